From an optimization exercise on the open Yosys and OpenROAD flow, aimed at small area and a short achievable clock period; shortcuts taken in it are not production practice.
Where RTL was checked, it was by simulation tests only, not by an equivalence proof against the original.
Runs are listed by start time; runs that overlapped did not see each other's results, and the first one shown may already differ from the original design.
Some runs may be left out. An edit can pass the tests and still lose a function that they never use.
Only the layout flow was run in run 1; the RTL was not checked for function there.
Power and IR drop assume default switching activity.

==> design.v <==
module RST_N_SYN(
    clk_sys,     
    rst_n,       
	en,          
	rst_syn_n
);
input clk_sys;          
input rst_n;            
input en;               
output reg rst_syn_n;  
reg rst_syn_n_buf;
always @(posedge clk_sys or negedge rst_n) begin
	if(~rst_n) begin
		rst_syn_n_buf <= 1'b0;
		rst_syn_n <= 1'b0;
	end else if(en) begin
		rst_syn_n_buf <= 1'b1;
		rst_syn_n <= rst_syn_n_buf;		
	end
end
endmodule
module CLK_12P(
	clk_50M,
	rst_n,
	clk_3p2M,
	en_rise,
	en_fall
);
input  clk_50M;
input  rst_n;
output clk_3p2M;
output en_rise;  
output en_fall;  
reg [3:0] cnt_12;
always @(posedge clk_50M or negedge rst_n) begin
	if(!rst_n) begin
		cnt_12 <= 0;
	end else if(cnt_12==11) begin
		cnt_12 <= 0;
	end else begin
		cnt_12 <= cnt_12 + 1'b1;
	end
end
assign clk_3p2M = cnt_12>5 ? 1 : 0;
assign en_rise  = (cnt_12==5);
assign en_fall  = (cnt_12==11);
endmodule
module elec_register_cache(
	clk,
	en,
	rst_n,
	state,
	write_cache_en,
	addr,
	data_in,
	data_out
);
parameter SPI_ADDR_LEN = 10;
parameter SPI_DATA_LEN = 16;
input	clk;
input	en;  
input	rst_n;
input	[3:0] state;
input	write_cache_en;
input	[SPI_ADDR_LEN-1:0]	addr;
input	[SPI_DATA_LEN-1:0]	data_in;
output	data_out;
reg 	[1023:0] 	reg_cache;
always @(posedge clk or negedge rst_n) begin
	if(!rst_n)
		reg_cache <= 0;
	else if(!en)
		reg_cache <= reg_cache;
	else if(write_cache_en) begin
		case(addr)
			0: reg_cache[15:0] <= data_in;
			1: reg_cache[31:16] <= data_in;
			2: reg_cache[47:32] <= data_in;
			3: reg_cache[63:48] <= data_in;
			4: reg_cache[79:64] <= data_in;
			5: reg_cache[95:80] <= data_in;
			6: reg_cache[111:96] <= data_in;
			7: reg_cache[127:112] <= data_in;
			8: reg_cache[143:128] <= data_in;
			9: reg_cache[159:144] <= data_in;
			10: reg_cache[175:160] <= data_in;
			11: reg_cache[191:176] <= data_in;
			12: reg_cache[207:192] <= data_in;
			13: reg_cache[223:208] <= data_in;
			14: reg_cache[239:224] <= data_in;
			15: reg_cache[255:240] <= data_in;
			16: reg_cache[271:256] <= data_in;
			17: reg_cache[287:272] <= data_in;
			18: reg_cache[303:288] <= data_in;
			19: reg_cache[319:304] <= data_in;
			20: reg_cache[335:320] <= data_in;
			21: reg_cache[351:336] <= data_in;
			22: reg_cache[367:352] <= data_in;
			23: reg_cache[383:368] <= data_in;
			24: reg_cache[399:384] <= data_in;
			25: reg_cache[415:400] <= data_in;
			26: reg_cache[431:416] <= data_in;
			27: reg_cache[447:432] <= data_in;
			28: reg_cache[463:448] <= data_in;
			29: reg_cache[479:464] <= data_in;
			30: reg_cache[495:480] <= data_in;
			31: reg_cache[511:496] <= data_in;
			32: reg_cache[527:512] <= data_in;
			33: reg_cache[543:528] <= data_in;
			34: reg_cache[559:544] <= data_in;
			35: reg_cache[575:560] <= data_in;
			36: reg_cache[591:576] <= data_in;
			37: reg_cache[607:592] <= data_in;
			38: reg_cache[623:608] <= data_in;
			39: reg_cache[639:624] <= data_in;
			40: reg_cache[655:640] <= data_in;
			41: reg_cache[671:656] <= data_in;
			42: reg_cache[687:672] <= data_in;
			43: reg_cache[703:688] <= data_in;
			44: reg_cache[719:704] <= data_in;
			45: reg_cache[735:720] <= data_in;
			46: reg_cache[751:736] <= data_in;
			47: reg_cache[767:752] <= data_in;
			48: reg_cache[783:768] <= data_in;
			49: reg_cache[799:784] <= data_in;
			50: reg_cache[815:800] <= data_in;
			51: reg_cache[831:816] <= data_in;
			52: reg_cache[847:832] <= data_in;
			53: reg_cache[863:848] <= data_in;
			54: reg_cache[879:864] <= data_in;
			55: reg_cache[895:880] <= data_in;
			56: reg_cache[911:896] <= data_in;
			57: reg_cache[927:912] <= data_in;
			58: reg_cache[943:928] <= data_in;
			59: reg_cache[959:944] <= data_in;
			60: reg_cache[975:960] <= data_in;
			61: reg_cache[991:976] <= data_in;
			62: reg_cache[1007:992] <= data_in;
			63: reg_cache[1023:1008] <= data_in;			
		endcase
	end
	else if(state==4'b0010 || state==4'b0100)
		reg_cache <= {reg_cache[0],reg_cache[1023:1]};
end
assign data_out = reg_cache[0];
endmodule
module FSM(
    clk,         
    rst_n,       
	rx_output,      
	rdy_spi,        
	spi_busy,       
	push_tx,        
	ack_fetch_spi,  
	tx_input,   
	code,      
	addr,      
	data_in,   
	data_out,  
	data_to_elec,  
	clk_to_elec,   
	data_to_elec_chem,   
	clk_to_elec_chem,    
	rst_n_to_probe,  
	clk_3p2M,  
	en_rise,   
	en_fall,   
	chem_out  
);
parameter LEN_SPI = 32 ;  
parameter SPI_ADDR_LEN = 10;
parameter SPI_DATA_LEN = 16;
parameter SPI_CODE_LEN = 6;
parameter ELE_NUM       = 1024;  
parameter ELE_CHEM_NUM  = 1024;  
parameter ELE_GROUP_WID = 16;    
localparam IDLE             = 5'b00001;
localparam WRITE_ELEC       = 5'b00010;
localparam READ_ELEC        = 5'b00100;
localparam FINISH_READ_ELEC	= 5'b01000;
localparam RESET_ELEC       = 5'b10000;
input clk;
input rst_n;
input [LEN_SPI-1:0] rx_output;
input rdy_spi;
input spi_busy;
output reg [LEN_SPI-1:0] tx_input;
output push_tx;
output reg ack_fetch_spi;
output data_to_elec;        
output clk_to_elec;         
output data_to_elec_chem;   
output clk_to_elec_chem;    
output rst_n_to_probe;      
wire   rst_n_to_elec;       
wire   rst_n_to_elec_chem;  
assign rst_n_to_probe = rst_n_to_elec & rst_n_to_elec_chem;
output [SPI_CODE_LEN-1:0] code;
output [SPI_ADDR_LEN-1:0] addr;
output [SPI_DATA_LEN-1:0] data_in;
input  [SPI_DATA_LEN-1:0] data_out;
wire data_out_en;  
input clk_3p2M;
input en_rise;
input en_fall;
input [7:0] chem_out;  
reg  [7:0] chem_out_cnt_1d;
reg  [7:0] chem_out_cnt_2d;
wire [7:0] chem_out_cnt_pos;
reg [15:0] chem_out_cnt[7:0];
reg [15:0] chem_out_cnt_buf[7:0];
integer i; 
always @(posedge clk or negedge rst_n) begin
	if(~rst_n) begin
		for (i = 0; i<8; i=i+1) begin
			chem_out_cnt[i] <= 16'b0;
		end
	end else begin
		for (i = 0; i<8; i=i+1) begin
			if (chem_out[i] == 1'b1) begin
				chem_out_cnt[i] <= chem_out_cnt[i] + 1'b1;
			end else if(chem_out_cnt_pos[i])begin 
				chem_out_cnt[i] <= 16'b0;
			end else begin 
				chem_out_cnt[i] <= chem_out_cnt[i];
			end
		end
	end
end
always @(posedge clk or negedge rst_n) begin
	if(~rst_n) begin
		for (i = 0; i<8; i=i+1) begin
			chem_out_cnt_1d[i] <= 1'b0;
			chem_out_cnt_2d[i] <= 1'b0;
		end
	end else begin
		for (i = 0; i<8; i=i+1) begin
			chem_out_cnt_1d[i] <= chem_out[i];
			chem_out_cnt_2d[i] <= chem_out_cnt_1d[i];
		end
	end
end
assign chem_out_cnt_pos = chem_out_cnt_2d & ~chem_out_cnt_1d;
always @(negedge clk or negedge rst_n) begin
	if(~rst_n) begin
		for (i = 0; i<8; i=i+1) begin
			chem_out_cnt_buf[i] <= 16'b0;
		end
	end else begin
		for (i = 0; i<8; i=i+1) begin
			if (chem_out_cnt_pos[i] == 1'b1) begin
				chem_out_cnt_buf[i] <= chem_out_cnt[i];
			end else begin 
				chem_out_cnt_buf[i] <= chem_out_cnt_buf[i];
			end
		end
	end
end
reg [LEN_SPI-1:0] rx_output_buf;
always @(negedge clk or negedge rst_n) begin
	if(!rst_n) begin
		rx_output_buf <= {(LEN_SPI){1'b0}};
		ack_fetch_spi <= 1'b0;
	end else if(rdy_spi==1'b1 && spi_busy==1'b0) begin
		rx_output_buf <= rx_output;
		ack_fetch_spi <= 1'b1;
	end else begin
		ack_fetch_spi <= 1'b0;
	end
end
reg [4:0]              current_state;
reg [4:0]              next_state;
reg [9:0]              counter_1024;
reg [SPI_DATA_LEN-1:0] read_elec_data;  
reg [4:0]              current_state_chem;
reg [4:0]              next_state_chem;
reg [9:0]              counter_1024_chem;
reg [SPI_DATA_LEN-1:0] read_elec_data_chem;  
always @(posedge clk or negedge rst_n) begin
	if(!rst_n) begin		
		tx_input <= {(LEN_SPI){1'b0}};
	end else if(data_out_en) begin  
		tx_input <= {rx_output_buf[LEN_SPI-1:SPI_DATA_LEN],data_out};
	end else if(current_state == FINISH_READ_ELEC) begin  
		tx_input <= read_elec_data;
	end else if(current_state_chem == FINISH_READ_ELEC) begin  
		tx_input <= read_elec_data_chem;
	end else if(code == 25) begin  
		case (addr[2:0])
			3'd0: tx_input <= chem_out_cnt_buf[0];
			3'd1: tx_input <= chem_out_cnt_buf[1];
			3'd2: tx_input <= chem_out_cnt_buf[2];
			3'd3: tx_input <= chem_out_cnt_buf[3];
			3'd4: tx_input <= chem_out_cnt_buf[4];
			3'd5: tx_input <= chem_out_cnt_buf[5];
			3'd6: tx_input <= chem_out_cnt_buf[6];
			3'd7: tx_input <= chem_out_cnt_buf[7];
			default:  ;
		endcase
	end
end
reg [LEN_SPI-1:0] spi_bus;  
always @(posedge clk or negedge rst_n) begin
	if(~rst_n) begin
		spi_bus <= {(LEN_SPI){1'b0}};
	end else if(en_rise) begin
		spi_bus <= rx_output_buf;
	end
end
assign code    = spi_bus[LEN_SPI-1:LEN_SPI-SPI_CODE_LEN];
assign addr    = spi_bus[SPI_ADDR_LEN+SPI_DATA_LEN-1:SPI_DATA_LEN];
assign data_in = spi_bus[SPI_DATA_LEN-1:0];
reg data_out_en_1d;
reg data_out_en_2d;
reg data_out_en_3d;
always @(posedge clk or negedge rst_n) begin
	if(!rst_n) begin
		data_out_en_1d <= 1'b0;
		data_out_en_2d <= 1'b0;
		data_out_en_3d <= 1'b0;
	end else if(!en_fall) begin
		data_out_en_1d <= data_out_en_1d;
		data_out_en_2d <= data_out_en_2d;
		data_out_en_3d <= data_out_en_3d;
	end else if(code==1 || code==2 || code==3 || code==15 || code==17 || code==19) begin
		data_out_en_1d <= 1'b1;
		data_out_en_2d <= data_out_en_1d;
		data_out_en_3d <= data_out_en_2d;
	end else begin
		data_out_en_1d <= 1'b0;
		data_out_en_2d <= data_out_en_1d;
		data_out_en_3d <= data_out_en_2d;
	end
end
assign data_out_en = data_out_en_3d & data_out_en_1d;
assign push_tx = 1'b1;
wire 	reg_cache_0;
always @(posedge clk or negedge rst_n) begin
	if(!rst_n)
		current_state <= IDLE;
	else if(en_rise)
		current_state <= next_state;
end
always @(*)
	case(current_state)
		IDLE:	
			if(code == 10)				next_state <= WRITE_ELEC;
			else if(code == 11)			next_state <= READ_ELEC;
			else if(code ==12)			next_state <= RESET_ELEC;
			else						next_state <= IDLE;
		WRITE_ELEC:
			if(counter_1024 == ELE_NUM-1) next_state <= IDLE;
			else						next_state <= WRITE_ELEC;
		READ_ELEC:
			if(counter_1024 == ELE_NUM-1) next_state <= FINISH_READ_ELEC;
			else						next_state <= READ_ELEC;
		FINISH_READ_ELEC:					next_state <= IDLE;
		RESET_ELEC:						next_state <= IDLE;
		default:						next_state <= IDLE;
	endcase
always @(posedge clk or negedge rst_n) begin
	if(!rst_n)
		counter_1024 <= 0;
	else if(!en_rise)
		counter_1024 <= counter_1024;
	else if(current_state==WRITE_ELEC || current_state == READ_ELEC) begin
		if(counter_1024 == ELE_NUM-1) 		counter_1024 <= 0;
		else						counter_1024 <= counter_1024 + 1;
	end
	else
		counter_1024 <= 0;		
end
assign clk_to_elec = ~clk_3p2M && (current_state == WRITE_ELEC);
assign data_to_elec = reg_cache_0;
assign rst_n_to_elec = rst_n && (~(code == 12));
reg [5:0] elec_addr;
always @(posedge clk or negedge rst_n)
	if(!rst_n)
		elec_addr <= 0;
	else if(!en_rise)
		elec_addr <= elec_addr;
	else if(next_state == READ_ELEC && current_state == IDLE)
		elec_addr <= addr;
	else if(next_state == IDLE && current_state == IDLE)
		elec_addr <= 0;
always @(posedge clk or negedge rst_n) begin
	if(!rst_n)
		read_elec_data <= 0;
	else if(en_rise && current_state == READ_ELEC && (counter_1024>>4)==elec_addr)
		read_elec_data <= {reg_cache_0,read_elec_data[15:1]};		
end
wire 	reg_cache_0_chem;
always @(posedge clk or negedge rst_n) begin
	if(!rst_n)
		current_state_chem <= IDLE;
	else if(en_rise)
		current_state_chem <= next_state_chem;
end
always @(*)
	case(current_state_chem)
		IDLE:	
			if(code == 20)				next_state_chem <= WRITE_ELEC;
			else if(code == 21)			next_state_chem <= READ_ELEC;
			else if(code ==22)			next_state_chem <= RESET_ELEC;
			else						next_state_chem <= IDLE;
		WRITE_ELEC:
			if(counter_1024_chem == ELE_CHEM_NUM-1) next_state_chem <= IDLE;
			else						next_state_chem <= WRITE_ELEC;
		READ_ELEC:
			if(counter_1024_chem == ELE_CHEM_NUM-1) next_state_chem <= FINISH_READ_ELEC;
			else						next_state_chem <= READ_ELEC;
		FINISH_READ_ELEC:					next_state_chem <= IDLE;
		RESET_ELEC:						next_state_chem <= IDLE;
		default:						next_state_chem <= IDLE;
	endcase
always @(posedge clk or negedge rst_n) begin
	if(!rst_n)
		counter_1024_chem <= 0;
	else if(!en_rise)
		counter_1024_chem <= counter_1024_chem;
	else if(current_state_chem==WRITE_ELEC || current_state_chem == READ_ELEC) begin
		if(counter_1024_chem == ELE_CHEM_NUM-1) 		counter_1024_chem <= 0;
		else						counter_1024_chem <= counter_1024_chem + 1;
	end
	else
		counter_1024_chem <= 0;		
end
assign clk_to_elec_chem = ~clk_3p2M && (current_state_chem == WRITE_ELEC);
assign data_to_elec_chem = reg_cache_0_chem;
assign rst_n_to_elec_chem = rst_n && (~(code == 22));
reg [5:0] elec_addr_chem;
always @(posedge clk or negedge rst_n)
	if(!rst_n)
		elec_addr_chem <= 0;
	else if(!en_rise)
		elec_addr_chem <= elec_addr_chem;
	else if(next_state_chem == READ_ELEC && current_state_chem == IDLE)
		elec_addr_chem <= addr;
	else if(next_state_chem == IDLE && current_state_chem == IDLE)
		elec_addr_chem <= 0;
always @(posedge clk or negedge rst_n) begin
	if(!rst_n)
		read_elec_data_chem <= 0;
	else if(en_rise && current_state_chem == READ_ELEC && (counter_1024_chem>>4)==elec_addr_chem)
		read_elec_data_chem <= {reg_cache_0_chem,read_elec_data_chem[15:1]};		
end
wire 	write_cache_en;
assign 	write_cache_en = (code==23) ? 1 : 0;
elec_register_cache elec_register_cache_i1(
	.clk					(clk),
	.en					(en_rise),
	.rst_n				(rst_n),
	.state				(current_state[3:0]),
	.write_cache_en		(write_cache_en),
	.addr				(addr),
	.data_in				(data_in),
	.data_out			(reg_cache_0)
);
wire 	write_cache_en_chem;
assign 	write_cache_en_chem = (code==24) ? 1 : 0;
elec_register_cache elec_register_cache_i2(
	.clk					(clk),
	.en					(en_rise),
	.rst_n				(rst_n),
	.state				(current_state_chem[3:0]),
	.write_cache_en		(write_cache_en_chem),
	.addr				(addr),
	.data_in				(data_in),
	.data_out			(reg_cache_0_chem)
);
endmodule
module P2S(
	p_data,
	clk_50M,
	en_fall,
	rst_n,
	s_data,
	data_valid
);
parameter NUM_COL = 8;    
parameter BITS_ADC = 12;
input [BITS_ADC:0] p_data;  
input			   clk_50M;
input			   en_fall;  
input              rst_n;
output             s_data;
output   	       data_valid;
reg [BITS_ADC:0] p_data_syn;  
always @(posedge clk_50M or negedge rst_n) begin 
	if(!rst_n) begin 
		p_data_syn <= {(BITS_ADC){1'b1}};
	end else if(en_fall) begin 
		p_data_syn <= p_data;
	end
end
reg clk_gate_en_l;
always @(negedge clk_50M or negedge rst_n) begin 
	if(!rst_n) begin 
		clk_gate_en_l <= 1'b1;
	end else begin 
		clk_gate_en_l <= p_data_syn[BITS_ADC];
	end
end
reg clk_gate_en_l_1d;
always @(negedge clk_50M or negedge rst_n) begin 
	if(!rst_n) begin 
		clk_gate_en_l_1d <= 1'b1;
	end else begin 
		clk_gate_en_l_1d <= clk_gate_en_l;
	end
end
reg	[4:0]	cnt_12;  
always @(negedge clk_50M or negedge rst_n) begin 
	if(!rst_n) begin 
		cnt_12 <= 'b0;
	end else if (clk_gate_en_l) begin
		cnt_12 <= cnt_12;
	end else if (p_data_syn[BITS_ADC]==0) begin 
		if (cnt_12 < BITS_ADC-1) begin
			cnt_12 <= cnt_12 + 1;
		end else begin 
			cnt_12 <= 'b0;
		end
	end else begin 
		cnt_12 <= 'b0;
	end
end
reg [BITS_ADC:0] p_buffer;
always @(negedge clk_50M or negedge rst_n) begin 
	if(!rst_n) begin 
		p_buffer <= 'b0;
	end else if (clk_gate_en_l) begin
		p_buffer <= p_buffer;
	end else if ((p_data_syn[BITS_ADC]==0) && (cnt_12 == 'b0)) begin  
		p_buffer <= p_data_syn[BITS_ADC:0];
	end else begin  
		p_buffer <= {1'b0,p_buffer[BITS_ADC:1]};
	end
end
assign s_data = p_buffer[0];
assign data_valid = clk_gate_en_l_1d;
endmodule
module npx_main_fsm (
	clk_50M,        
	rst_n,          
	chem_out,       
	p_data,         
	s_data,         
	data_valid,     
	clk_3p2M,       
	rst_n_block,    
	code,           
	addr,           
	data_in,        
	data_out,       
	data_to_elec,
	clk_to_elec,
	data_to_elec_chem,
	clk_to_elec_chem,
	rst_n_to_probe,
	rx_output,      
	rdy_spi,        
	spi_busy,       
	ack_fetch_spi,  
	tx_input        
);
parameter LEN_SPI = 32;
parameter SPI_ADDR_LEN = 10;
parameter SPI_DATA_LEN = 16;
parameter SPI_CODE_LEN = 6;
parameter ROW_NUM = 8;
parameter BITS_ADC = 12;
input rst_n, clk_50M;
input [7:0] chem_out;
input  [ROW_NUM*(BITS_ADC+1)-1:0] p_data;
output [ROW_NUM-1:0] s_data;
output [ROW_NUM-1:0] data_valid;
output clk_3p2M;
output rst_n_block;
output [SPI_CODE_LEN-1:0] code;
output [SPI_ADDR_LEN-1:0] addr;
output [SPI_DATA_LEN-1:0] data_in;
input  [SPI_DATA_LEN-1:0] data_out;
output data_to_elec;
output clk_to_elec;
output data_to_elec_chem;
output clk_to_elec_chem;
output rst_n_to_probe;
input  [LEN_SPI-1:0] rx_output;
input  rdy_spi;
input  spi_busy;
output ack_fetch_spi;
output [LEN_SPI-1:0] tx_input;
wire rst_syn_n;
wire en_rise;
wire en_fall;
wire push_tx;
RST_N_SYN rst_n_syn(
	.clk_sys(clk_50M),
	.rst_n(rst_n),
	.en(1'b1),
	.rst_syn_n(rst_syn_n)
);
RST_N_SYN rst_n_syn2block(
	.clk_sys(clk_50M),
	.rst_n(rst_syn_n),
	.en(en_rise),
	.rst_syn_n(rst_n_block)
);
CLK_12P clk_12p(
	.clk_50M(clk_50M),
	.rst_n(rst_syn_n),
	.clk_3p2M(clk_3p2M),
	.en_rise(en_rise),
	.en_fall(en_fall)
);
FSM fsm(
	.clk(clk_50M),
	.rst_n(rst_syn_n),
	.rx_output(rx_output),
	.rdy_spi(rdy_spi),
	.spi_busy(spi_busy),
	.push_tx(push_tx),
	.ack_fetch_spi(ack_fetch_spi),
	.tx_input(tx_input),
	.code(code),
	.addr(addr),
	.data_in(data_in),
	.data_out(data_out),
	.data_to_elec(data_to_elec),
	.clk_to_elec(clk_to_elec),
	.data_to_elec_chem(data_to_elec_chem),
	.clk_to_elec_chem(clk_to_elec_chem),
	.rst_n_to_probe(rst_n_to_probe),
	.clk_3p2M(clk_3p2M),
	.en_rise(en_rise),
	.en_fall(en_fall),
	.chem_out(chem_out)
);
genvar x;
generate
	for (x = 0; x < ROW_NUM; x=x+1) begin : P2S_i
		P2S p2s(
			.p_data(p_data[x*(BITS_ADC+1)+:(BITS_ADC+1)]),
			.clk_50M(clk_50M),
			.en_fall(en_fall),
			.rst_n(rst_syn_n),
			.s_data(s_data[x]),
			.data_valid(data_valid[x])
		);
	end
endgenerate
endmodule
==> run.sh <==
#!/bin/bash
# synth_recipe.tcl (not shown) runs the flow's synth.tcl, then flattens the netlist and writes it again
# the make line also repeats each setting of config.mk as NAME=value (left out here)
make -C /OpenROAD-flow-scripts/flow DESIGN_CONFIG=/design/flow/config.mk WORK_HOME=/design/flow/orfs CLKGATE_MAP_FILE= SYNTH_SCRIPT=/design/flow/synth_recipe.tcl finish
==> config.mk <==
export PLATFORM = sky130hd
export DESIGN_NAME = npx_main_fsm
export DESIGN_NICKNAME = npx_main_fsm
export VERILOG_FILES = /design/flow/design.v
export SDC_FILE = /design/flow/constraint.sdc
export NUM_CORES = 4
export LEC_CHECK = 0
export CAP_MARGIN = 20
export CORE_MARGIN = 2
export CORE_UTILIZATION = 40
export SLEW_MARGIN = 20
==> constraint.sdc <==
create_clock -name core_clock -period 7.0 [get_ports {clk_50M}]
set_input_delay 1.4000 -clock core_clock [delete_from_list [all_inputs] [get_ports {clk_50M}]]
set_output_delay 1.4000 -clock core_clock [all_outputs]
set_load 0.01 [all_outputs]
==> results_dict.tcl, run 1 <==
set metrics [dict create \
    cts_tree "yes" \
    grt_pass1_wl_um 504000 \
    setup_violations 0 \
    whs_ns 0.351 \
    post_drt_wl_per_cell_um 19.4 \
    synth_seq_area_share_pct 55.0 \
    crit_fanout 1 \
    netlist_area_sq_um 126000 \
    die_area_sq_um 320000 \
    critPathKind "flop to output port" \
    synth_ff_type "dfrtp_1" \
    io_buffers 251 \
    io_pins 252 \
    outcome "complete, no violations" \
    r2r_cells 4 \
    hp-start "rst_n_syn.rst_syn_n_buf$_DFF_PN0_" \
    ys_types 80 \
    num_rows 206 \
    netlist_instances 12300 \
    grt-ovfl-total 0 \
    wirelength_um 318000 \
    clock_path_buffers 4 \
    finalNonFillerCells 16400 \
    root_buffer "clkbuf_16" \
    whs_endpoint "rst_n_syn.rst_syn_n$_DFF_PN0_" \
    comb_power_share_pct 6.6 \
    seqCellArea_sq_um 69400 \
    worst_hold_path.num_cells 0 \
    synth_edf_count 0 \
    hpwlAfterDp_um 175000 \
    grt_use_met3_pct 2.83 \
    pre_cts_ws_ns 0.665 \
    min_path_type "flop to flop" \
    drv_cap 0 \
    fillers 29200 \
    busiest_layer "met2" \
    firstDrtPassIters 6 \
    rrSetupSlack_ns 1.69 \
    leakagePower_nw 65.3 \
    coreArea_sq_um 314000 \
    p_sw_share_pct 24.6 \
    yosys_warnings 7 \
    vias 88900 \
    area_delta_synth_final_pct 11.6 \
    antenna_found_initial 9 \
    path_cells "clkdlybuf4s50_1" \
    slew_viol_final 0 \
    synthesis.nets 12500 \
    met1_usage_pct 29.1 \
    endpoint_kind "output port" \
    cts_resized 0 \
    drc 0 \
    htreeDepth 5 \
    cts.sinks 2766 \
    tightest_slew_ns 1.19 \
    grt_pass1_vias 85000 \
    finalHoldViolations 0 \
    final_nets 12200 \
    max_slew_margin_pct 20.6 \
    p_int_w 0.0266 \
    grt_usage_pct 19.6 \
    cp.arrival_ns 5.43 \
    use_met2_pct 29.5 \
    clkTransAtPathRegs_ns 0.06 \
    p_per_area_nw_per_um2 251 \
    post_route_cells_drive_above_1_share_pct 8.96 \
    async_flop_share_pct 100 \
    slowest_delay_ns 0.53 \
    crit_buf_inv 1 \
    p_switching_w 0.00869 \
    post_cts_buffers 0 \
    clkPwrFrac_pct 45.1 \
    gp_congestion 0.782 \
    rsz0062_at_grt "no" \
    cpMaxStageDelayCell "clkdlybuf4s50_1" \
    drtIter0Drc 8967 \
    vdd_drop_max_mv 0.182 \
    antenna_left 0 \
    numCtsBuffers 303 \
    hold_buffers 0 \
    fp.dieH_um 565 \
    fp.dieW_um 565 \
    worst_r2r_endpoint "P2S_i[0].p2s.p_buffer[6]$_DFFE_NN0N_" \
    via_per_inst 5.42 \
    cp_num_cells 1 \
    finClkSkew_ns 0.0950 \
    worst_skew_pair.late_latency_ns 0.91 \
    start_kind "flop" \
    required_ns 5.60 \
    placed_cells 15800 \
    power_frac_seq_pct 48.4 \
    synth_seq_cells 2766 \
    finalSetupTns_ns 0 \
    multi_input_area_sq_um 47200 \
    path_delay_family "buffers and inverters" \
    setup_ws_ns 0.167 \
    start_util_pct 40.1 \
    r2r-start "P2S_i[0].p2s.p_data_syn[12]$_DFFE_PN0N_" \
    avgSynthCellArea_sq_um 10.2 \
    grt_max_degree 265 \
]
==> layer usage <==
metal | part of all wire [%] | vias up
met5 | 0.012 | -
met4 | 2.7 | 6
met3 | 5.2 | 472
met2 | 44 | 1948
met1 | 48 | 44400
li1 | - | 42100
==> worst register-to-register path: cells and delay by family, from the launching register on <==
kind               cells  cell delay [ns]
DFF                    1             0.40
muxes                  1             0.27
AOI/OAI and AO/OA      1             0.09
and+or+nand+nor        2             0.82
==> layout by cell type (no fill, tap or decap), types with 55 or more instances in the layout <==
cell type,synthesis,final
clkdlybuf4s50_1,0,251
o21ai_4,60,98
inv_1,1323,1338
dfrtn_1,305,305
nand3_1,98,98
a31oi_1,793,793
mux2i_1,1435,1435
nand2_1,710,709
dfrtp_1,2347,2345
a21oi_1,2858,2858
nor2_1,124,123
clkbuf_1,611,89
dfstp_2,114,114
clkbuf_16,0,307
mux2_2,176,176
o21ai_0,271,271
clkbuf_8,0,55
buf_4,52,128
==> cell type report <==
class	instances	share of cell area (%)
multi-input cells	7175	33.6
flip-flops and latches	2766	49.3
repair buffers	411	2.91
clock inverters	100	0.710
inverters	1323	3.53
clock buffers	452	6.24
well taps	4160	3.70
diodes	4	0.00712
==> cells in the mapped netlist, types with 24 or more instances <==
master / instances / area share (%)
a21oi_1: 2858 / 11
dfrtp_1: 2347 / 47
mux2i_1: 1435 / 11
inv_1: 1323 / 3.9
a31oi_1: 793 / 3.9
nand2_1: 710 / 2.1
clkbuf_1: 611 / 1.8
dfrtn_1: 305 / 6.1
buf_2: 273 / 1.1
o21ai_0: 271 / 1.1
mux2_2: 176 / 1.6
nor2_1: 124 / 0.37
dfstp_2: 114 / 2.4
nand3_1: 98 / 0.39
buf_6: 61 / 0.55
o21ai_4: 60 / 0.77
buf_1: 57 / 0.17
and3_1: 52 / 0.26
buf_4: 52 / 0.31
nand2b_1: 51 / 0.25
o211ai_1: 43 / 0.26
nand4_1: 37 / 0.18
a221oi_1: 30 / 0.21
and2_1: 29 / 0.14
ha_1: 29 / 0.29
o21ai_2: 29 / 0.20
o31ai_1: 26 / 0.15
nor2b_1: 25 / 0.12
o22ai_1: 24 / 0.12
==> power groups by stage <==
| stage | Clock, W | Sequential (W) | Combinational [W] |
|---|---|---|---|
| floorplan | 0.0000149 | 0.0174 | 0.00128 |
| global placement | 0.0000149 | 0.0174 | 0.00233 |
| detailed placement | 0.0000149 | 0.0173 | 0.00235 |
| CTS | 0.0163 | 0.0171 | 0.00236 |
| global route | 0.0169 | 0.0171 | 0.00261 |
| finish | 0.0159 | 0.0171 | 0.00233 |
==> flip-flops by register name, indices dropped and copies added (netlist names), 6 cells and up <==
name,cells
fsm.rx_output_buf,32
fsm.elec_addr_chem,6
fsm.read_elec_data_chem,16
fsm.counter_1024,10
fsm.spi_bus,32
P2S_i.p2s.p_buffer,104
fsm.chem_out_cnt_1d,8
fsm.elec_register_cache_i2.reg_cache,1024
fsm.chem_out_cnt_buf,128
P2S_i.p2s.cnt_12,40
P2S_i.p2s.clk_gate_en_l_1d,8
fsm.chem_out_cnt,128
fsm.elec_addr,6
P2S_i.p2s.p_data_syn,104
fsm.counter_1024_chem,10
fsm.read_elec_data,16
P2S_i.p2s.clk_gate_en_l,8
fsm.tx_input,32
fsm.chem_out_cnt_2d,8
fsm.elec_register_cache_i1.reg_cache,1024
==> worst max path at each step <==
stage                                                 start                                  to  slack (ns)
finish              P2S_i[3].p2s.clk_gate_en_l_1d$_DFF_NN1_                       data_valid[3]        0.17
global route        P2S_i[3].p2s.clk_gate_en_l_1d$_DFF_NN1_                       data_valid[3]        0.11
CTS                 P2S_i[3].p2s.clk_gate_en_l_1d$_DFF_NN1_                       data_valid[3]        0.12
detailed placement                                  rdy_spi    fsm.rx_output_buf[7]$_DFFE_NN0P_        0.67
global placement                                    rdy_spi    fsm.rx_output_buf[9]$_DFFE_NN0P_        0.67
floorplan                     rst_n_syn.rst_syn_n$_DFF_PN0_  P2S_i[0].p2s.cnt_12[0]$_DFFE_NN0N_      -22.09
==> stage by stage <==
step | utilization, % | area [sq um] | power [W]
after floorplan | - | 126000 | 0.0187
final | 44.8 | 141000 | 0.0353
after global routing | 44.8 | 141000 | 0.0367
after global placement | 41.6 | 131000 | 0.0197
after CTS | 44.7 | 140000 | 0.0357
after detailed placement | 41.6 | 131000 | 0.0197
==> logic make-up after synthesis <==
group | count (synthesis) | share of synthesized area (%)
AO/OA/AOI/OAI | 4254 | 18.8
XOR/XNOR | 25 | 0.174
adder cells (fa/ha/maj) | 29 | 0.288
buffers and inverters | 2384 | 7.97
flip-flops | 2766 | 55.0
multiplexers | 1621 | 13.1
other | 1 | 0.00298
AND/OR/NAND/NOR | 1245 | 4.65
==> inputs of run 2 (changes only) <==
==> design.v (replaced) <==
module RST_N_SYN(
	clk_sys,
	rst_n,
	en,
	rst_syn_n
);
input clk_sys;
input rst_n;
input en;
output reg rst_syn_n;
reg rst_syn_n_buf;
always @(posedge clk_sys or negedge rst_n) begin
	if(~rst_n) begin
		rst_syn_n_buf <= 1'b0;
		rst_syn_n <= 1'b0;
	end else if(en) begin
		rst_syn_n_buf <= 1'b1;
		rst_syn_n <= rst_syn_n_buf;
	end
end
endmodule
module CLK_12P(
	clk_50M,
	rst_n,
	cnt,
	clk_3p2M,
	en_rise,
	en_fall
);
input  clk_50M;
input  rst_n;
output reg [3:0] cnt;
output clk_3p2M;
output en_rise;  
output en_fall;  
always @(posedge clk_50M or negedge rst_n) begin
	if(!rst_n)
		cnt <= 4'd0;
	else if(cnt == 4'd11)
		cnt <= 4'd0;
	else
		cnt <= cnt + 1'b1;
end
assign clk_3p2M = (cnt > 4'd5);
assign en_rise  = (cnt == 4'd5);
assign en_fall  = (cnt == 4'd11);
endmodule
module elec_register_cache(
	clk,
	en,
	rst_n,
	rotate,
	write_cache_en,
	addr,
	data_in,
	data_out
);
parameter SPI_ADDR_LEN = 10;
parameter SPI_DATA_LEN = 16;
input	clk;
input	en;              
input	rst_n;
input	rotate;          
input	write_cache_en;
input	[SPI_ADDR_LEN-1:0]	addr;
input	[SPI_DATA_LEN-1:0]	data_in;
output	data_out;
reg  [1023:0] cache;
reg  [63:0]   valid;
wire wr  = en & write_cache_en;
wire rot = en & ~write_cache_en & rotate;
wire addr_hi_zero = ~|addr[SPI_ADDR_LEN-1:6];
wire [63:0] we;    
wire [63:0] rv;    
wire [63:0] hold;  
wire [1023:0] nxt;
genvar w, o;
generate
	for (w = 0; w < 64; w = w + 1) begin : word
		assign we[w]   = wr & addr_hi_zero & (addr[5:0] == w);
		assign rv[w]   = rot & valid[w];
		assign hold[w] = ~(we[w] | rot);
		for (o = 0; o < 16; o = o + 1) begin : bit_
			localparam integer I = w*16 + o;
			localparam integer J = (I + 1) % 1024;
			wire src_valid = (o == 15) ? rv[(w + 1) % 64] : rv[w];
			assign nxt[I] = (we[w] & data_in[o]) | (src_valid & cache[J]) | (hold[w] & cache[I]);
		end
	end
endgenerate
always @(posedge clk)
	cache <= nxt;
always @(posedge clk or negedge rst_n) begin
	if(!rst_n)
		valid <= 64'b0;
	else if(rot)
		valid <= {64{1'b1}};
	else
		valid <= valid | we;
end
assign data_out = cache[0] & valid[0];
endmodule
module FSM(
	clk,
	rst_n,
	rx_output,
	rdy_spi,
	spi_busy,
	ack_fetch_spi,
	tx_input,
	code,
	addr,
	data_in,
	data_out,
	data_to_elec,
	clk_to_elec,
	data_to_elec_chem,
	clk_to_elec_chem,
	rst_n_to_probe,
	clk_3p2M,
	en_rise,
	en_fall,
	chem_out
);
parameter LEN_SPI = 32;
parameter SPI_ADDR_LEN = 10;
parameter SPI_DATA_LEN = 16;
parameter SPI_CODE_LEN = 6;
localparam [2:0] IDLE             = 3'd0;
localparam [2:0] WRITE_ELEC       = 3'd1;
localparam [2:0] READ_ELEC        = 3'd2;
localparam [2:0] FINISH_READ_ELEC = 3'd3;
localparam [2:0] RESET_ELEC       = 3'd4;
input clk;
input rst_n;
input [LEN_SPI-1:0] rx_output;
input rdy_spi;
input spi_busy;
output reg [LEN_SPI-1:0] tx_input;
output ack_fetch_spi;
output data_to_elec;
output clk_to_elec;
output data_to_elec_chem;
output clk_to_elec_chem;
output rst_n_to_probe;
output [SPI_CODE_LEN-1:0] code;
output [SPI_ADDR_LEN-1:0] addr;
output [SPI_DATA_LEN-1:0] data_in;
input  [SPI_DATA_LEN-1:0] data_out;
input clk_3p2M;
input en_rise;
input en_fall;
input [7:0] chem_out;
reg  [7:0] chem_out_cnt_1d;
reg  [7:0] chem_out_cnt_2d;
wire [7:0] chem_out_cnt_pos = chem_out_cnt_2d & ~chem_out_cnt_1d;
reg  [15:0] chem_out_cnt[7:0];
reg  [15:0] chem_out_cnt_buf[7:0];    
wire [15:0] chem_out_cnt_buf_n[7:0];  
integer i;
always @(posedge clk or negedge rst_n) begin
	if(~rst_n) begin
		for (i = 0; i < 8; i = i + 1)
			chem_out_cnt[i] <= 16'b0;
	end else begin
		for (i = 0; i < 8; i = i + 1) begin
			if (chem_out[i])
				chem_out_cnt[i] <= chem_out_cnt[i] + 1'b1;
			else if (chem_out_cnt_pos[i])
				chem_out_cnt[i] <= 16'b0;
		end
	end
end
always @(posedge clk or negedge rst_n) begin
	if(~rst_n) begin
		chem_out_cnt_1d <= 8'b0;
		chem_out_cnt_2d <= 8'b0;
	end else begin
		chem_out_cnt_1d <= chem_out;
		chem_out_cnt_2d <= chem_out_cnt_1d;
	end
end
genvar g;
generate
	for (g = 0; g < 8; g = g + 1) begin : chem_buf
		assign chem_out_cnt_buf_n[g] = chem_out_cnt_pos[g] ? chem_out_cnt[g] : chem_out_cnt_buf[g];
	end
endgenerate
always @(posedge clk or negedge rst_n) begin
	if(~rst_n) begin
		for (i = 0; i < 8; i = i + 1)
			chem_out_cnt_buf[i] <= 16'b0;
	end else begin
		for (i = 0; i < 8; i = i + 1)
			chem_out_cnt_buf[i] <= chem_out_cnt_buf_n[i];
	end
end
wire take = rdy_spi & ~spi_busy;
assign ack_fetch_spi = rst_n & take;
reg  [LEN_SPI-1:0] rx_output_buf;    
wire [LEN_SPI-1:0] rx_output_buf_n = take ? rx_output : rx_output_buf;
always @(posedge clk or negedge rst_n) begin
	if(!rst_n)
		rx_output_buf <= {(LEN_SPI){1'b0}};
	else
		rx_output_buf <= rx_output_buf_n;
end
reg [LEN_SPI-1:0] spi_bus;
always @(posedge clk or negedge rst_n) begin
	if(~rst_n)
		spi_bus <= {(LEN_SPI){1'b0}};
	else if(en_rise)
		spi_bus <= rx_output_buf_n;
end
assign code    = spi_bus[LEN_SPI-1:LEN_SPI-SPI_CODE_LEN];
assign addr    = spi_bus[SPI_ADDR_LEN+SPI_DATA_LEN-1:SPI_DATA_LEN];
assign data_in = spi_bus[SPI_DATA_LEN-1:0];
wire code_blk = (code==1 || code==2 || code==3 || code==15 || code==17 || code==19);
reg data_out_en_1d;
reg data_out_en_2d;
reg data_out_en_3d;
always @(posedge clk or negedge rst_n) begin
	if(!rst_n) begin
		data_out_en_1d <= 1'b0;
		data_out_en_2d <= 1'b0;
		data_out_en_3d <= 1'b0;
	end else if(en_fall) begin
		data_out_en_1d <= code_blk;
		data_out_en_2d <= data_out_en_1d;
		data_out_en_3d <= data_out_en_2d;
	end
end
wire data_out_en = data_out_en_3d & data_out_en_1d;
reg [2:0]              current_state;
reg [9:0]              counter_1024;
reg [5:0]              elec_addr;
reg [SPI_DATA_LEN-1:0] read_elec_data;
reg [2:0]              current_state_chem;
reg [9:0]              counter_1024_chem;
reg [5:0]              elec_addr_chem;
reg [SPI_DATA_LEN-1:0] read_elec_data_chem;
wire reg_cache_0;
wire reg_cache_0_chem;
always @(posedge clk or negedge rst_n) begin
	if(!rst_n)
		tx_input <= {(LEN_SPI){1'b0}};
	else if(data_out_en)
		tx_input <= {rx_output_buf_n[LEN_SPI-1:SPI_DATA_LEN], data_out};
	else if(current_state == FINISH_READ_ELEC)
		tx_input <= {16'b0, read_elec_data};
	else if(current_state_chem == FINISH_READ_ELEC)
		tx_input <= {16'b0, read_elec_data_chem};
	else if(code == 25)
		tx_input <= {16'b0, chem_out_cnt_buf_n[addr[2:0]]};
end
wire last     = (counter_1024 == 10'd1023);
wire last_chem = (counter_1024_chem == 10'd1023);
wire busy      = (current_state == WRITE_ELEC) || (current_state == READ_ELEC);
wire busy_chem = (current_state_chem == WRITE_ELEC) || (current_state_chem == READ_ELEC);
always @(posedge clk or negedge rst_n) begin
	if(!rst_n) begin
		current_state <= IDLE;
		counter_1024  <= 10'd0;
		elec_addr     <= 6'd0;
	end else if(en_rise) begin
		case(current_state)
			IDLE:
				if(code == 10)      current_state <= WRITE_ELEC;
				else if(code == 11) current_state <= READ_ELEC;
				else if(code == 12) current_state <= RESET_ELEC;
			WRITE_ELEC:
				if(last) current_state <= IDLE;
			READ_ELEC:
				if(last) current_state <= FINISH_READ_ELEC;
			default:
				current_state <= IDLE;
		endcase
		counter_1024 <= busy ? counter_1024 + 1'b1 : 10'd0;
		if(current_state == IDLE) begin
			if(code == 11)
				elec_addr <= addr[5:0];
			else if(code != 10 && code != 12)
				elec_addr <= 6'd0;
		end
	end
end
always @(posedge clk or negedge rst_n) begin
	if(!rst_n)
		read_elec_data <= 16'd0;
	else if(en_rise && current_state == READ_ELEC && counter_1024[9:4] == elec_addr)
		read_elec_data <= {reg_cache_0, read_elec_data[15:1]};
end
assign clk_to_elec  = ~clk_3p2M & (current_state == WRITE_ELEC);
assign data_to_elec = reg_cache_0;
always @(posedge clk or negedge rst_n) begin
	if(!rst_n) begin
		current_state_chem <= IDLE;
		counter_1024_chem  <= 10'd0;
		elec_addr_chem     <= 6'd0;
	end else if(en_rise) begin
		case(current_state_chem)
			IDLE:
				if(code == 20)      current_state_chem <= WRITE_ELEC;
				else if(code == 21) current_state_chem <= READ_ELEC;
				else if(code == 22) current_state_chem <= RESET_ELEC;
			WRITE_ELEC:
				if(last_chem) current_state_chem <= IDLE;
			READ_ELEC:
				if(last_chem) current_state_chem <= FINISH_READ_ELEC;
			default:
				current_state_chem <= IDLE;
		endcase
		counter_1024_chem <= busy_chem ? counter_1024_chem + 1'b1 : 10'd0;
		if(current_state_chem == IDLE) begin
			if(code == 21)
				elec_addr_chem <= addr[5:0];
			else if(code != 20 && code != 22)
				elec_addr_chem <= 6'd0;
		end
	end
end
always @(posedge clk or negedge rst_n) begin
	if(!rst_n)
		read_elec_data_chem <= 16'd0;
	else if(en_rise && current_state_chem == READ_ELEC && counter_1024_chem[9:4] == elec_addr_chem)
		read_elec_data_chem <= {reg_cache_0_chem, read_elec_data_chem[15:1]};
end
assign clk_to_elec_chem  = ~clk_3p2M & (current_state_chem == WRITE_ELEC);
assign data_to_elec_chem = reg_cache_0_chem;
assign rst_n_to_probe = rst_n & (code != 12) & (code != 22);
elec_register_cache elec_register_cache_i1(
	.clk            (clk),
	.en             (en_rise),
	.rst_n          (rst_n),
	.rotate         (busy),
	.write_cache_en (code == 23),
	.addr           (addr),
	.data_in        (data_in),
	.data_out       (reg_cache_0)
);
elec_register_cache elec_register_cache_i2(
	.clk            (clk),
	.en             (en_rise),
	.rst_n          (rst_n),
	.rotate         (busy_chem),
	.write_cache_en (code == 24),
	.addr           (addr),
	.data_in        (data_in),
	.data_out       (reg_cache_0_chem)
);
endmodule
module P2S(
	p_data,
	clk_50M,
	en_fall,
	rst_n,
	phase,
	s_data,
	data_valid
);
parameter BITS_ADC = 12;
input [BITS_ADC:0] p_data;  
input              clk_50M;
input              en_fall;
input              rst_n;
input  [11:0]      phase;    
output             s_data;
output reg         data_valid;
reg [BITS_ADC:0] p_data_syn;
always @(posedge clk_50M or negedge rst_n) begin
	if(!rst_n)
		p_data_syn <= {1'b0, {(BITS_ADC){1'b1}}};
	else if(en_fall)
		p_data_syn <= p_data;
end
reg z;
always @(posedge clk_50M or negedge rst_n) begin
	if(!rst_n)
		z <= 1'b0;
	else if(en_fall && !p_data_syn[BITS_ADC])
		z <= p_data_syn[BITS_ADC-1];
end
always @(posedge clk_50M or negedge rst_n) begin
	if(!rst_n)
		data_valid <= 1'b1;
	else
		data_valid <= p_data_syn[BITS_ADC];
end
wire [BITS_ADC-2:0] sel = phase[BITS_ADC-1:1] & {(BITS_ADC-1){~p_data_syn[BITS_ADC]}};
assign s_data = |(sel & p_data_syn[BITS_ADC-2:0]) | (z & ~|sel);
endmodule
module npx_main_fsm (
	clk_50M,        
	rst_n,          
	chem_out,       
	p_data,         
	s_data,         
	data_valid,     
	clk_3p2M,       
	rst_n_block,    
	code,           
	addr,           
	data_in,        
	data_out,       
	data_to_elec,
	clk_to_elec,
	data_to_elec_chem,
	clk_to_elec_chem,
	rst_n_to_probe,
	rx_output,      
	rdy_spi,        
	spi_busy,       
	ack_fetch_spi,  
	tx_input        
);
parameter LEN_SPI = 32;
parameter SPI_ADDR_LEN = 10;
parameter SPI_DATA_LEN = 16;
parameter SPI_CODE_LEN = 6;
parameter ROW_NUM = 8;
parameter BITS_ADC = 12;
input rst_n, clk_50M;
input [7:0] chem_out;
input  [ROW_NUM*(BITS_ADC+1)-1:0] p_data;
output [ROW_NUM-1:0] s_data;
output [ROW_NUM-1:0] data_valid;
output clk_3p2M;
output rst_n_block;
output [SPI_CODE_LEN-1:0] code;
output [SPI_ADDR_LEN-1:0] addr;
output [SPI_DATA_LEN-1:0] data_in;
input  [SPI_DATA_LEN-1:0] data_out;
output data_to_elec;
output clk_to_elec;
output data_to_elec_chem;
output clk_to_elec_chem;
output rst_n_to_probe;
input  [LEN_SPI-1:0] rx_output;
input  rdy_spi;
input  spi_busy;
output ack_fetch_spi;
output [LEN_SPI-1:0] tx_input;
wire rst_syn_n;
wire en_rise;
wire en_fall;
wire [3:0] cnt_12;
RST_N_SYN rst_n_syn(
	.clk_sys(clk_50M),
	.rst_n(rst_n),
	.en(1'b1),
	.rst_syn_n(rst_syn_n)
);
RST_N_SYN rst_n_syn2block(
	.clk_sys(clk_50M),
	.rst_n(rst_syn_n),
	.en(en_rise),
	.rst_syn_n(rst_n_block)
);
CLK_12P clk_12p(
	.clk_50M(clk_50M),
	.rst_n(rst_syn_n),
	.cnt(cnt_12),
	.clk_3p2M(clk_3p2M),
	.en_rise(en_rise),
	.en_fall(en_fall)
);
wire [11:0] phase;
genvar p;
generate
	for (p = 0; p < 12; p = p + 1) begin : phase_dec
		assign phase[p] = (cnt_12 == p);
	end
endgenerate
FSM fsm(
	.clk(clk_50M),
	.rst_n(rst_syn_n),
	.rx_output(rx_output),
	.rdy_spi(rdy_spi),
	.spi_busy(spi_busy),
	.ack_fetch_spi(ack_fetch_spi),
	.tx_input(tx_input),
	.code(code),
	.addr(addr),
	.data_in(data_in),
	.data_out(data_out),
	.data_to_elec(data_to_elec),
	.clk_to_elec(clk_to_elec),
	.data_to_elec_chem(data_to_elec_chem),
	.clk_to_elec_chem(clk_to_elec_chem),
	.rst_n_to_probe(rst_n_to_probe),
	.clk_3p2M(clk_3p2M),
	.en_rise(en_rise),
	.en_fall(en_fall),
	.chem_out(chem_out)
);
genvar x;
generate
	for (x = 0; x < ROW_NUM; x=x+1) begin : P2S_i
		P2S p2s(
			.p_data(p_data[x*(BITS_ADC+1)+:(BITS_ADC+1)]),
			.clk_50M(clk_50M),
			.en_fall(en_fall),
			.rst_n(rst_syn_n),
			.phase(phase),
			.s_data(s_data[x]),
			.data_valid(data_valid[x])
		);
	end
endgenerate
endmodule
==> run 2 against run 1 <==
Effect of this change: sequential share of layout area is 1.2 points lower; first-iteration DRC count shrank 7.8%; hold slack got worse by 0.0048 ns; worst setup slack gained 1.4 ns; clock power about the same; die area decreased by 14%; total power fell by 1.8%; register-to-register slack better by 0.70 ns; combinational power shrank 12%; largest cell class unchanged; synthesized area is 14% lower; still clean on timing, DRC and antenna; clock-buffer cell count up 3.
==> results_dict.tcl, run 2 <==
set metrics [dict create \
    numCtsBuffers 303 \
    period_needed_ns 5.40 \
    cts_tree "yes" \
    synthesis.nets 10500 \
    layout_commonest_cell "dfxtp_1" \
    hold_buffers 0 \
    critPathLaunch "clk_12p.cnt[3]$_DFF_PN0_" \
    die_area_sq_um 274000 \
    antenna_found_initial 22 \
    drc 0 \
    r2r_cells 9 \
    gp_congestion 0.884 \
    grt_pass1_wl_um 492000 \
    htreeDepth 5 \
    rrSetupSlack_ns 2.39 \
    leakagePower_nw 49.8 \
    endpoint_kind "output port" \
    tightest_slew_ns 1.19 \
    clock_path_buffers 4 \
    setup_violations 0 \
    netlist.area_leader.share_pct 38.0 \
    required_ns 5.60 \
    grt-ovfl-total 0 \
    firstDrtPassIters 6 \
    grt_usage_pct 22.6 \
    critPathKind "flop to output port" \
    post_cts_buffers 0 \
    hpwlAfterDp_um 191000 \
    worst_r2r_endpoint "fsm.elec_register_cache_i1.cache[300]$_DFF_P_" \
    place_area_sq_um 112000 \
    synth_ff_type "dfxtp_1" \
    worst_skew_pair.late_latency_ns 0.96 \
    synthTopCellsByArea "dfxtp_1 (38%), a221o_1 (18%), dfrtp_1 (14%)" \
    fp.dieW_um 524 \
    yosys_warnings 7 \
    async_flop_share_pct 25.4 \
    grt_max_degree 193 \
    cts_resized 0 \
    synth.most_common_cell "dfxtp_1" \
    power_w 0.0347 \
    cp.arrival_ns 4.00 \
    outcome "complete, no violations" \
    drtIter0Drc 8270 \
    io_pins 252 \
    setup_ws_ns 1.60 \
    post_drt_wl_per_cell_um 23.3 \
    finalSetupTns_ns 0 \
    finalHoldViolations 0 \
    via_per_inst 6.08 \
    start_util_pct 40.3 \
    layout_common_cells "dfxtp_1 (2048), a221o_1 (1924), nor2_1 (1300)" \
    avgSynthCellArea_sq_um 10.5 \
    fp.dieH_um 524 \
    netlist_area_sq_um 108000 \
    max_slew_margin_pct 19.9 \
    ys_types 77 \
    root_buffer "clkbuf_16" \
    num_rows 190 \
    clkTransAtPathRegs_ns 0.06 \
    rsz0062_at_grt "no" \
    post_route_cells_drive_above_1_share_pct 10.4 \
    vdd_drop_max_mv 0.278 \
    fmax_mhz 185 \
    wirelength_um 322000 \
    synth_edf_count 0 \
    synth_seq_cells 2745 \
    synth_seq_area_share_pct 54.2 \
    p_per_area_nw_per_um2 284 \
    min_path_type "flop to flop" \
    final_nets 10200 \
    start_kind "flop" \
    finalCritPeriodShare_pct 77.1 \
    grt_pass1_vias 80400 \
    slew_viol_final 0 \
    post-synth-top-area-cell "dfxtp_1" \
    pre_cts_ws_ns 2.12 \
    cts.sinks 2745 \
    vias 84000 \
    synth_common_cells "dfxtp_1 (2048), a221o_1 (1924), nor2_1 (1304), nand2_1 (887), and3_1 (798)" \
    crit_fanout 15 \
    drv_cap 0 \
    r2r-start "clk_12p.cnt[1]$_DFF_PN0_" \
    endpoint "s_data[7]" \
    final_area_sq_um 122000 \
    coreArea_sq_um 268000 \
    io_buffers 251 \
    largestRegisters "fsm.elec_register_cache_i1.cache: 1024 flops, fsm.elec_register_cache_i2.cache: 1024 flops" \
    finalCoreUtilization_pct 45.5 \
    fillers 24400 \
    antenna_left 0 \
    finClkSkew_ns 0.0844 \
    netlist_instances 10300 \
    area_delta_synth_final_pct 13.0 \
]
## run 2: cell count changes after synthesis, moves of 75 or more
cell	previous run	this run
a21oi_1	2858	71
a221o_1	0	1924
a31oi_1	793	23
and3_1	52	798
buf_2	273	198
dfrtn_1	305	0
dfrtp_1	2347	593
dfxtp_1	0	2048
inv_1	1323	51
mux2i_1	1435	72
nand2_1	710	887
nand3_1	98	199
nor2_1	124	1304
or3_1	7	88
## run 2: worst max-delay path: stages (launching register included)
cell and delay, ns:
dfrtp_1 0.68, buf_4 0.34, nor2b_1 0.55, a222oi_1 0.18, o22ai_1 0.27, nor2_1 0.12
o21ai_0 0.34, clkdlybuf4s50_1 0.62
## run 2: logic make-up after synthesis
| group | share of synthesized area [%] |
|---|---|
| adder cells (fa/ha/maj) | 0.162 |
| XOR/XNOR | 0.162 |
| multiplexers | 2.61 |
| AND/OR/NAND/NOR | 16.5 |
| flip-flops | 54.2 |
| buffers and inverters | 4.21 |
| AO/OA/AOI/OAI | 22.1 |
| other | 0.00347 |
## run 2: area by class of cell
type,instances,area [sq um],area share (%)
Tap cell,3552,4440,3.64
Clock buffer,455,8930,7.32
Sequential cell,2745,58600,48.1
Inverter,53,199,0.163
Multi-Input combinational cell,6539,45000,36.9
Antenna cell,20,50.0,0.0410
Timing Repair Buffer,374,3630,2.97
Clock inverter,84,1070,0.878
## run 2: metrics by stage
stage | hold WS, ns | instances
2_1_floorplan | 0.331 | 10300
4_1_cts | 0.352 | 13800
3_3_place_gp | 0.336 | 13300
6_report | 0.346 | 13800
5_1_grt | 0.352 | 13800
3_5_place_dp | 0.344 | 13300
## run 2: routing by layer
metal	GRT usage, %	vias up	wire, um
li1	-	38300	-
met1	31.0	42300	142000
met2	35.4	2830	146000
met3	4.37	634	22500
met4	8.33	2	11600
met5	0	-	16
## run 2: how the worst min path moves through the flow
stage	end	startpoint	slack [ns]	depth (start not counted)
after CTS	rst_n_syn.rst_syn_n$_DFF_PN0_	rst_n_syn.rst_syn_n_buf$_DFF_PN0_	0.35	0
after floorplan	rst_n_syn.rst_syn_n$_DFF_PN0_	rst_n_syn.rst_syn_n_buf$_DFF_PN0_	0.33	0
after global placement	rst_n_syn.rst_syn_n$_DFF_PN0_	rst_n_syn.rst_syn_n_buf$_DFF_PN0_	0.34	0
final	rst_n_syn.rst_syn_n$_DFF_PN0_	rst_n_syn.rst_syn_n_buf$_DFF_PN0_	0.35	0
after global routing	rst_n_syn.rst_syn_n$_DFF_PN0_	rst_n_syn.rst_syn_n_buf$_DFF_PN0_	0.35	0
after detailed placement	rst_n_syn.rst_syn_n$_DFF_PN0_	rst_n_syn.rst_syn_n_buf$_DFF_PN0_	0.34	0
## run 2: power by group
part	internal [W]	total [W]	switching [W]	leakage [nW]
Clock	0.00966	0.0162	0.00650	4.92
Combinational	0.000628	0.00206	0.00143	20.1
Sequential	0.0160	0.0165	0.000458	24.8
==> inputs of run 3 (changes only) <==
--- a/design.v
+++ b/design.v
@@ -2,13 +2,14 @@
 	clk_sys,
 	rst_n,
 	en,
-	rst_syn_n
+	rst_syn_n,
+	rst_syn_n_buf
 );
 input clk_sys;
 input rst_n;
 input en;
 output reg rst_syn_n;
-reg rst_syn_n_buf;
+output reg rst_syn_n_buf;  
 always @(posedge clk_sys or negedge rst_n) begin
 	if(~rst_n) begin
 		rst_syn_n_buf <= 1'b0;
@@ -30,7 +31,7 @@
 input  clk_50M;
 input  rst_n;
 output reg [3:0] cnt;
-output clk_3p2M;
+output reg clk_3p2M;
 output en_rise;  
 output en_fall;  
 always @(posedge clk_50M or negedge rst_n) begin
@@ -41,7 +42,12 @@
 	else
 		cnt <= cnt + 1'b1;
 end
-assign clk_3p2M = (cnt > 4'd5);
+always @(posedge clk_50M or negedge rst_n) begin
+	if(!rst_n)
+		clk_3p2M <= 1'b0;
+	else
+		clk_3p2M <= (cnt >= 4'd5) && (cnt != 4'd11);
+end
 assign en_rise  = (cnt == 4'd5);
 assign en_fall  = (cnt == 4'd11);
 endmodule
@@ -65,44 +71,71 @@
 input	[SPI_ADDR_LEN-1:0]	addr;
 input	[SPI_DATA_LEN-1:0]	data_in;
 output	data_out;
-reg  [1023:0] cache;
-reg  [63:0]   valid;
+reg           valid;
+wire [1023:0] cache;
 wire wr  = en & write_cache_en;
 wire rot = en & ~write_cache_en & rotate;
 wire addr_hi_zero = ~|addr[SPI_ADDR_LEN-1:6];
+wire no_hold = rot | (wr & ~valid);
 wire [63:0] we;    
-wire [63:0] rv;    
 wire [63:0] hold;  
+genvar w;
+generate
+	for (w = 0; w < 64; w = w + 1) begin : word
+		assign we[w]   = wr & addr_hi_zero & (addr[5:0] == w);
+		assign hold[w] = ~(we[w] | no_hold);
+	end
+endgenerate
+cache_array u_array (
+	.clk  (clk),
+	.we   (we),
+	.rv   (rot & valid),
+	.hold (hold),
+	.d    (data_in),
+	.q    (cache)
+);
+always @(posedge clk or negedge rst_n) begin
+	if(!rst_n)
+		valid <= 1'b0;
+	else if(wr | rot)
+		valid <= 1'b1;
+end
+assign data_out = cache[0] & valid;
+endmodule
+module cache_array(
+	clk,
+	we,
+	rv,
+	hold,
+	d,
+	q
+);
+input           clk;
+input  [63:0]   we;
+input           rv;
+input  [63:0]   hold;
+input  [15:0]   d;
+output reg [1023:0] q;
+wire [1023:0] src = {q[0], q[1023:1]};
 wire [1023:0] nxt;
 genvar w, o;
 generate
 	for (w = 0; w < 64; w = w + 1) begin : word
-		assign we[w]   = wr & addr_hi_zero & (addr[5:0] == w);
-		assign rv[w]   = rot & valid[w];
-		assign hold[w] = ~(we[w] | rot);
 		for (o = 0; o < 16; o = o + 1) begin : bit_
 			localparam integer I = w*16 + o;
-			localparam integer J = (I + 1) % 1024;
-			wire src_valid = (o == 15) ? rv[(w + 1) % 64] : rv[w];
-			assign nxt[I] = (we[w] & data_in[o]) | (src_valid & cache[J]) | (hold[w] & cache[I]);
+			assign nxt[I] = (we[w] & d[o]) | (rv & src[I]) | (hold[w] & q[I]);
 		end
 	end
 endgenerate
 always @(posedge clk)
-	cache <= nxt;
-always @(posedge clk or negedge rst_n) begin
-	if(!rst_n)
-		valid <= 64'b0;
-	else if(rot)
-		valid <= {64{1'b1}};
-	else
-		valid <= valid | we;
-end
-assign data_out = cache[0] & valid[0];
+	q <= nxt;
 endmodule
 module FSM(
 	clk,
 	rst_n,
+	rst_n_pad,
+	rst_n_pre,
+	cnt_12,
 	rx_output,
 	rdy_spi,
 	spi_busy,
@@ -133,16 +166,19 @@
 localparam [2:0] RESET_ELEC       = 3'd4;
 input clk;
 input rst_n;
+input rst_n_pad;   
+input rst_n_pre;   
+input [3:0] cnt_12;
 input [LEN_SPI-1:0] rx_output;
 input rdy_spi;
 input spi_busy;
 output reg [LEN_SPI-1:0] tx_input;
 output ack_fetch_spi;
 output data_to_elec;
-output clk_to_elec;
+output reg clk_to_elec;
 output data_to_elec_chem;
-output clk_to_elec_chem;
-output rst_n_to_probe;
+output reg clk_to_elec_chem;
+output reg rst_n_to_probe;
 output [SPI_CODE_LEN-1:0] code;
 output [SPI_ADDR_LEN-1:0] addr;
 output [SPI_DATA_LEN-1:0] data_in;
@@ -158,7 +194,7 @@
 reg  [15:0] chem_out_cnt_buf[7:0];    
 wire [15:0] chem_out_cnt_buf_n[7:0];  
 integer i;
-always @(posedge clk or negedge rst_n) begin
+always @(posedge clk) begin
 	if(~rst_n) begin
 		for (i = 0; i < 8; i = i + 1)
 			chem_out_cnt[i] <= 16'b0;
@@ -171,7 +207,7 @@
 		end
 	end
 end
-always @(posedge clk or negedge rst_n) begin
+always @(posedge clk) begin
 	if(~rst_n) begin
 		chem_out_cnt_1d <= 8'b0;
 		chem_out_cnt_2d <= 8'b0;
@@ -186,7 +222,7 @@
 		assign chem_out_cnt_buf_n[g] = chem_out_cnt_pos[g] ? chem_out_cnt[g] : chem_out_cnt_buf[g];
 	end
 endgenerate
-always @(posedge clk or negedge rst_n) begin
+always @(posedge clk) begin
 	if(~rst_n) begin
 		for (i = 0; i < 8; i = i + 1)
 			chem_out_cnt_buf[i] <= 16'b0;
@@ -199,7 +235,7 @@
 assign ack_fetch_spi = rst_n & take;
 reg  [LEN_SPI-1:0] rx_output_buf;    
 wire [LEN_SPI-1:0] rx_output_buf_n = take ? rx_output : rx_output_buf;
-always @(posedge clk or negedge rst_n) begin
+always @(posedge clk) begin
 	if(!rst_n)
 		rx_output_buf <= {(LEN_SPI){1'b0}};
 	else
@@ -219,7 +255,7 @@
 reg data_out_en_1d;
 reg data_out_en_2d;
 reg data_out_en_3d;
-always @(posedge clk or negedge rst_n) begin
+always @(posedge clk) begin
 	if(!rst_n) begin
 		data_out_en_1d <= 1'b0;
 		data_out_en_2d <= 1'b0;
@@ -258,23 +294,16 @@
 wire busy      = (current_state == WRITE_ELEC) || (current_state == READ_ELEC);
 wire busy_chem = (current_state_chem == WRITE_ELEC) || (current_state_chem == READ_ELEC);
 always @(posedge clk or negedge rst_n) begin
-	if(!rst_n) begin
+	if(!rst_n)
 		current_state <= IDLE;
+	else
+		current_state <= state_next;
+end
+always @(posedge clk) begin
+	if(!rst_n) begin
 		counter_1024  <= 10'd0;
 		elec_addr     <= 6'd0;
 	end else if(en_rise) begin
-		case(current_state)
-			IDLE:
-				if(code == 10)      current_state <= WRITE_ELEC;
-				else if(code == 11) current_state <= READ_ELEC;
-				else if(code == 12) current_state <= RESET_ELEC;
-			WRITE_ELEC:
-				if(last) current_state <= IDLE;
-			READ_ELEC:
-				if(last) current_state <= FINISH_READ_ELEC;
-			default:
-				current_state <= IDLE;
-		endcase
 		counter_1024 <= busy ? counter_1024 + 1'b1 : 10'd0;
 		if(current_state == IDLE) begin
 			if(code == 11)
@@ -284,32 +313,24 @@
 		end
 	end
 end
-always @(posedge clk or negedge rst_n) begin
+always @(posedge clk) begin
 	if(!rst_n)
 		read_elec_data <= 16'd0;
 	else if(en_rise && current_state == READ_ELEC && counter_1024[9:4] == elec_addr)
 		read_elec_data <= {reg_cache_0, read_elec_data[15:1]};
 end
-assign clk_to_elec  = ~clk_3p2M & (current_state == WRITE_ELEC);
 assign data_to_elec = reg_cache_0;
 always @(posedge clk or negedge rst_n) begin
-	if(!rst_n) begin
+	if(!rst_n)
 		current_state_chem <= IDLE;
+	else
+		current_state_chem <= state_next_chem;
+end
+always @(posedge clk) begin
+	if(!rst_n) begin
 		counter_1024_chem  <= 10'd0;
 		elec_addr_chem     <= 6'd0;
 	end else if(en_rise) begin
-		case(current_state_chem)
-			IDLE:
-				if(code == 20)      current_state_chem <= WRITE_ELEC;
-				else if(code == 21) current_state_chem <= READ_ELEC;
-				else if(code == 22) current_state_chem <= RESET_ELEC;
-			WRITE_ELEC:
-				if(last_chem) current_state_chem <= IDLE;
-			READ_ELEC:
-				if(last_chem) current_state_chem <= FINISH_READ_ELEC;
-			default:
-				current_state_chem <= IDLE;
-		endcase
 		counter_1024_chem <= busy_chem ? counter_1024_chem + 1'b1 : 10'd0;
 		if(current_state_chem == IDLE) begin
 			if(code == 21)
@@ -319,15 +340,65 @@
 		end
 	end
 end
-always @(posedge clk or negedge rst_n) begin
+always @(posedge clk) begin
 	if(!rst_n)
 		read_elec_data_chem <= 16'd0;
 	else if(en_rise && current_state_chem == READ_ELEC && counter_1024_chem[9:4] == elec_addr_chem)
 		read_elec_data_chem <= {reg_cache_0_chem, read_elec_data_chem[15:1]};
 end
-assign clk_to_elec_chem  = ~clk_3p2M & (current_state_chem == WRITE_ELEC);
 assign data_to_elec_chem = reg_cache_0_chem;
-assign rst_n_to_probe = rst_n & (code != 12) & (code != 22);
+wire clk_3p2M_next = (cnt_12 >= 4'd5) && (cnt_12 != 4'd11);
+wire [5:0] code_next = en_rise ? rx_output_buf_n[LEN_SPI-1:LEN_SPI-SPI_CODE_LEN] : code;
+reg [2:0] state_next;
+always @(*) begin
+	state_next = current_state;
+	if(en_rise)
+		case(current_state)
+			IDLE:
+				if(code == 10)      state_next = WRITE_ELEC;
+				else if(code == 11) state_next = READ_ELEC;
+				else if(code == 12) state_next = RESET_ELEC;
+			WRITE_ELEC:
+				if(last) state_next = IDLE;
+			READ_ELEC:
+				if(last) state_next = FINISH_READ_ELEC;
+			default:
+				state_next = IDLE;
+		endcase
+end
+reg [2:0] state_next_chem;
+always @(*) begin
+	state_next_chem = current_state_chem;
+	if(en_rise)
+		case(current_state_chem)
+			IDLE:
+				if(code == 20)      state_next_chem = WRITE_ELEC;
+				else if(code == 21) state_next_chem = READ_ELEC;
+				else if(code == 22) state_next_chem = RESET_ELEC;
+			WRITE_ELEC:
+				if(last_chem) state_next_chem = IDLE;
+			READ_ELEC:
+				if(last_chem) state_next_chem = FINISH_READ_ELEC;
+			default:
+				state_next_chem = IDLE;
+		endcase
+end
+always @(posedge clk or negedge rst_n) begin
+	if(!rst_n) begin
+		clk_to_elec      <= 1'b0;
+		clk_to_elec_chem <= 1'b0;
+	end else begin
+		clk_to_elec      <= ~clk_3p2M_next & (state_next == WRITE_ELEC);
+		clk_to_elec_chem <= ~clk_3p2M_next & (state_next_chem == WRITE_ELEC);
+	end
+end
+wire [5:0] code_after = rst_n ? code_next : 6'd0;
+always @(posedge clk or negedge rst_n_pad) begin
+	if(!rst_n_pad)
+		rst_n_to_probe <= 1'b0;
+	else
+		rst_n_to_probe <= rst_n_pre & (code_after != 6'd12) & (code_after != 6'd22);
+end
 elec_register_cache elec_register_cache_i1(
 	.clk            (clk),
 	.en             (en_rise),
@@ -354,7 +425,7 @@
 	clk_50M,
 	en_fall,
 	rst_n,
-	phase,
+	cnt,
 	s_data,
 	data_valid
 );
@@ -363,31 +434,26 @@
 input              clk_50M;
 input              en_fall;
 input              rst_n;
-input  [11:0]      phase;    
-output             s_data;
+input  [3:0]       cnt;      
+output reg         s_data;
 output reg         data_valid;
 reg [BITS_ADC:0] p_data_syn;
-always @(posedge clk_50M or negedge rst_n) begin
+always @(posedge clk_50M) begin
 	if(!rst_n)
 		p_data_syn <= {1'b0, {(BITS_ADC){1'b1}}};
 	else if(en_fall)
 		p_data_syn <= p_data;
 end
-reg z;
 always @(posedge clk_50M or negedge rst_n) begin
-	if(!rst_n)
-		z <= 1'b0;
-	else if(en_fall && !p_data_syn[BITS_ADC])
-		z <= p_data_syn[BITS_ADC-1];
-end
-always @(posedge clk_50M or negedge rst_n) begin
-	if(!rst_n)
+	if(!rst_n) begin
+		s_data     <= 1'b0;
 		data_valid <= 1'b1;
-	else
+	end else begin
+		if(!p_data_syn[BITS_ADC])
+			s_data <= p_data_syn[cnt];
 		data_valid <= p_data_syn[BITS_ADC];
+	end
 end
-wire [BITS_ADC-2:0] sel = phase[BITS_ADC-1:1] & {(BITS_ADC-1){~p_data_syn[BITS_ADC]}};
-assign s_data = |(sel & p_data_syn[BITS_ADC-2:0]) | (z & ~|sel);
 endmodule
 module npx_main_fsm (
 	clk_50M,        
@@ -441,6 +507,7 @@
 output ack_fetch_spi;
 output [LEN_SPI-1:0] tx_input;
 wire rst_syn_n;
+wire rst_syn_n_buf;
 wire en_rise;
 wire en_fall;
 wire [3:0] cnt_12;
@@ -448,13 +515,15 @@
 	.clk_sys(clk_50M),
 	.rst_n(rst_n),
 	.en(1'b1),
-	.rst_syn_n(rst_syn_n)
+	.rst_syn_n(rst_syn_n),
+	.rst_syn_n_buf(rst_syn_n_buf)
 );
 RST_N_SYN rst_n_syn2block(
 	.clk_sys(clk_50M),
 	.rst_n(rst_syn_n),
 	.en(en_rise),
-	.rst_syn_n(rst_n_block)
+	.rst_syn_n(rst_n_block),
+	.rst_syn_n_buf()
 );
 CLK_12P clk_12p(
 	.clk_50M(clk_50M),
@@ -464,16 +533,12 @@
 	.en_rise(en_rise),
 	.en_fall(en_fall)
 );
-wire [11:0] phase;
-genvar p;
-generate
-	for (p = 0; p < 12; p = p + 1) begin : phase_dec
-		assign phase[p] = (cnt_12 == p);
-	end
-endgenerate
 FSM fsm(
 	.clk(clk_50M),
 	.rst_n(rst_syn_n),
+	.rst_n_pad(rst_n),
+	.rst_n_pre(rst_syn_n_buf),
+	.cnt_12(cnt_12),
 	.rx_output(rx_output),
 	.rdy_spi(rdy_spi),
 	.spi_busy(spi_busy),
@@ -501,7 +566,7 @@
 			.clk_50M(clk_50M),
 			.en_fall(en_fall),
 			.rst_n(rst_syn_n),
-			.phase(phase),
+			.cnt(cnt_12),
 			.s_data(s_data[x]),
 			.data_valid(data_valid[x])
 		);
--- a/config.mk
+++ b/config.mk
@@ -6,6 +6,12 @@
 export NUM_CORES = 4
 export LEC_CHECK = 0
 export CAP_MARGIN = 20
+export CELL_PAD_IN_SITES_DETAIL_PLACEMENT = 1
+export CELL_PAD_IN_SITES_GLOBAL_PLACEMENT = 1
 export CORE_MARGIN = 2
 export CORE_UTILIZATION = 40
+export PLACE_DENSITY = 0.5
+export SETUP_SLACK_MARGIN = 3.8
 export SLEW_MARGIN = 20
+export SYNTH_HIERARCHICAL = 1
+export SYNTH_MINIMUM_KEEP_SIZE = 6000
==> run 3 against run 2 <==
Effect of this change: combinational power decreased by 27%; still clean on timing, DRC and antenna; total power decreased by 6.9%; largest cell class unchanged; synthesized cell count decreased by 3.9%; critical endpoint is now ack_fetch_spi.
==> results_dict.tcl, run 3 <==
set metrics [dict create \
    period_needed_ns 3.33 \
    finClkSkew_ns 0.0504 \
    power_w 0.0323 \
    synth_common_cells "dfxtp_1 (2523), inv_1 (2083), a222oi_1 (2048), clkbuf_1 (610), nor2_1 (468)" \
    finalCoreUtilization_pct 46.8 \
    htreeDepth 5 \
    max_slew_margin_pct 24.9 \
    async_flop_share_pct 3.81 \
    num_rows 182 \
    netlist_area_sq_um 98500 \
    crit_buf_inv 3 \
    grt-ovfl-total 0 \
    hold_buffers 0 \
    die_area_sq_um 250000 \
    layout_common_cells "dfxtp_1 (2521), inv_1 (2083), a222oi_1 (2048)" \
    outcome "complete, no violations" \
    coreArea_sq_um 245000 \
    tightest_slew_ns 1.12 \
    path_cells "buf_6 -> nand2b_4 -> buf_12 -> nor2_4 -> buf_6" \
    antenna_left 0 \
    cts_tree "yes" \
    worst_skew_pair.late_latency_ns 0.93 \
    finalSetupTns_ns 0 \
    area_delta_synth_final_pct 16.5 \
    drv_cap 0 \
    clock_path_buffers 4 \
    synthesis.nets 10100 \
    grt_pass1_vias 79900 \
    final_area_sq_um 115000 \
    cpMaxStageDelayCell "nand2b_4" \
    yosys_warnings 14 \
    synth_seq_area_share_pct 53.8 \
    setup_violations 0 \
    hpwlAfterDp_um 192000 \
    post-synth-top-area-cell "dfxtp_1" \
    vias 82000 \
    layout_commonest_cell "dfxtp_1" \
    synth_edf_count 0 \
    p_per_area_nw_per_um2 282 \
    final_nets 9939 \
    finalCritPeriodShare_pct 47.6 \
    ys_types 66 \
    via_per_inst 6.21 \
    multi_input_area_sq_um 34600 \
    crit_fanout 2 \
    netlist_instances 9885 \
    slew_viol_final 0 \
    synth_ff_type "dfxtp_1" \
    io_buffers 251 \
    clkTransAtPathRegs_ns 0.06 \
    cpMostUsedCell "buf_6" \
    synthTopCellsByArea "dfxtp_1 (51%), a222oi_1 (21%), inv_1 (7.9%)" \
    largestRegisters "fsm.elec_register_cache_i1.u_array.q: 1024 flops, fsm.elec_register_cache_i2.u_array.q: 1024 flops" \
    fillers 26500 \
    cp.arrival_ns 1.93 \
    antenna_found_initial 11 \
    io_pins 252 \
    numCtsBuffers 308 \
    firstDrtPassIters 14 \
    synth.most_common_cell "dfxtp_1" \
    drc 0 \
    grt_max_degree 215 \
    post_drt_wl_per_cell_um 26.9 \
    required_ns 5.60 \
    endpoint_kind "output port" \
    wirelength_um 355000 \
    root_buffer "clkbuf_16" \
    post_route_cells_drive_above_1_share_pct 11.5 \
    synth_seq_cells 2623 \
    rsz0062_at_grt "yes" \
    gp_congestion 0.778 \
    fp.dieH_um 500 \
    slowest_delay_ns 0.14 \
    avgSynthCellArea_sq_um 9.96 \
    drtIter0Drc 14200 \
    start_util_pct 40.1 \
    grt_usage_pct 27.0 \
    fmax_mhz 300 \
    place_area_sq_um 102000 \
    seqCellArea_sq_um 53100 \
    vdd_drop_max_mv 0.207 \
    finalHoldViolations 0 \
    grt_pass1_wl_um 522000 \
    fp.dieW_um 500 \
    start_kind "input pin" \
    min_path_type "flop to flop" \
    path_delay_family "buffers and inverters" \
    leakagePower_nw 57.2 \
    whs_ns 0.328 \
    cts.sinks 2623 \
    critPathKind "input pin to output port" \
    netlist.area_leader.share_pct 51.3 \
]
## run 3: final timing paths
kind	from	cells after the start	slack (ns)	endpoint
max in group asynchronous	rst_n_syn.rst_syn_n$_DFF_PN0_	3	4.51	clk_12p.cnt[1]$_DFF_PN0_
setup reg to reg	fsm.spi_bus[23]$_DFFE_PN0N_	8	3.84	fsm.elec_register_cache_i2.u_array.q[369]$_DFF_P_
hold / removal	P2S_i[2].p2s.p_data_syn[12]$_SDFFE_PN0N_	0	0.33	P2S_i[2].p2s.data_valid$_DFF_PN1_
setup / recovery	spi_busy	5	3.67	ack_fetch_spi
min in group asynchronous	rst_n_syn.rst_syn_n$_DFF_PN0_	1	0.49	fsm.spi_bus[11]$_DFFE_PN0N_
hold reg to reg	P2S_i[2].p2s.p_data_syn[12]$_SDFFE_PN0N_	0	0.33	P2S_i[2].p2s.data_valid$_DFF_PN1_
## run 3: layer usage
metal	track usage (%)	share of wire, %
met1	35.8	43
met2	46.7	49
met3	2.88	5.7
met4	7.37	2.4
met5	0	0.0065
## run 3: layout make-up
class	instances	area share, %
Multi-Input combinational cell	4231	30.2
Clock inverter	65	0.648
Timing Repair Buffer	512	4.70
Antenna cell	4	0.00872
Clock buffer	462	7.85
Tap cell	3220	3.51
Sequential cell	2623	46.3
Inverter	2085	6.84
Timing Repair inverter	1	0.00981
## run 3: report_power, final
group	total, W	switching (W)	internal (W)
sequential	0.0152	0.0000986	0.0151
combinational	0.00150	0.00112	0.000383
clock	0.0156	0.00629	0.00936
total	0.0323	0.00751	0.0248
## run 3: modules after synthesis, one instance, submodules excluded
module        cell area [sq um]  flip-flops and latches  copies in the design
cache_array               36400                    1024                     2
npx_main_fsm              25800                     575                     1
## run 3: logic make-up after synthesis
logic type      synth area share [%]
mux                             2.99
simple gates                    6.20
xor+xnor                       0.320
buf+inv                         12.5
flops                           53.8
other cells                  0.00381
compound gates                  23.9
fa+ha+maj                      0.165
## run 3: what timing repair did
item / in CTS / in global routing
buffers inserted: 85 / 12
endpoints found under the hold margin: 0 / 0
cloned: 6 / 5
setup endpoints to repair: 2140 / 1602
pin swaps: 28 / 11
gates resized for setup: 498 / 36
## run 3: through the flow
step                      cells  setup WS (ns)
after floorplan            9885           3.52
after global placement    12600           2.60
after detailed placement  12600           2.44
after CTS                 13200           3.64
after global routing      13200           3.66
final                     13200           3.67
## run 3: worst register-to-register path, stage by stage (launching register included)
cell	delay, ns
dfrtp_1	0.42
nor4_4	0.50
nand2_1	0.26
nor2_1	0.36
nand2_1	0.13
buf_4	0.38
nor2_2	0.68
a222oi_1	0.24
inv_1	0.09

-- what the ideal ports hide --
How much do the figures lean on ideal ports? The routed layouts below were timed once more, with nothing changed but the port constraints. Step 1 assumes that a clkbuf_16 drives the clock port and a buf_2 every other input. Step 2, shift: input delay + t, output delay - t, t = (earliest + latest rising clock arrival at the registers) / 2. This alone moves slack from input paths to output paths. Three values: ideal ports, drivers, drivers and shift; two values: the first two.
| run | t (ns) | setup WS [ns] | hold WS [ns] | clock arrival spread, ns | pins driven straight from the clock port |
|---|---|---|---|---|---|
| run 2 | 1.026 | 1.600 / 1.490 / 2.393 | 0.346 / 0.346 / 0.346 | 0.102 / 0.101 | 1 |
| run 3 | 0.990 | 3.666 / 3.631 / 3.394 | 0.328 / 0.328 / 0.328 | 0.058 / 0.057 | 1 |
After both steps every run listed still meets setup and hold. For run 3, which loses most, drivers alone change the setup slack by -0.035 ns; drivers and shift together by -0.272 ns.
